From an optimization exercise on the open Yosys and OpenROAD flow, aimed at small area; shortcuts taken in it are not production practice. Only simulation tests tie the RTL to the original design; equivalence was not proved. The runs stand in the order in which they began. Some may have run side by side, so a run need not build on the results above it, and the first need not be the original design. Some runs may be left out. An edit can pass the tests and still lose a function that they never use. The clock cells of runs 5 to 9 come from the design's own scripts or RTL, not from TritonCTS. The flow treats the clock pin as an ideal source. Dropping or thinning the clock tree relies on that and would not hold on a real chip. Power and IR drop assume default switching activity.

==> flow/run.sh <==
#!/bin/bash
# synth_recipe.tcl (not shown) runs the flow's synth.tcl, then flattens the netlist and writes it again
# the make line also repeats each setting of config.mk as NAME=value (left out here)
make -C /OpenROAD-flow-scripts/flow DESIGN_CONFIG=/design/flow/config.mk WORK_HOME=/design/flow/orfs CLKGATE_MAP_FILE= SYNTH_SCRIPT=/design/flow/synth_recipe.tcl finish
==> flow/config.mk <==
export PLATFORM = sky130hd
export DESIGN_NAME = cpu
export DESIGN_NICKNAME = cpu
export VERILOG_FILES = /design/flow/design.v
export SDC_FILE = /design/flow/constraint.sdc
export NUM_CORES = 4
export LEC_CHECK = 0
export CAP_MARGIN = 20
export CORE_MARGIN = 2
export CORE_UTILIZATION = 40
export SLEW_MARGIN = 20
==> flow/constraint.sdc <==
create_clock -name core_clock -period 5.0 [get_ports {clk}]
set_input_delay 1.0000 -clock core_clock [delete_from_list [all_inputs] [get_ports {clk}]]
set_output_delay 1.0000 -clock core_clock [all_outputs]
set_load 0.01 [all_outputs]
==> flow/design.v <==
module ram16x8 (data_out, clk, w_mem, address, data_in);
input[3:0] address;
input[7:0] data_in;
input w_mem, clk;
output[7:0] data_out;
reg[7:0] ram_data[15:0];
reg[7:0] data_out;
always@(posedge clk)begin
	if (w_mem == 1'b0)
		data_out <= ram_data[address];
	else
		ram_data[address] <= data_in;
end
endmodule
module cpu(out, in, clk, reset);
parameter DATA_IN=0, REG_C_O=1, ALU_OUT=2, MEM_OUT=3;
input[7:0] in;
input clk, reset;
output[7:0] out;
reg[7:0] reg_a, reg_b, reg_c, instr, write_data, out;
wire[7:0] in, mem_out, alu_out;
wire clk, reset;
wire [3:0] addr;
wire [1:0] sel;
wire ready, w_out, w_reg_a, w_reg_b, w_reg_c, w_mem;
always@(alu_out or in or mem_out or reg_c or sel)begin
	if (sel == DATA_IN)
		write_data = in;
	else if (sel == ALU_OUT)
		write_data = alu_out;
	else if (sel==MEM_OUT)
		write_data=mem_out; 
  else
 	  write_data=reg_c; 
end   
always@(posedge clk)begin
	if(reset)begin
		instr <= 0;
		reg_a <= 0;
		reg_b <= 0;
		reg_c <= 0;
		out <= 0;
	end
	else begin
	    instr <= in;
		if(ready)begin
			if (w_reg_c)
				reg_c <= write_data;
			else if (w_reg_a)
				reg_a <= write_data;
			else if (w_reg_b)
				reg_b <= write_data;
			else if(w_out)
				out <= write_data;
      else
        out <= 0;
		end
	end
end
ram16x8 r1(
	.data_out	(mem_out[7:0]),
	.address	(addr[3:0]),
	.data_in	(write_data[7:0]),
	.w_mem		(w_mem),
	.clk		(clk));
ALU a1(
	.alu_out	(alu_out[7:0]),
	.reg_a		(reg_a[7:0]),
	.reg_b		(reg_b[7:0]),
	.sel_fun	(instr[6:4]));
Control c1(
	.addr		(addr[3:0]),
	.sel		(sel[1:0]),
	.ready		(ready),
	.w_out		(w_out),
	.w_reg_a	(w_reg_a),
	.w_reg_b	(w_reg_b),
	.w_reg_c	(w_reg_c),
	.w_mem		(w_mem),
	.opcode		(instr[7:0]),
	.clk		(clk),
	.reset		(reset));
endmodule
module Control(opcode, clk, reset, addr, sel, ready,
		w_out, w_reg_a, w_reg_b, w_reg_c, w_mem) ;
parameter DATA_IN=0, REG_C_O=1, ALU_OUT=2, MEM_OUT=3;
parameter ST_0=0, ST_1=1, ST_2=2, ST_3=3;
input[7:0] opcode;
input clk, reset;
output[3:0] addr;
output[1:0] sel;
output ready, w_out, w_reg_a, w_reg_b, w_reg_c, w_mem;
reg[3:0] addr;
reg[1:0] sel;
reg ready, w_mem, w_out, w_reg_a, w_reg_b, w_reg_c;
reg[1:0] current_state, next_state;
always@(posedge clk)begin
	if (!reset)
		current_state <= next_state;
	else
		current_state <= ST_0;
	end
always@(current_state or opcode)begin
	case(current_state)
	ST_0:begin
		ready = 1;
		addr = opcode[3:0];
		case (opcode[7:4])
		4'b0000:begin
				w_out=0; w_reg_a=0; w_reg_b=0; w_reg_c=1; w_mem=0;
				sel=ALU_OUT; next_state=ST_0; 
				end
		4'b0001:begin
				w_out=0; w_reg_a=0; w_reg_b=0; w_reg_c=1; w_mem=0; 
				sel=ALU_OUT; next_state=ST_0;
				end
		4'b0010:begin
				w_out=0; w_reg_a=0; w_reg_b=0; w_reg_c=1; w_mem=0; 
				sel=ALU_OUT; next_state=ST_0;
				end
		4'b0011:begin
				w_out=0; w_reg_a=0; w_reg_b=0; w_reg_c=1; w_mem=0; 
				sel=ALU_OUT; next_state=ST_0;
				end
		4'b0100:begin
				w_out=0; w_reg_a=0; w_reg_b=0; w_reg_c=1; w_mem=0;
				sel=ALU_OUT; next_state=ST_0;
				end
		4'b0101:begin
				w_out=0; w_reg_a=0; w_reg_b=0; w_reg_c=1; w_mem=0;
				sel=ALU_OUT; next_state=ST_0;
				end
		4'b0110:begin
				w_out=0; w_reg_a=1; w_reg_b=0; w_reg_c=0; w_mem=0;
				sel=DATA_IN; next_state=ST_1;
				end
		4'b0111:begin
				w_out=0; w_reg_a=0; w_reg_b=1; w_reg_c=0; w_mem=0; 
				sel=DATA_IN; next_state=ST_1;  
				end
		4'b1000:begin
				w_out=0; w_reg_a=0; w_reg_b=0; w_reg_c=0; w_mem=1; 
				sel=DATA_IN; next_state=ST_1;
				end
		4'b1001:begin  
				w_out=0; w_reg_a=0; w_reg_b=0; w_reg_c=0; w_mem=1; 
				sel=REG_C_O; next_state=ST_0;  
				end
		4'b1010:begin  
				w_out=0; w_reg_a=0; w_reg_b=0; w_reg_c=0; w_mem=0; 
				sel=MEM_OUT; next_state=ST_2;  
				end
		4'b1011:begin  
				w_out=1; w_reg_a=0; w_reg_b=0; w_reg_c=0; w_mem=0;
				sel=REG_C_O; next_state=ST_0;  
				end
		4'b1100:begin  
				w_out=0; w_reg_a=0; w_reg_b=0; w_reg_c=0; w_mem=0; 
				sel=MEM_OUT; next_state=ST_3;   
				end
		4'b1101:begin  
				w_out=0; w_reg_a=1; w_reg_b=0; w_reg_c=0; w_mem=0;
				sel=REG_C_O; next_state=ST_0;
				end
		4'b1110:begin  
				w_out=0; w_reg_a=0; w_reg_b=1; w_reg_c=0; w_mem=0;
				sel=REG_C_O; next_state=ST_0;
				end
		default:begin
				w_out=0; w_reg_a=0; w_reg_b=0; w_reg_c=0; w_mem=0;
				sel=ALU_OUT; next_state=ST_0;
				end
		endcase
	end
	ST_1 : begin
			ready = 0; addr = 0;
			w_out = 0; w_reg_a = 0; w_reg_b = 0; w_reg_c = 0; w_mem = 0;
			sel = DATA_IN; next_state = ST_0;  
			end
	ST_2 : begin
			ready = 1; addr = 0;
			w_out = 0; w_reg_a = 0; w_reg_b = 0; w_reg_c = 1; w_mem = 0;
			sel = MEM_OUT; next_state = ST_0;  
			end
	ST_3 : begin
			ready = 1; addr = 0;
			w_out = 1; w_reg_a = 0; w_reg_b = 0; w_reg_c = 0; w_mem = 0;
			sel = MEM_OUT; next_state = ST_0;  
			end       
	endcase 
end
endmodule
module ALU(alu_out, reg_a, reg_b, sel_fun) ;
input[7:0]  reg_a, reg_b;
input[2:0] 	sel_fun;
output[7:0] alu_out;
reg[7:0] 	alu_out;
always@(reg_a or reg_b or sel_fun)begin
	case (sel_fun) 
	3'b000 : alu_out = reg_a + reg_b;  
	3'b001 : alu_out = reg_a - reg_b;  
	3'b010 : alu_out = reg_a + 1;
	3'b011 : alu_out = reg_a - 1;
	3'b100 : alu_out = reg_a + reg_b + 1;  
	3'b101 : alu_out = ~reg_a;  
	default: alu_out = 8'b0;
	endcase
end
endmodule
==> results.toml, run 1 <==
[drt]
drc_errors = 0
routed_wl_um = 23500
drt_iter0_drc = 577
vias = 6202
viasPerCell = 5.83
dr.pass1.iters = 6
wl_per_cell_um = 22.1
detail-route-antenna-nets = 0

[sta]
finalSetupViolations = 0
fin_skew_ns = 0.0118
finalCritPeriodShare_pct = 80.3
setup_slack_ns = 0.984
tightest_slew_ns = 0.986
finalHoldViolations = 0
max_freq_ghz = 0.249
setup-tns-final_ns = 0
timing.hold.ws_ns = 0.454
relSlewSlack_pct = 34.0
period_needed_ns = 4.02
final_max_slew_viol_count = 0
grt_setup_unrepaired = "false"

[logic_synthesis]
yosysSeqAreaShare_pct = 58.4
yosysWarningCount = 4
yosys.cell_types.count = 65
async_flop_share_pct = 0
ys_ff_latch = 186
synth_top_family_by_area = "compound AO/OA/AOI/OAI gates"
synthCells = 769
synth_nets = 802
synth.mux.area_fraction_pct = 5.70
yosys.area_share.simple_pct = 13.3
syn_area_mm2 = 0.00871
synth-edff-count = 136
synth_compound_area_share_pct = 15.5
synthAdderAreaFrac_pct = 3.48
ys.flop_type = "edfxtp_1"
synth_xor_area_share_pct = 0.704
syn-mean-instance-area_um2 = 11.3

[clocking]
hold_buffers = 0
clock_latency_ns = 0.44
clock-root-buffer = "clkbuf_16"
cts_sinks = 186
post_cts_buffers = 0
cts.clk_slew.worst_paths_ns = 0.07
h-tree-depth = 4
ctsResizeCount = 0
cts-buffers-inserted = 17
tritoncts = "yes"
cts_max_path_buffers = 2

[global_route]
grt_max_degree = 41
grt_pass1_wl_um = 36300
grt_pass1_vias = 5997
track_usage_pct = 21.5
grt.overflow.total = 0
antenna_found_initial = 0

[placed_design]
pre_cts_slack_ns = 1.05
finalWeightedCongestion = 0.885
portBuffers = 17
dpl.hpwl_um = 16300

[run]
timing.max_cap.violations = 0

[floorplan]
die_w_um = 152
fp.coreArea_mm2 = 0.0212
dieArea_mm2 = 0.0230
rows = 53
dieHeight_um = 152
start_util_pct = 41.0
io_pins = 18

[finish]
syn_to_final_growth_pct = 12.1
drive_gt1_share_pct = 10.3
antenna_cells = 0
final_nets = 809
layout_commonest_cell = "edfxtp_1"
mostFrequentLayoutCells = "136 x edfxtp_1, 81 x nor2_1, 63 x a21oi_1, 63 x nand2_1, 49 x dfxtp_1"
utilization_pct = 46.0

[setup_path]
start_kind = "flip-flop"
path_class = "flip-flop to flip-flop"
cp_max_fo = 18
cp.arrival_ns = 4.09
crit_path_end_kind = "flip-flop"
worstPathRequired_ns = 5.08

[power_and_ir_drop]
power_mw = 3.56
power_density_mw_per_mm2 = 365
ir_drop_mv = 0.199
p_leak_nw = 3.31

[min_path]
hold_path_class = "flip-flop to flip-flop"

[run_status]
status = "finished clean"
==> area by class of cell <==
type                    instances  area [um2]
flip-flops and latches        186        5090
well taps                     275         344
multi-input cells             519        3390
clock inverters                13         161
repair buffers                 28         253
fillers                      1935       11500
clock buffers                  19         433
inverters                      24        90.1
==> power by group <==
group	internal [mW]	total, mW	leakage [nW]	switching [mW]
clock	0.752	1.36	0.283	0.606
combinational	0.129	0.426	1.37	0.297
sequential	1.75	1.78	1.66	0.0324
total	2.63	3.56	3.31	0.936
==> sequential cells by signal (all words and copies together) (netlist names), named ones only <==
name / count
reg_b: 8
reg_a: 8
r1.ram_data: 128
r1.data_out: 8
reg_c: 8
instr: 7
out: 8
c1.current_state: 2
==> layer usage <==
layer  GRT usage [%]  part of all wire (%)  vias to the layer above
li1                -                     -                     2884
met1            30.8                    46                     3066
met2            32.5                    46                      220
met3            5.48                   6.8                       32
met4            5.97                   1.8                        0
met5               0                     0                        -
==> logic make-up (layout without fill, tap and decap cells) <==
logic type / after synthesis / after routing
and+or+nand+nor: 240 / 240
adders and majority gates: 23 / 23
muxes: 41 / 41
xor gates and xnor gates: 7 / 7
buffers and inverters: 64 / 84
DFF: 186 / 186
AOI/OAI and AO/OA: 208 / 208
==> path summary, 6_finish.rpt <==
kind                               start                  to  slack, ns  depth (start not counted)
worst min-delay path              out[7]              out[7]       0.45                          2
worst max-delay path            instr[6]  r1.ram_data[14][5]       0.98                         12
worst min register to register    out[7]              out[7]       0.45                          2
worst max register to register  instr[6]  r1.ram_data[14][5]       0.98                         12
==> cells in the mapped netlist, drive strengths merged, types with 6 or more instances <==
master | n | area (um2)
o221ai | 13 | 114
nand3 | 8 | 40.0
or3 | 6 | 37.5
a22oi | 14 | 105
nand2b | 13 | 81.3
buf | 10 | 50.1
o22ai | 11 | 82.6
clkbuf | 30 | 113
mux2i | 17 | 170
nor2 | 81 | 304
nor2b | 24 | 150
nand3b | 14 | 105
edfxtp | 136 | 4080
o21ai | 53 | 269
nor3 | 8 | 40.0
o2111ai | 8 | 70.1
nand2 | 63 | 236
ha | 21 | 263
inv | 24 | 90.1
a21oi | 65 | 325
dfxtp | 50 | 1000
o22a | 6 | 52.6
mux2 | 19 | 214
==> worst max-delay path, stage by stage, from the launching register on <==
cell      delay, ns
dfxtp_1        0.78
inv_2          0.22
nand2_1        0.22
a21oi_1        0.06
a311o_1        0.34
ha_1           0.35
and2_1         0.18
a221oi_1       0.41
nand2_1        0.12
xnor2_1        0.15
o21ai_1        0.07
o21ai_1        0.37
inv_1          0.36
==> per-stage QoR <==
| stage | area, um2 | cells |
|---|---|---|
| 3_3_place_gp | 9140 | 1031 |
| 5_1_grt | 9760 | 1064 |
| 6_report | 9760 | 1064 |
| 4_1_cts | 9750 | 1063 |
| 3_5_place_dp | 9150 | 1031 |
| 2_1_floorplan | 8710 | 769 |
==> run 2, diff against run 1 <==
==> flow/design.v (replaced) <==
module cpu(out, in, clk, reset);
input  [7:0] in;
input        clk, reset;
output [7:0] out;
reg  [7:0] out;
reg  [7:0] reg_a, reg_b, reg_c;
reg  [7:0] mem [0:15];
reg  [3:0] op;      
reg  [3:0] n;       
reg        s1, s0;
wire ex    = ~s1 & ~s0;
wire two   = s1;
wire two_a = s1 & ~s0;
wire two_c = s1 &  s0;
wire op_alu = ex & ~op[3] & ~(op[2] & op[1]);    
wire op_lda = ex & (op == 4'h6);
wire op_ldb = ex & (op == 4'h7);
wire op_sti = ex & (op == 4'h8);
wire op_stc = ex & (op == 4'h9);
wire op_ldm = ex & (op == 4'ha);
wire op_outc= ex & (op == 4'hb);
wire op_outm= ex & (op == 4'hc);
wire op_ac  = ex & (op == 4'hd);
wire op_bc  = ex & (op == 4'he);
wire op_nop = ex & (op == 4'hf);
wire [2:0] f = op[2:0];
wire use_b = ~f[1] & ~(f[2] & f[0]);             
wire inv_q = f[0] & ~f[2];                        
wire inv_p = f[2] & f[0];                         
wire cin   = (~f[2] & (f[0] ^ f[1])) | (f[2] & ~f[0]);  
wire [7:0] p = reg_a ^ {8{inv_p}};
wire [7:0] q = (reg_b & {8{use_b}}) ^ {8{inv_q}};
wire [7:0] alu = p + q + {7'b0, cin};
wire [7:0] rd = mem[n];
wire nr = ~reset;
wire sel_in  = nr & (op_lda | op_ldb | op_sti);
wire sel_c   = nr & (op_stc | op_outc | op_ac | op_bc);
wire sel_alu = nr & op_alu;
wire sel_mem = nr & two;
wire [7:0] bus = ({8{sel_in}}  & in)
               | ({8{sel_c}}   & reg_c)
               | ({8{sel_alu}} & alu)
               | ({8{sel_mem}} & rd);
wire ld_a   = reset | op_lda | op_ac;
wire ld_b   = reset | op_ldb | op_bc;
wire ld_c   = reset | op_alu | two_a;
wire ld_out = reset | two_c | op_sti | op_stc | op_ldm | op_outc | op_outm | op_nop;
wire wr_mem = op_sti | op_stc;
wire s1_nx = nr & (op_ldm | op_outm);
wire s0_nx = reset | op_lda | op_ldb | op_sti | op_outm;
always @(posedge clk) begin
	s1 <= s1_nx;
	s0 <= s0_nx;
	op <= in[7:4];
	if (!s1_nx)
		n <= in[3:0];
	if (ld_a)   reg_a <= bus;
	if (ld_b)   reg_b <= bus;
	if (ld_c)   reg_c <= bus;
	if (ld_out) out   <= bus & {8{~wr_mem}};
	if (wr_mem) mem[n] <= bus;
end
endmodule
==> run 2 against run 1 <==
First-iteration DRC count decreased by 40%. Combinational power down 37%. Non-clock buffer count down 6. Sequential power down 6%. Wire length shrank 27%. Power down 9.8%. Design area shrank 14%. Die area shrank 13%. Utilization shrank 0.56 points. Clock skew shrank 0.0029 ns. Critical path depth unchanged. Area after synthesis fell by 14%.
==> results.toml, run 2 <==
[run_status]
status = "finished clean"

[power_and_ir_drop]
p_comb_share_pct = 8.3
power_mw = 3.22
intPower_mw = 2.48
swShare_pct = 22.8
power_density_mw_per_mm2 = 381
ir_drop_mv = 0.271
power_switching_mw = 0.733
p_seq_share_pct = 51.9
p_leak_nw = 2.92
pwr-share-clk_pct = 39.8

[drt]
viasPerCell = 5.69
dr.pass1.iters = 5
vias = 4135
detail-route-antenna-nets = 0
routed_wl_um = 17100
drt_iter0_drc = 348
drc_errors = 0
wl_per_cell_um = 23.5

[setup_path]
crit_path_top_delay_cell = "nand3_1"
cp_max_fo = 19
crit_family = "adder cells"
start_kind = "flip-flop"
worstPathBufferInverterCount = 2
crit_path_end_kind = "flip-flop"
path_class = "flip-flop to flip-flop"
cp.arrival_ns = 4.15
max_stage_delay_ns = 0.60
worstPathRequired_ns = 5.11
path_cells = "inv_1, ha_1, mux2_2, fa_1, inv_1, fa_1, nor2b_1, o21ai_0, a21boi_0, a211oi_1, nor2_1, nand3_1"

[sta]
finalCritPeriodShare_pct = 80.9
relSlewSlack_pct = 24.5
period_needed_ns = 4.04
tightest_slew_ns = 1.13
final_max_slew_viol_count = 0
fin_skew_ns = 0.00892
grt_setup_unrepaired = "false"
timing.hold.ws_ns = 0.706
max_freq_ghz = 0.247
finalSetupViolations = 0
setup-tns-final_ns = 0
finalHoldViolations = 0

[logic_synthesis]
synth-edff-count = 164
syn-mean-instance-area_um2 = 16.4
async_flop_share_pct = 0
synth.area.top_cells = "edfxtp_1 65%, mux2i_1 5.3%, mux4_2 4.5%, dfxtp_1 2.7%, ha_1 1.7%"
ys.flop_type = "edfxtp_1"
synthCells = 459
syn_area_mm2 = 0.00752
yosysMostFrequentCell = "edfxtp_1"
yosysWarningCount = 1
synthTopCellsByCount = "164 x edfxtp_1, 40 x mux2i_1, 27 x nor2_1"
synth_top_cell_by_area = "edfxtp_1"
yosys.cell_types.count = 63
yosysSeqAreaShare_pct = 68.1
ys_ff_latch = 174
synth.top_cell.area_share_pct = 65.5
synth_nets = 481

[clocking]
cts_sinks = 174
cts-buffers-inserted = 17
post_cts_buffers = 0
tritoncts = "yes"
ctsResizeCount = 0
h-tree-depth = 4
clock-root-buffer = "clkbuf_16"
clock_latency_ns = 0.43
cts_max_path_buffers = 2
cts.clk_slew.worst_paths_ns = 0.06
hold_buffers = 0

[floorplan]
dieHeight_um = 141
start_util_pct = 40.5
fp.coreArea_mm2 = 0.0186
io_pins = 18
dieArea_mm2 = 0.0199
die_w_um = 141
rows = 50

[finish]
num-fill-cells = 1575
drive_gt1_share_pct = 15.0
largest_reg_flops = 128
layout_commonest_cell = "edfxtp_1"
multi_input_area_mm2 = 0.00221
design_area_mm2 = 0.00844
seqCellArea_mm2 = 0.00513
final_nets = 502
utilization_pct = 45.4
antenna_cells = 0
top_register = "mem"
syn_to_final_growth_pct = 12.2
mostFrequentLayoutCells = "164 x edfxtp_1, 40 x mux2i_1, 26 x nor2_1"

[min_path]
hold_path_class = "flip-flop to flip-flop"

[global_route]
grt_pass1_vias = 4101
track_usage_pct = 18.1
grt_max_degree = 32
grt.overflow.total = 0
antenna_found_initial = 0
grt_pass1_wl_um = 25800

[placed_design]
dpl.hpwl_um = 11200
finalWeightedCongestion = 0.865
dpl_cell_area_mm2 = 0.00787
portBuffers = 17

[run]
timing.max_cap.violations = 0
[run 2: cells by family (layout without fill, tap and decap cells)]
logic type / Yosys count / count (layout) / share of synthesized area, %
AOI/OAI and AO/OA: 66 / 66 / 6.55
xor gates and xnor gates: 12 / 12 / 1.40
adders and majority gates: 12 / 12 / 2.20
buffers and inverters: 29 / 63 / 2.73
DFF: 174 / 174 / 68.1
muxes: 69 / 69 / 12.6
and+or+nand+nor: 97 / 97 / 6.44
[run 2: stage by stage]
stage / setup slack (ns) / std cells
3_3_place_gp: 1.15 / 695
4_1_cts: 0.975 / 727
5_1_grt: 0.591 / 727
2_1_floorplan: 1.64 / 459
6_report: 0.956 / 727
3_5_place_dp: 1.01 / 695
[run 2: worst reg2reg max path: stages, from the launching register on]
cell and delay (ns):
dfxtp_1 0.58, inv_1 0.15, ha_1 0.31, mux2_2 0.28, fa_1 0.48, inv_1 0.11, fa_1 0.21, nor2b_1 0.06
o21ai_0 0.19, a21boi_0 0.14, a211oi_1 0.47, nor2_1 0.15, nand3_1 0.60
[run 2: final timing paths]
| check | startpoint | endpoint | slack, ns | depth (start not counted) |
|---|---|---|---|---|
| worst max register to register | op[0] | reg_a[4] | 0.96 | 12 |
| worst min register to register | reg_c[4] | out[4] | 0.71 | 2 |
| worst min-delay path | reg_c[4] | out[4] | 0.71 | 2 |
| worst max-delay path | op[0] | reg_a[4] | 0.96 | 12 |
[run 2: layout make-up]
class | instances | area share [%]
Timing Repair Buffer | 22 | 2.46
Multi-Input combinational cell | 256 | 26.2
Tap cell | 234 | 3.47
Clock buffer | 18 | 5.08
Inverter | 9 | 0.400
Sequential cell | 174 | 60.7
Clock inverter | 14 | 1.69
[run 2: routing by layer]
metal | vias to the layer above | GRT usage (%) | wire length, um
met5 | - | 0 | 0
met1 | 2122 | 24.0 | 7550
met4 | 0 | 7.53 | 487
li1 | 1840 | - | -
met3 | 31 | 3.94 | 861
met2 | 142 | 29.0 | 8200
[run 2: power by group through the flow]
stage / logic [mW] / registers (mW) / clock network, mW
after floorplan: 0.187 / 1.69 / 0
after global placement: 0.261 / 1.70 / 0
after detailed placement: 0.265 / 1.70 / 0
after CTS: 0.266 / 1.67 / 1.29
after global routing: 0.288 / 1.67 / 1.35
final: 0.267 / 1.67 / 1.28
==> run 3, diff against run 2 <==
==> flow/design.v (replaced) <==
module cpu_aoi222(a0, s0, a1, s1, a2, s2, y);
input a0, s0, a1, s1, a2, s2;
output y;
assign y = ~((a0 & s0) | (a1 & s1) | (a2 & s2));
endmodule
module cpu_a2bb2oi(an, sn, b, s, y);
input an, sn, b, s;
output y;
assign y = ~((~an & ~sn) | (b & s));
endmodule
module cpu_addbit(a, b, x, y, ci, s, co);
input a, b, x, y, ci;
output s, co;
wire q = b ? x : y;
assign {co, s} = a + q + ci;
endmodule
module cpu_nor2(a, b, y);
input a, b;
output y;
assign y = ~(a | b);
endmodule
module cpu_nand3(a, b, c, y);
input a, b, c;
output y;
assign y = ~(a & b & c);
endmodule
module cpu_nand2(a, b, y);
input a, b;
output y;
assign y = ~(a & b);
endmodule
module cpu_dec(n, en_r, en_w, rs, we);
input [3:0] n;
input en_r, en_w;
output [15:0] rs, we;
wire [3:0] nn = ~n;
wire [3:0] lo_n, hr_n, hw_n;
genvar j, k;
generate for (j = 0; j < 4; j = j + 1) begin : g_pre
	cpu_nand2 u_lo(.a(j[0] ? n[0] : nn[0]), .b(j[1] ? n[1] : nn[1]), .y(lo_n[j]));
	cpu_nand3 u_hr(.a(j[0] ? n[2] : nn[2]), .b(j[1] ? n[3] : nn[3]), .c(en_r), .y(hr_n[j]));
	cpu_nand3 u_hw(.a(j[0] ? n[2] : nn[2]), .b(j[1] ? n[3] : nn[3]), .c(en_w), .y(hw_n[j]));
end endgenerate
generate for (k = 0; k < 16; k = k + 1) begin : g_out
	cpu_nor2 u_r(.a(hr_n[k/4]), .b(lo_n[k%4]), .y(rs[k]));
	cpu_nor2 u_w(.a(hw_n[k/4]), .b(lo_n[k%4]), .y(we[k]));
end endgenerate
endmodule
module cpu(out, in, clk, reset);
input  [7:0] in;
input        clk, reset;
output [7:0] out;
reg  [7:0] out;
reg  [7:0] reg_a, reg_b, reg_c;
reg  [7:0] mem [0:15];
reg  [3:0] op;      
reg  [3:0] n;       
reg        s1, s0;
wire ex    = ~s1 & ~s0;
wire two_a = s1 & ~s0;
wire two_c = s1 &  s0;
reg  [3:0] enc_in;
always @(*) begin
	case (in[7:4])
	4'h0: enc_in = 4'b0001;  4'h1: enc_in = 4'b0110;  4'h2: enc_in = 4'b0100;  4'h3: enc_in = 4'b0011;
	4'h4: enc_in = 4'b0101;  4'h5: enc_in = 4'b0000;  4'h6: enc_in = 4'b1000;  4'h7: enc_in = 4'b1001;
	4'h8: enc_in = 4'b1010;  4'h9: enc_in = 4'b1011;  4'ha: enc_in = 4'b1100;  4'hb: enc_in = 4'b1101;
	4'hc: enc_in = 4'b0111;  4'hd: enc_in = 4'b1110;  4'he: enc_in = 4'b1111;  default: enc_in = 4'b0010;
	endcase
end
wire is_not = (op == 4'b0000);
wire is_nop = (op == 4'b0010);
wire is_outm= (op == 4'b0111);
wire op_alu = ex & ~op[3] & ~is_nop & ~is_outm;    
wire op_add = op_alu & ~is_not;                    
wire op_not = ex & is_not;
wire op_lda = ex & (op == 4'b1000);
wire op_ldb = ex & (op == 4'b1001);
wire op_sti = ex & (op == 4'b1010);
wire op_stc = ex & (op == 4'b1011);
wire op_ldm = ex & (op == 4'b1100);
wire op_outc= ex & (op == 4'b1101);
wire op_outm= ex & is_outm;
wire op_ac  = ex & (op == 4'b1110);
wire op_bc  = ex & (op == 4'b1111);
wire op_nop = ex & is_nop;
wire add_x = op[0];
wire add_y = op[1];
wire cin   = op[2];
wire [8:0] c;
wire [7:0] sum;
assign c[0] = cin;
genvar i, b;
generate for (i = 0; i < 8; i = i + 1) begin : g_add
	cpu_addbit u_add(.a(reg_a[i]), .b(reg_b[i]), .x(add_x), .y(add_y),
	                 .ci(c[i]), .s(sum[i]), .co(c[i+1]));
end endgenerate
wire nr = ~reset;
wire sel_in  = nr & (op_lda | op_ldb | op_sti);
wire sel_c   = nr & (op_stc | op_outc | op_ac | op_bc);
wire sel_add = nr & op_add;
wire seln_not = ~(nr & op_not);
wire sel_mem = nr & s1;
wire [15:0] rs, we;
wire wr_mem = op_sti | op_stc;
cpu_dec u_dec(.n(n), .en_r(sel_mem), .en_w(wr_mem), .rs(rs), .we(we));
wire [7:0] bus;
generate for (b = 0; b < 8; b = b + 1) begin : g_bus
	wire [6:0] g;
	for (i = 0; i < 5; i = i + 1) begin : g_m
		cpu_aoi222 u_m(.a0(mem[3*i][b]),   .s0(rs[3*i]),
		               .a1(mem[3*i+1][b]), .s1(rs[3*i+1]),
		               .a2(mem[3*i+2][b]), .s2(rs[3*i+2]), .y(g[i]));
	end
	cpu_aoi222 u_r(.a0(in[b]), .s0(sel_in), .a1(reg_c[b]), .s1(sel_c),
	               .a2(sum[b]), .s2(sel_add), .y(g[5]));
	cpu_a2bb2oi u_n(.an(reg_a[b]), .sn(seln_not), .b(mem[15][b]), .s(rs[15]),
	                .y(g[6]));
	assign bus[b] = ~&g;
end endgenerate
wire ld_a   = reset | op_lda | op_ac;
wire ld_b   = reset | op_ldb | op_bc;
wire ld_c   = reset | op_alu | two_a;
wire ld_out = reset | two_c | op_sti | op_stc | op_ldm | op_outc | op_outm | op_nop;
wire s1_nx = nr & (op_ldm | op_outm);
wire s0_nx = reset | op_lda | op_ldb | op_sti | op_outm;
always @(posedge clk) begin
	s1 <= s1_nx;
	s0 <= s0_nx;
	op <= enc_in;
	if (!s1_nx)
		n <= in[3:0];
	if (ld_a)   reg_a <= bus;
	if (ld_b)   reg_b <= bus;
	if (ld_c)   reg_c <= bus;
	if (ld_out) out   <= bus & {8{~wr_mem}};
end
generate for (i = 0; i < 16; i = i + 1) begin : g_mem
	always @(posedge clk)
		if (we[i]) mem[i] <= bus;
end endgenerate
endmodule
==> flow/flow/run.sh (new file) <==
#!/bin/bash
# The standard ORFS layout, with two changes made through ORFS's own variables:
# a clock tree of clkbuf_8 without dummy loads, and power recovery (downsizing
# of gates off the critical paths) after global routing.
set -euo pipefail
export CTS_ARGS="-sink_clustering_enable -repair_clock_nets -dont_use_dummy_load -buf_list sky130_fd_sc_hd__clkbuf_8"
export RECOVER_POWER=100
bash standard.sh > standard.log 2>&1
==> flow/standard.sh (new file) <==
#!/bin/bash
# synth_recipe.tcl (not shown) runs the flow's synth.tcl, then flattens the netlist and writes it again
# the make line also repeats each setting of config.mk as NAME=value (left out here)
make -C /OpenROAD-flow-scripts/flow DESIGN_CONFIG=/design/flow/config.mk WORK_HOME=/design/flow/orfs CLKGATE_MAP_FILE= SYNTH_SCRIPT=/design/flow/synth_recipe.tcl "${@:-finish}"
--- a/flow/config.mk
+++ b/flow/config.mk
@@ -11 +11,2 @@
 export SLEW_MARGIN = 20
+export SYNTH_HIERARCHICAL = 1
removed: flow/run.sh
==> run 3 against run 2 <==
Still clean. Sequential power about the same. Design area down 11%. Utilization rose by 0.33 points. Area after synthesis fell by 11%. Combinational power is 4% lower. Critical endpoint is now mem[1][7].
==> results.toml, run 3 <==
[global_route]
grt_pass1_vias = 3653
antenna_found_initial = 0
grt.overflow.total = 0
grt_pass1_wl_um = 22000
grt_max_degree = 21
track_usage_pct = 17.2

[finish]
syn_to_final_growth_pct = 12.6
mostFrequentLayoutCells = "164 x edfxtp_1, 48 x a222oi_1, 34 x nor2_1"
utilization_pct = 45.8
antenna_cells = 0
num-fill-cells = 1393
top_register = "mem"
drive_gt1_share_pct = 15.3
layout_commonest_cell = "edfxtp_1"
largest_reg_flops = 128
final_cells = 645
final_nets = 448

[sta]
finalCritPeriodShare_pct = 95.5
max_freq_ghz = 0.209
tightest_slew_ns = 1.09
final_max_slew_viol_count = 0
relSlewSlack_pct = 27.5
period_needed_ns = 4.77
finalSetupViolations = 0
finalHoldViolations = 0
setup-tns-final_ns = 0
fin_skew_ns = 0.0172

[drt]
detail-route-antenna-nets = 0
dr.pass1.iters = 6
viasPerCell = 5.84
wl_met2_um = 6750
routed_wl_um = 14600
drt_iter0_drc = 549
drc_errors = 0
vias = 3766
drt-met1-wl_um = 6460
top_layer = "met4"
wl_per_cell_um = 22.6
met3_length_um = 885

[run]
timing.max_cap.violations = 0

[floorplan]
dieHeight_um = 133
dieArea_mm2 = 0.0178
io_pins = 18
rows = 47
fp.coreArea_mm2 = 0.0165
die_w_um = 133
start_util_pct = 40.7

[power_and_ir_drop]
p_leak_nw = 2.49
ir_drop_mv = 0.136
power_mw = 2.63
power_density_mw_per_mm2 = 349

[setup_path]
worstPathBufferInverterCount = 2
cp_max_fo = 9
worstPathRequired_ns = 5.21
cp-startpoint = "reg_b[0]"
crit_family = "adder cells"
path_cells = "mux2_4, fa_2, fa_2, fa_2, fa_2, fa_2, fa_2, fa_2, fa_1, a222oi_1, and4_1, nand4_1, buf_6, buf_6"
cp.arrival_ns = 4.98
path_class = "flip-flop to flip-flop"
start_kind = "flip-flop"
crit_path_top_delay_cell = "fa_1"
crit_path_end_kind = "flip-flop"
r2r-start = "reg_b[0]"
crit_top_cell = "fa_2"
max_stage_delay_ns = 0.43

[clocking]
cts_sinks = 170
hold_buffers = 0
cts-buffers-inserted = 17
clock-root-buffer = "clkbuf_8"
cts_max_path_buffers = 2
clock_latency_ns = 0.46
h-tree-depth = 4
tritoncts = "yes"
cts.clk_slew.worst_paths_ns = 0.08

[logic_synthesis]
synthCells = 370
synth_top_cell_by_area = "edfxtp_1"
synth.top_cell.area_share_pct = 73.6
yosysWarningCount = 9
synth-edff-count = 164
ys_ff_latch = 170
syn-mean-instance-area_um2 = 18.1
yosysMostFrequentCell = "edfxtp_1"
synth.area.top_cells = "edfxtp_1 74%, a222oi_1 7.2%, fa_1 2.4%, nor2_1 1.9%, dfxtp_1 1.8%"
ys.flop_type = "edfxtp_1"
syn_area_mm2 = 0.00670
synthTopCellsByCount = "164 x edfxtp_1, 48 x a222oi_1, 34 x nor2_1"
yosys.cell_types.count = 39
async_flop_share_pct = 0
yosysSeqAreaShare_pct = 75.4
synth_nets = 391

[min_path]
hold_path_class = "flip-flop to flip-flop"
hold_start = "mem[15][6]"

[placed_design]
finalWeightedCongestion = 0.795
placedCellCount = 625
dpl.hpwl_um = 9810
portBuffers = 17

[run_status]
status = "finished clean"
==> run 3: cell types whose count changed after synthesis, sizes merged, moves of 8 or more <==
cell and change:
buf -9, xnor2 -9, nand2 -18, a222oi +48
and4 +8, mux4 -18, mux2i -40, o21ai -8
a2bb2oi +8
==> run 3: per-stage QoR <==
stage	hold slack [ns]	instance area [um2]	worst slack (ns)
after floorplan	0.591	6710	0.00210
after global placement	0.634	7290	0.158
after detailed placement	0.635	7290	0.103
after CTS	0.647	7520	0.0917
after global routing	0.661	7540	-0.00320
final	0.653	7540	0.226
==> run 3: final timing paths <==
check | endpoint | slack (ns) | cells past startpoint
setup / recovery | mem[1][7] | 0.23 | 14
hold / removal | out[6] | 0.65 | 2
setup reg to reg | mem[1][7] | 0.23 | 14
hold reg to reg | out[6] | 0.65 | 2
==> run 3: cell families (layout without fill, tap and decap cells) <==
family / after synthesis / in the layout / synth area share, %
flip-flops: 170 / 170 / 75.4
AND/OR/NAND/NOR: 90 / 90 / 7.21
AO/OA/AOI/OAI: 74 / 74 / 11.0
buffers and inverters: 14 / 69 / 1.23
adder cells (fa/ha/maj): 12 / 12 / 3.10
multiplexers: 8 / 8 / 1.79
XOR/XNOR: 2 / 2 / 0.262
==> run 3: repair_timing <==
item	in CTS	in global routing
resized for setup	0	9
setup endpoints to repair	0	20
setup buffers	0	1
==> run 3: final cells by class <==
class / instances / area [um2] / share of cell area, %
Multi-Input combinational cell: 186 / 1590 / 21.1
Tap cell: 220 / 275 / 3.65
Clock buffer: 17 / 234 / 3.10
Sequential cell: 170 / 5040 / 66.9
Inverter: 8 / 30.0 / 0.398
Timing Repair Buffer: 44 / 360 / 4.78
==> run 3: worst register-to-register path, stage by stage (launching register included) <==
cell and delay (ns):
edfxtp_1 0.38, mux2_4 0.31, fa_2 0.34, fa_2 0.35, fa_2 0.34, fa_2 0.35
fa_2 0.36, fa_2 0.37, fa_2 0.34, fa_1 0.43, a222oi_1 0.32, and4_1 0.25
nand4_1 0.11, buf_6 0.17, buf_6 0.13
==> run 3: power breakdown <==
| group | total [mW] | internal (mW) | switching [mW] |
|---|---|---|---|
| logic | 0.256 | 0.104 | 0.152 |
| clock network | 0.709 | 0.300 | 0.409 |
| registers | 1.67 | 1.64 | 0.0265 |
==> run 3: per-layer routing <==
metal,GRT usage [%],up-vias
met1,23.7,1910
li1,-,1692
met5,0,-
met3,4.41,22
met4,8.51,0
met2,25.5,142
==> run 3: Yosys stat by module (local to each module, per instance) <==
module | cell area (um2) | times used | cells inside | flops+latches
cpu_dec | 15.0 | 1 | 4 | 0
cpu_nor2 | 3.75 | 32 | 1 | 0
cpu_nand3 | 5.00 | 8 | 1 | 0
cpu | 5620 | 1 | 250 | 170
cpu_a2bb2oi | 15.0 | 8 | 1 | 0
cpu_nand2 | 3.75 | 4 | 1 | 0
cpu_addbit | 35.0 | 8 | 2 | 0
cpu_aoi222 | 10.0 | 48 | 1 | 0
==> run 4, diff against run 3 <==
==> flow/flow/run.sh (replaced) <==
#!/bin/bash
# The standard ORFS layout (standard.sh), steered through ORFS's own variables:
#  - port buffers are buf_1 (the smallest buffer) instead of the resizer's pick;
#  - after floorplan, every combinational cell is swapped to the smallest cell
#    of its family (flow/downsize.tcl); later repair steps upsize where needed;
#  - a clock tree of clkbuf_8 without dummy loads;
#  - power recovery (downsizing off the critical paths) after global routing.
set -euo pipefail
here=$(pwd)
export BUFFER_PORTS_ARGS="-buffer_cell sky130_fd_sc_hd__buf_1"
export POST_FLOORPLAN_TCL="$here/flow/downsize.tcl"
export CTS_ARGS="-sink_clustering_enable -repair_clock_nets -dont_use_dummy_load -buf_list sky130_fd_sc_hd__clkbuf_8"
export RECOVER_POWER=100
bash standard.sh > standard.log 2>&1
==> flow/flow/downsize.tcl (new file) <==
# Swap every combinational cell to the smallest-area cell of its family
# (same name up to the drive-strength suffix); the later repair steps
# upsize again wherever slew, capacitance or timing needs it.
proc ds_family {name} {
  if {[regexp {^(sky130_fd_sc_hd__[a-z0-9]+)_[0-9]+$} $name -> fam]} { return $fam }
  return ""
}
set ds_db [ord::get_db]
set ds_best [dict create]
foreach lib [$ds_db getLibs] {
  foreach m [$lib getMasters] {
    set fam [ds_family [$m getName]]
    if {$fam eq ""} continue
    set lc [get_lib_cells -quiet */[$m getName]]
    if {$lc eq "" || [get_property $lc dont_use]} continue
    set a [expr {[$m getWidth] * [$m getHeight]}]
    if {![dict exists $ds_best $fam] || $a < [lindex [dict get $ds_best $fam] 1]} {
      dict set ds_best $fam [list $m $a]
    }
  }
}
set ds_n 0
foreach inst [[ord::get_db_block] getInsts] {
  set m [$inst getMaster]
  set name [$m getName]
  if {[regexp {df|dl|edf|sdf|conb|tap|fill|decap|clkbuf|clkinv|diode} $name]} continue
  set fam [ds_family $name]
  if {$fam eq "" || ![dict exists $ds_best $fam]} continue
  set best [lindex [dict get $ds_best $fam] 0]
  if {$best ne $m && [lindex [dict get $ds_best $fam] 1] < [$m getWidth] * [$m getHeight]} {
    replace_cell [get_cells [$inst getName]] [get_lib_cells */[$best getName]]
    incr ds_n
  }
}
puts "downsize: swapped $ds_n instances to their family's smallest cell"
--- a/flow/config.mk
+++ b/flow/config.mk
@@ -9,3 +9,3 @@
 export CORE_MARGIN = 2
-export CORE_UTILIZATION = 40
+export CORE_UTILIZATION = 55
 export SLEW_MARGIN = 20
==> run 4 against run 3 <==
Count of clock-buffer cells in the layout is the same. Global-route usage grew 6.8 points. Area after synthesis unchanged. Sequential share of layout area rose by 3.6 points. Synthesized cell count unchanged. Combinational power is 9.0% lower. Power is 1.1% lower. Clock power about the same. Wire length down 0.62%. Worst hold slack improved by 0.021 ns. Critical endpoint is now mem[10][7]. Highest routed layer unchanged. Sequential power hardly changed. Final cell count shrank 13%.
==> results.toml, run 4 <==
[finish]
seqCellArea_mm2 = 0.00504
largest_reg_flops = 128
syn_to_final_growth_pct = 6.77
multi_input_area_mm2 = 0.00150
num-fill-cells = 917
mostFrequentLayoutCells = "164 x edfxtp_1, 48 x a222oi_1, 35 x nor2_1"
antenna_cells = 0
top_register = "mem"
drive_gt1_share_pct = 7.97
utilization_pct = 59.8
layout_commonest_cell = "edfxtp_1"
final_nets = 437

[sta]
setup_slack_ns = 0.0864
setup-tns-final_ns = 0
final_max_slew_viol_count = 0
relSlewSlack_pct = 38.1
fin_skew_ns = 0.0256
tightest_slew_ns = 0.929
finalCritPeriodShare_pct = 98.3
finalHoldViolations = 0
period_needed_ns = 4.91
grt_setup_unrepaired = "true"
timing.hold.ws_ns = 0.674
max_freq_ghz = 0.204
finalSetupViolations = 0

[min_path]
hold_start = "mem[4][2]"
hold_path_class = "flip-flop to flip-flop"

[logic_synthesis]
async_flop_share_pct = 0
synthCells = 370
synthAdderAreaFrac_pct = 3.10
ys.flop_type = "edfxtp_1"
synth_xor_area_share_pct = 0.262
synth_compound_area_share_pct = 11.0
yosys.cell_types.count = 39
synth_top_cell_by_area = "edfxtp_1"
synth_nets = 391
syn_area_mm2 = 0.00670
syn-mean-instance-area_um2 = 18.1
synth_top_family_by_area = "compound AO/OA/AOI/OAI gates"
ys_ff_latch = 170
yosys.area_share.simple_pct = 7.21
yosysMostFrequentCell = "edfxtp_1"
synth-edff-count = 164
synthTopCellsByCount = "164 x edfxtp_1, 48 x a222oi_1, 34 x nor2_1"
synth.top_cell.area_share_pct = 73.6
yosysSeqAreaShare_pct = 75.4
synth.area.top_cells = "edfxtp_1 74%, a222oi_1 7.2%, fa_1 2.4%, nor2_1 1.9%, dfxtp_1 1.8%"
yosysWarningCount = 9
synth.mux.area_fraction_pct = 1.79

[drt]
drc_errors = 0
vias = 3725
viasPerCell = 6.64
wl_per_cell_um = 25.8
routed_wl_um = 14500
detail-route-antenna-nets = 0
drt_iter0_drc = 643
dr.pass1.iters = 9

[setup_path]
r2r_cells = 14
cp-endpoint = "mem[10][7]"
cp-startpoint = "reg_b[0]"
worstPathRequired_ns = 5.20
start_kind = "flip-flop"
r2r-end = "mem[10][7]"
cp.arrival_ns = 5.12
r2r-start = "reg_b[0]"
path_class = "flip-flop to flip-flop"
r2r_setup_slack_ns = 0.09
cp_max_fo = 8
crit_path_end_kind = "flip-flop"

[power_and_ir_drop]
power_mw = 2.60
p_leak_nw = 2.32
ir_drop_mv = 0.210
power_density_mw_per_mm2 = 364

[clocking]
cts.clk_slew.worst_paths_ns = 0.09
clock-root-buffer = "clkbuf_8"
cts_max_path_buffers = 2
h-tree-depth = 4
hold_buffers = 0
clock_latency_ns = 0.46
cts-buffers-inserted = 17
cts_sinks = 170
tritoncts = "yes"

[floorplan]
rows = 40
dieArea_mm2 = 0.0131
start_util_pct = 56.0
io_pins = 18
die_w_um = 114
fp.coreArea_mm2 = 0.0120
dieHeight_um = 114

[placed_design]
dpl.hpwl_um = 9720
finalWeightedCongestion = 0.749
pre_cts_slack_ns = -0.428
portBuffers = 17

[global_route]
track_usage_pct = 24.0
grt_pass1_wl_um = 22000
grt_pass1_vias = 3586
grt_max_degree = 18
grt.overflow.total = 0
antenna_found_initial = 0

[run_status]
status = "finished clean"

[run]
timing.max_cap.violations = 0
==> run 4: cell counts after synthesis <==
Identical to the previous run, type by type.
==> run 4: Yosys stat by module, one instance, submodules excluded <==
module,cell area [um2],times used,flip-flops and latches
cpu_aoi222,10.0,48,0
cpu_addbit,35.0,8,0
cpu,5620,1,170
cpu_nand3,5.00,8,0
cpu_dec,15.0,1,0
cpu_nor2,3.75,32,0
cpu_nand2,3.75,4,0
cpu_a2bb2oi,15.0,8,0
==> run 4: layout make-up <==
| type | count | area share, % |
|---|---|---|
| Tap cell | 147 | 2.57 |
| Clock buffer | 17 | 3.27 |
| Multi-Input combinational cell | 186 | 20.9 |
| Inverter | 8 | 0.420 |
| Timing Repair Buffer | 33 | 2.22 |
| Sequential cell | 170 | 70.6 |
==> run 4: worst max-delay path, cell delays in order, from the launching register on <==
cell and delay (ns):
edfxtp_1 0.38, mux2_4 0.32, fa_2 0.34, fa_2 0.35
fa_2 0.35, fa_2 0.35, fa_2 0.35, fa_2 0.38
fa_2 0.38, fa_1 0.45, a222oi_1 0.35, and4_1 0.25
nand4_1 0.12, buf_6 0.17, buf_4 0.15
==> run 4: metal layers <==
metal / up-vias / GRT usage [%] / part of all wire [%]
met5: - / 0 / 0
met1: 1876 / 33.7 / 43
met3: 30 / 4.82 / 5.8
li1: 1661 / - / -
met4: 0 / 10.2 / 2.8
met2: 158 / 37.3 / 49
==> run 4: logic make-up after synthesis <==
group | count (synthesis)
multiplexers | 8
buffers and inverters | 14
AND/OR/NAND/NOR | 90
flip-flops | 170
adder cells (fa/ha/maj) | 12
AO/OA/AOI/OAI | 74
XOR/XNOR | 2
==> run 4: metrics by stage <==
step                      cells  area [um2]
after global placement      542        6900
after detailed placement    542        6900
after CTS                   561        7180
after floorplan             370        6710
after global routing        561        7150
final                       561        7150
==> run 4: how the worst min path moves through the flow <==
stage	endpoint	slack, ns	depth (start not counted)
after floorplan	out[6]	0.59	2
after global placement	mem[11][7]	0.64	2
after detailed placement	mem[11][7]	0.65	2
after CTS	s1	0.68	2
after global routing	mem[9][7]	0.73	3
final	mem[11][2]	0.67	2
==> run 4: power by group <==
part / total (mW) / internal (mW) / switching, mW
clock network: 0.706 / 0.300 / 0.406
logic: 0.233 / 0.0804 / 0.152
registers: 1.66 / 1.64 / 0.0243
total: 2.60 / 2.02 / 0.583
==> run 4: what timing repair did <==
item,in CTS,in global routing
endpoints found under the setup margin,33,18
pin swaps,4,8
cloned,1,0
endpoints found under the hold margin,0,0
buffers inserted,1,0
resized for setup,11,1
==> run 5, diff against run 4 <==
--- a/flow/design.v
+++ b/flow/design.v
@@ -5,6 +5,6 @@
 endmodule
-module cpu_a2bb2oi(an, sn, b, s, y);
-input an, sn, b, s;
+module cpu_cmux(bus, s, sel_s, a, seln_n, y);
+input bus, s, sel_s, a, seln_n;
 output y;
-assign y = ~((~an & ~sn) | (b & s));
+assign y = bus | (s & sel_s) | (~a & ~seln_n);
 endmodule
@@ -61,30 +61,20 @@
 wire two_c = s1 &  s0;
-reg  [3:0] enc_in;
-always @(*) begin
-	case (in[7:4])
-	4'h0: enc_in = 4'b0001;  4'h1: enc_in = 4'b0110;  4'h2: enc_in = 4'b0100;  4'h3: enc_in = 4'b0011;
-	4'h4: enc_in = 4'b0101;  4'h5: enc_in = 4'b0000;  4'h6: enc_in = 4'b1000;  4'h7: enc_in = 4'b1001;
-	4'h8: enc_in = 4'b1010;  4'h9: enc_in = 4'b1011;  4'ha: enc_in = 4'b1100;  4'hb: enc_in = 4'b1101;
-	4'hc: enc_in = 4'b0111;  4'hd: enc_in = 4'b1110;  4'he: enc_in = 4'b1111;  default: enc_in = 4'b0010;
-	endcase
-end
-wire is_not = (op == 4'b0000);
-wire is_nop = (op == 4'b0010);
-wire is_outm= (op == 4'b0111);
-wire op_alu = ex & ~op[3] & ~is_nop & ~is_outm;    
-wire op_add = op_alu & ~is_not;                    
-wire op_not = ex & is_not;
-wire op_lda = ex & (op == 4'b1000);
-wire op_ldb = ex & (op == 4'b1001);
-wire op_sti = ex & (op == 4'b1010);
-wire op_stc = ex & (op == 4'b1011);
-wire op_ldm = ex & (op == 4'b1100);
-wire op_outc= ex & (op == 4'b1101);
-wire op_outm= ex & is_outm;
-wire op_ac  = ex & (op == 4'b1110);
-wire op_bc  = ex & (op == 4'b1111);
-wire op_nop = ex & is_nop;
-wire add_x = op[0];
-wire add_y = op[1];
-wire cin   = op[2];
+wire [3:0] o = {op[3], op[2], op[1] ^ op[0], op[0]};    
+wire [3:0] enc_in = {in[7], in[6], in[5] ^ in[4], in[4]};
+wire op_alu = ex & ~o[3] & ~(o[2] & o[1]);       
+wire op_add = op_alu & ~(o[2] & o[0]);           
+wire op_not = ex & (o == 4'h5);
+wire op_lda = ex & (o == 4'h6);
+wire op_ldb = ex & (o == 4'h7);
+wire op_sti = ex & (o == 4'h8);
+wire op_stc = ex & (o == 4'h9);
+wire op_ldm = ex & (o == 4'ha);
+wire op_outc= ex & (o == 4'hb);
+wire op_outm= ex & (o == 4'hc);
+wire op_ac  = ex & (o == 4'hd);
+wire op_bc  = ex & (o == 4'he);
+wire op_nop = ex & (o == 4'hf);
+wire add_x = ~op[1];
+wire add_y = op[0];
+wire cin   = op[2] | op[1];
 wire [8:0] c;
@@ -107,4 +97,5 @@
 wire [7:0] bus;
+wire [7:0] c_in;
 generate for (b = 0; b < 8; b = b + 1) begin : g_bus
-	wire [6:0] g;
+	wire [5:0] g;
 	for (i = 0; i < 5; i = i + 1) begin : g_m
@@ -115,6 +106,6 @@
 	cpu_aoi222 u_r(.a0(in[b]), .s0(sel_in), .a1(reg_c[b]), .s1(sel_c),
-	               .a2(sum[b]), .s2(sel_add), .y(g[5]));
-	cpu_a2bb2oi u_n(.an(reg_a[b]), .sn(seln_not), .b(mem[15][b]), .s(rs[15]),
-	                .y(g[6]));
+	               .a2(mem[15][b]), .s2(rs[15]), .y(g[5]));
 	assign bus[b] = ~&g;
+	cpu_cmux u_c(.bus(bus[b]), .s(sum[b]), .sel_s(sel_add), .a(reg_a[b]),
+	             .seln_n(seln_not), .y(c_in[b]));
 end endgenerate
@@ -134,3 +125,3 @@
 	if (ld_b)   reg_b <= bus;
-	if (ld_c)   reg_c <= bus;
+	if (ld_c)   reg_c <= c_in;
 	if (ld_out) out   <= bus & {8{~wr_mem}};
--- a/flow/flow/run.sh
+++ b/flow/flow/run.sh
@@ -5,3 +5,5 @@
 #    of its family (flow/downsize.tcl); later repair steps upsize where needed;
-#  - a clock tree of clkbuf_8 without dummy loads;
+#  - the clock tree is a root clkbuf_8 driving 12 clkbuf_8 leaves, one per
+#    cluster of nearby flip-flops (flow/cts_hook.tcl, flow/mycts.tcl), in place
+#    of TritonCTS; the rest of the CTS step (legalisation, repair) is ORFS's;
 #  - power recovery (downsizing off the critical paths) after global routing.
@@ -11,3 +13,3 @@
 export POST_FLOORPLAN_TCL="$here/flow/downsize.tcl"
-export CTS_ARGS="-sink_clustering_enable -repair_clock_nets -dont_use_dummy_load -buf_list sky130_fd_sc_hd__clkbuf_8"
+export PRE_CTS_TCL="$here/flow/cts_hook.tcl"
 export RECOVER_POWER=100
==> flow/flow/cts_hook.tcl (new file) <==
# Replaces TritonCTS with a two-level tree built by mycts.tcl: the clock port
# drives one root clkbuf_8, which drives 12 clkbuf_8 leaves, each feeding the
# clock pins of one cluster of nearby flip-flops (k-means on their locations).
source [file join [file dirname [info script]] mycts.tcl]
rename clock_tree_synthesis orig_clock_tree_synthesis
proc clock_tree_synthesis {args} {
  mycts_build 12 sky130_fd_sc_hd__clkbuf_8 sky130_fd_sc_hd__clkbuf_8
}
==> flow/flow/mycts.tcl (new file) <==
proc mycts_build {nleaf leaf_cell root_cell} {
  set block [ord::get_db_block]
  set db [ord::get_db]
  set clknet [$block findNet clk]
  set sinks {}
  foreach it [$clknet getITerms] { lappend sinks $it }
  set n [llength $sinks]
  set xs {}; set ys {}
  foreach it $sinks {
    set bb [[$it getInst] getBBox]
    lappend xs [expr {([$bb xMin] + [$bb xMax]) / 2.0}]
    lappend ys [expr {([$bb yMin] + [$bb yMax]) / 2.0}]
  }
  # k-means, seeded by sorting along a space-filling order
  set idx [lsort -integer -indices [lmap x $xs y $ys {expr {int($x/10000)*1000000 + int($y)}}]]
  set cx {}; set cy {}
  for {set k 0} {$k < $nleaf} {incr k} {
    set j [lindex $idx [expr {int(($k + 0.5) * $n / $nleaf)}]]
    lappend cx [lindex $xs $j]; lappend cy [lindex $ys $j]
  }
  set asg [lrepeat $n 0]
  for {set iter 0} {$iter < 50} {incr iter} {
    # balanced-ish assignment: nearest centre, with a size cap
    set cap [expr {int(ceil(1.15 * $n / $nleaf))}]
    set cnt [lrepeat $nleaf 0]
    set order {}
    for {set i 0} {$i < $n} {incr i} {
      set best 1e30
      for {set k 0} {$k < $nleaf} {incr k} {
        set d [expr {abs([lindex $xs $i]-[lindex $cx $k]) + abs([lindex $ys $i]-[lindex $cy $k])}]
        if {$d < $best} {set best $d}
      }
      lappend order [list $i $best]
    }
    foreach p [lsort -real -decreasing -index 1 $order] {
      set i [lindex $p 0]
      set ds {}
      for {set k 0} {$k < $nleaf} {incr k} {
        lappend ds [list $k [expr {abs([lindex $xs $i]-[lindex $cx $k]) + abs([lindex $ys $i]-[lindex $cy $k])}]]
      }
      foreach kd [lsort -real -index 1 $ds] {
        set k [lindex $kd 0]
        if {[lindex $cnt $k] < $cap} { lset asg $i $k; lset cnt $k [expr {[lindex $cnt $k]+1}]; break }
      }
    }
    set sx [lrepeat $nleaf 0.0]; set sy [lrepeat $nleaf 0.0]
    for {set i 0} {$i < $n} {incr i} {
      set k [lindex $asg $i]
      lset sx $k [expr {[lindex $sx $k] + [lindex $xs $i]}]
      lset sy $k [expr {[lindex $sy $k] + [lindex $ys $i]}]
    }
    for {set k 0} {$k < $nleaf} {incr k} {
      if {[lindex $cnt $k] > 0} {
        lset cx $k [expr {[lindex $sx $k] / [lindex $cnt $k]}]
        lset cy $k [expr {[lindex $sy $k] / [lindex $cnt $k]}]
      }
    }
  }
  set lm [$db findMaster $leaf_cell]
  set src $clknet
  if {$root_cell ne ""} {
    set rm [$db findMaster $root_cell]
    set root [odb::dbInst_create $block $rm clkbuf_root]
    set mx 0.0; set my 0.0
    for {set k 0} {$k < $nleaf} {incr k} { set mx [expr {$mx + [lindex $cx $k]}]; set my [expr {$my + [lindex $cy $k]}] }
    $root setLocation [expr {int($mx/$nleaf)}] [expr {int($my/$nleaf)}]
    $root setPlacementStatus PLACED
    set rnet [odb::dbNet_create $block clknet_root]
    $rnet setSigType CLOCK
    [$root findITerm A] connect $clknet
    [$root findITerm X] connect $rnet
    set src $rnet
  }
  set lnets {}
  for {set k 0} {$k < $nleaf} {incr k} {
    set b [odb::dbInst_create $block $lm clkbuf_leaf_$k]
    $b setLocation [expr {int([lindex $cx $k])}] [expr {int([lindex $cy $k])}]
    $b setPlacementStatus PLACED
    set net [odb::dbNet_create $block clknet_leaf_$k]
    $net setSigType CLOCK
    [$b findITerm A] connect $src
    [$b findITerm X] connect $net
    lappend lnets $net
  }
  for {set i 0} {$i < $n} {incr i} {
    set it [lindex $sinks $i]
    $it disconnect
    $it connect [lindex $lnets [lindex $asg $i]]
  }
  puts "mycts: $n sinks, $nleaf leaves of $leaf_cell, cluster sizes [lsort -integer $cnt]"
}
==> run 5 against run 4 <==
Via count decreased by 3.2%. Wire length shrank 4.9%. Sequential share of layout area rose by 2.1 points. Sequential cell count stayed put. First-iteration DRC count down 4.4%. Clock power decreased by 12%. Die area is 1.9% lower. Worst hold slack worse by 0.055 ns. Global-route usage shrank 2.5 points. Synthesized cell count decreased by 2.2%. Final cell count fell by 3.2%. Setup slack better by 0.27 ns. Critical endpoint is now reg_c[7]. Largest cell class unchanged. Largest power group unchanged.
==> results.toml, run 5 <==
[logic_synthesis]
synthCells = 362
synth-edff-count = 164
async_flop_share_pct = 0
synth.top_cell.area_share_pct = 75.0
synth.area.top_cells = "edfxtp_1 75%, a222oi_1 7.3%, fa_1 2.4%, mux2_4 2.1%, nor2_1 1.9%"
synth_nets = 384
synth_top_cell_by_area = "edfxtp_1"
synthTopCellsByCount = "164 x edfxtp_1, 48 x a222oi_1, 34 x nor2_1"
syn_area_mm2 = 0.00656
ys_ff_latch = 170
syn-mean-instance-area_um2 = 18.1
yosysSeqAreaShare_pct = 76.9
yosysMostFrequentCell = "edfxtp_1"
ys.flop_type = "edfxtp_1"
yosysWarningCount = 9
yosys.cell_types.count = 34

[drt]
drc_errors = 0
wl_per_cell_um = 25.3
dr.pass1.iters = 19
viasPerCell = 6.64
routed_wl_um = 13800
drt_iter0_drc = 615
vias = 3607
detail-route-antenna-nets = 0

[setup_path]
start_kind = "flip-flop"
cp.arrival_ns = 4.83
r2r-start = "op[1]"
crit_path_end_kind = "flip-flop"
cp_max_fo = 4
path_class = "flip-flop to flip-flop"
cp-startpoint = "op[1]"
worstPathRequired_ns = 5.19

[sta]
timing.hold.ws_ns = 0.619
setup-tns-final_ns = 0
final_max_slew_viol_count = 0
finalHoldViolations = 0
period_needed_ns = 4.65
max_freq_ghz = 0.215
relSlewSlack_pct = 28.8
finalCritPeriodShare_pct = 92.9
tightest_slew_ns = 1.07
setup_slack_ns = 0.354
grt_setup_unrepaired = "false"
fin_skew_ns = 0.0326
finalSetupViolations = 0

[clocking]
hold_buffers = 0
clock_latency_ns = 0.44
ctsResizeCount = 0
post_cts_buffers = 0
cts.clk_slew.worst_paths_ns = 0.10

[min_path]
hold_start = "reg_a[5]"
hold_path_class = "flip-flop to flip-flop"

[power_and_ir_drop]
p_comb_share_pct = 4.9
power_mw = 2.34
power_switching_mw = 0.482
pwr-share-clk_pct = 26.5
p_seq_share_pct = 68.6
p_leak_nw = 2.23
power_density_mw_per_mm2 = 337
ir_drop_mv = 0.226
intPower_mw = 1.86
swShare_pct = 20.6

[finish]
layout_commonest_cell = "edfxtp_1"
utilization_pct = 60.3
num-fill-cells = 869
antenna_cells = 0
final_cells = 543
final_nets = 424
drive_gt1_share_pct = 3.75
design_area_mm2 = 0.00694
largest_reg_flops = 128
syn_to_final_growth_pct = 5.78
top_register = "mem"
mostFrequentLayoutCells = "164 x edfxtp_1, 48 x a222oi_1, 35 x nor2_1"

[placed_design]
finalWeightedCongestion = 0.802
placedCellCount = 530
dpl_cell_area_mm2 = 0.00680
dpl.hpwl_um = 9310
pre_cts_slack_ns = 0.351
portBuffers = 17

[floorplan]
rows = 39
dieHeight_um = 113
die_w_um = 113
io_pins = 18
fp.coreArea_mm2 = 0.0115
start_util_pct = 57.0
dieArea_mm2 = 0.0128

[run]
timing.max_cap.violations = 0

[global_route]
grt_pass1_wl_um = 20800
grt_pass1_vias = 3509
antenna_found_initial = 0
track_usage_pct = 21.6
grt.overflow.total = 0
grt_max_degree = 21

[run_status]
status = "finished clean"
==> run 5: changes by cell type after synthesis, sizes merged, moves of 3 or more <==
cell     previous run  this run
buf                 4         1
nand4               8         0
a21oi               3        10
a2bb2oi             8         0
nand3              12        18
o21ai               3         9
==> run 5: final timing paths <==
check                  end  slack, ns  depth (start not counted)
hold reg to reg   reg_c[5]       0.62                          1
setup reg to reg  reg_c[7]       0.35                         12
setup / recovery  reg_c[7]       0.35                         12
hold / removal    reg_c[5]       0.62                          1
==> run 5: kinds of logic (layout without fill, tap and decap cells) <==
logic type                 after synthesis  after routing  share of synthesized area (%)
and+or+nand+nor                         82             82                           6.56
muxes                                   12             12                           2.54
xor gates and xnor gates                 1              1                          0.133
buffers and inverters                    8             46                          0.515
AOI/OAI and AO/OA                       77             77                           10.2
DFF                                    170            170                           76.9
adders and majority gates               12             12                           3.20
==> run 5: layout make-up <==
cell class | instances | area, um2 | share of cell area (%)
Timing Repair Buffer | 26 | 97.6 | 1.41
Tap cell | 143 | 179 | 2.58
Inverter | 7 | 26.3 | 0.379
Multi-Input combinational cell | 184 | 1420 | 20.4
Sequential cell | 170 | 5040 | 72.7
Buffer | 13 | 179 | 2.58
==> run 5: metal layers <==
layer  track usage [%]  up-vias  part of all wire (%)
li1                  -     1611                     -
met2              35.5      126                    49
met1              32.8     1850                    43
met5                 0        -                     0
met3              1.82       20                   6.2
met4              3.33        0                   1.7
==> run 5: power by group through the flow <==
stage / clock [mW] / sequential, mW / combinational, mW
3_3_place_gp: 0 / 1.64 / 0.118
2_1_floorplan: 0 / 1.64 / 0.0841
5_1_grt: 0.693 / 1.61 / 0.130
6_report: 0.621 / 1.60 / 0.115
3_5_place_dp: 0 / 1.64 / 0.121
4_1_cts: 0.471 / 1.64 / 0.121
==> run 5: worst max-delay path: stages (launching register included) <==
cell,delay (ns)
dfxtp_1,0.38
inv_1,0.06
mux2_1,0.31
fa_1,0.39
fa_1,0.42
fa_1,0.42
fa_1,0.42
fa_1,0.42
fa_1,0.43
fa_1,0.43
fa_1,0.46
a21oi_1,0.14
o21ai_0,0.11
==> run 5: modules after synthesis (local to each module, per instance) <==
module | flops+latches | times used | area [um2] | cells inside
cpu | 170 | 1 | 5530 | 234
cpu_addbit | 0 | 8 | 35.0 | 2
cpu_dec | 0 | 1 | 15.0 | 4
cpu_aoi222 | 0 | 48 | 10.0 | 1
cpu_cmux | 0 | 8 | 10.0 | 2
cpu_nand3 | 0 | 8 | 5.00 | 1
cpu_nand2 | 0 | 4 | 3.75 | 1
cpu_nor2 | 0 | 32 | 3.75 | 1
==> run 6, diff against run 5 <==
--- a/flow/design.v
+++ b/flow/design.v
@@ -52,3 +52,5 @@
 output [7:0] out;
-reg  [7:0] out;
+reg  [7:0] out_q;   
+reg        z;       
+assign out = out_q & {8{~z}};
 reg  [7:0] reg_a, reg_b, reg_c;
@@ -58,20 +60,18 @@
 reg        s1, s0;
-wire ex    = ~s1 & ~s0;
-wire two_a = s1 & ~s0;
-wire two_c = s1 &  s0;
-wire [3:0] o = {op[3], op[2], op[1] ^ op[0], op[0]};    
+wire ex    = ~s0;
+wire two_c = s1;
 wire [3:0] enc_in = {in[7], in[6], in[5] ^ in[4], in[4]};
-wire op_alu = ex & ~o[3] & ~(o[2] & o[1]);       
-wire op_add = op_alu & ~(o[2] & o[0]);           
-wire op_not = ex & (o == 4'h5);
-wire op_lda = ex & (o == 4'h6);
-wire op_ldb = ex & (o == 4'h7);
-wire op_sti = ex & (o == 4'h8);
-wire op_stc = ex & (o == 4'h9);
-wire op_ldm = ex & (o == 4'ha);
-wire op_outc= ex & (o == 4'hb);
-wire op_outm= ex & (o == 4'hc);
-wire op_ac  = ex & (o == 4'hd);
-wire op_bc  = ex & (o == 4'he);
-wire op_nop = ex & (o == 4'hf);
+wire op_alu = ex & ~op[3] & ~(op[2] & (op[1] ^ op[0]));   
+wire op_add = ex & ~op[3] & ~(op[2] & (op[1] | op[0]));   
+wire op_not = ex & (op == 4'b0111);    
+wire op_lda = ex & (op == 4'b0110);    
+wire op_ldb = ex & (op == 4'b0101);    
+wire op_sti = ex & (op == 4'b1000);    
+wire op_stc = ex & (op == 4'b1011);    
+wire op_ldm = ex & (op == 4'b1010);    
+wire op_outc= ex & (op == 4'b1001);    
+wire op_outm= ex & (op == 4'b1100);    
+wire op_ac  = ex & (op == 4'b1111);    
+wire op_bc  = ex & (op == 4'b1110);    
+wire op_nop = ex & (op == 4'b1101);    
 wire add_x = ~op[1];
@@ -92,3 +92,3 @@
 wire seln_not = ~(nr & op_not);
-wire sel_mem = nr & s1;
+wire sel_mem = nr & (op_ldm | op_outm);
 wire [15:0] rs, we;
@@ -113,6 +113,7 @@
 wire ld_b   = reset | op_ldb | op_bc;
-wire ld_c   = reset | op_alu | two_a;
-wire ld_out = reset | two_c | op_sti | op_stc | op_ldm | op_outc | op_outm | op_nop;
-wire s1_nx = nr & (op_ldm | op_outm);
-wire s0_nx = reset | op_lda | op_ldb | op_sti | op_outm;
+wire ld_c   = reset | op_alu | op_ldm;
+wire ld_out = op_outc | op_outm;
+wire z_nx   = reset | op_sti | op_stc | op_ldm | op_outm | op_nop | (z & ~two_c & ~op_outc);
+wire s1_nx = nr & op_outm;
+wire s0_nx = reset | op_lda | op_ldb | op_sti | op_ldm | op_outm;
 always @(posedge clk) begin
@@ -121,4 +122,3 @@
 	op <= enc_in;
-	if (!s1_nx)
-		n <= in[3:0];
+	n <= in[3:0];
 	if (ld_a)   reg_a <= bus;
@@ -126,3 +126,4 @@
 	if (ld_c)   reg_c <= c_in;
-	if (ld_out) out   <= bus & {8{~wr_mem}};
+	if (ld_out) out_q <= bus;
+	z <= z_nx;
 end
--- a/flow/flow/run.sh
+++ b/flow/flow/run.sh
@@ -5,3 +5,3 @@
 #    of its family (flow/downsize.tcl); later repair steps upsize where needed;
-#  - the clock tree is a root clkbuf_8 driving 12 clkbuf_8 leaves, one per
+#  - the clock tree is a root clkbuf_8 driving 10 clkbuf_8 leaves, one per
 #    cluster of nearby flip-flops (flow/cts_hook.tcl, flow/mycts.tcl), in place
==> flow/flow/cts_hook.tcl (replaced) <==
# Replaces TritonCTS with a two-level tree built by mycts.tcl: the clock port
# drives one root clkbuf_8, which drives 10 clkbuf_8 leaves, each feeding the
# clock pins of one cluster of nearby flip-flops (k-means on their locations).
source [file join [file dirname [info script]] mycts.tcl]
rename clock_tree_synthesis orig_clock_tree_synthesis
proc clock_tree_synthesis {args} {
  mycts_build 10 sky130_fd_sc_hd__clkbuf_8 sky130_fd_sc_hd__clkbuf_8
}
==> run 6 against run 5 <==
First-iteration DRC count shrank 8.0%. Sequential share of layout area is 0.079 points higher. Sequential power about the same. Power decreased by 2.0%. Final cell count is 0.55% higher. Global-route usage grew 0.23 points. Combinational power about the same.
==> results.toml, run 6 <==
[run_status]
status = "finished clean"

[drt]
vias = 3565
drt_iter0_drc = 566
drc_errors = 0
routed_wl_um = 13900
wl_per_cell_um = 25.5
viasPerCell = 6.53
dr.pass1.iters = 7
detail-route-antenna-nets = 0

[sta]
relSlewSlack_pct = 38.2
tightest_slew_ns = 0.920
fin_skew_ns = 0.0197
max_freq_ghz = 0.209
setup-tns-final_ns = 0
final_max_slew_viol_count = 0
finalCritPeriodShare_pct = 95.6
grt_setup_unrepaired = "false"
finalHoldViolations = 0
period_needed_ns = 4.78
finalSetupViolations = 0

[finish]
layout_commonest_cell = "edfxtp_1"
top_register = "mem"
antenna_cells = 0
utilization_pct = 60.0
mostFrequentLayoutCells = "160 x edfxtp_1, 48 x a222oi_1, 37 x nor2_1"
final_nets = 427
syn_to_final_growth_pct = 5.20
largest_reg_flops = 128
drive_gt1_share_pct = 3.47

[power_and_ir_drop]
p_leak_nw = 2.18
power_density_mw_per_mm2 = 332
ir_drop_mv = 0.208

[global_route]
grt_max_degree = 21
grt_pass1_wl_um = 21100
grt.overflow.total = 0
grt_pass1_vias = 3521
track_usage_pct = 21.8
antenna_found_initial = 0

[floorplan]
dieArea_mm2 = 0.0128
rows = 39
io_pins = 18
die_w_um = 113
start_util_pct = 57.0
fp.coreArea_mm2 = 0.0115
dieHeight_um = 113

[clocking]
post_cts_buffers = 0
cts.clk_slew.worst_paths_ns = 0.11
hold_buffers = 0
clock_latency_ns = 0.41
ctsResizeCount = 0

[logic_synthesis]
synthCells = 372
yosys.cell_types.count = 33
yosysWarningCount = 9
yosysSeqAreaShare_pct = 76.5
yosysMostFrequentCell = "edfxtp_1"
synth-edff-count = 160
ys_ff_latch = 171
synth_nets = 394
syn_area_mm2 = 0.00657
synth_top_cell_by_area = "edfxtp_1"
async_flop_share_pct = 0
ys.flop_type = "edfxtp_1"
synthTopCellsByCount = "160 x edfxtp_1, 48 x a222oi_1, 37 x nor2_1"
synth.area.top_cells = "edfxtp_1 73%, a222oi_1 7.3%, dfxtp_1 3.4%, fa_1 2.4%, nor2_1 2.1%"
synth.top_cell.area_share_pct = 73.2
syn-mean-instance-area_um2 = 17.6

[setup_path]
cp-endpoint = "reg_c[7]"
r2r-start = "op[1]"
path_class = "flip-flop to flip-flop"
cp_max_fo = 11
crit_path_end_kind = "flip-flop"
cp-startpoint = "op[1]"
r2r_cells = 12
r2r_setup_slack_ns = 0.22
start_kind = "flip-flop"
r2r-end = "reg_c[7]"
worstPathRequired_ns = 5.17
cp.arrival_ns = 4.95

[placed_design]
portBuffers = 17
finalWeightedCongestion = 0.895
dpl.hpwl_um = 9280

[run]
timing.max_cap.violations = 0

[min_path]
hold_path_class = "flip-flop to flip-flop"
-- run 6: worst min path at each step --
stage | start | to | slack [ns] | depth (start not counted)
floorplan | s0 | s0 | 0.49 | 1
global placement | s1 | z | 0.51 | 2
detailed placement | s1 | z | 0.52 | 2
CTS | s1 | z | 0.52 | 2
global route | s1 | z | 0.58 | 2
finish | s1 | z | 0.53 | 2
-- run 6: power breakdown --
group	total [mW]	leakage (nW)	internal [mW]	switching [mW]
logic	0.118	0.504	0.0378	0.0799
registers	1.61	1.59	1.59	0.0170
clock network	0.569	0.0791	0.199	0.371
-- run 6: stage by stage --
stage / std cells / area (um2) / power, mW / setup slack [ns] / hold WS, ns
2_1_floorplan: 372 / 6570 / 1.72 / 0.449 / 0.492
3_3_place_gp: 535 / 6770 / 1.75 / 0.301 / 0.514
3_5_place_dp: 535 / 6770 / 1.76 / 0.215 / 0.522
4_1_cts: 546 / 6920 / 2.19 / 0.210 / 0.522
5_1_grt: 546 / 6910 / 2.39 / 0.0129 / 0.583
6_report: 546 / 6910 / 2.29 / 0.221 / 0.532
-- run 6: metal layers --
metal / track usage, % / up-vias / part of all wire, %
met1: 32.3 / 1817 / 43
li1: - / 1609 / -
met4: 3.09 / 0 / 1.6
met2: 36.5 / 124 / 50
met5: 0 / - / 0
met3: 2.30 / 15 / 5.7
-- run 6: cell families (layout without fill, tap and decap cells) --
group | count (synthesis) | count (layout) | share of synthesized area [%]
simple gates | 88 | 88 | 6.90
compound gates | 77 | 77 | 10.0
fa+ha+maj | 12 | 12 | 3.20
mux | 11 | 11 | 2.29
flops | 171 | 171 | 76.5
xor+xnor | 1 | 1 | 0.133
buf+inv | 12 | 43 | 0.934
-- run 6: layout make-up --
cell class / instances / area (um2)
Tap cell: 143 / 179
Fill cell: 900 / 4610
Sequential cell: 171 / 5020
Multi-Input combinational cell: 189 / 1430
Inverter: 9 / 33.8
Timing Repair Buffer: 23 / 86.3
Buffer: 11 / 151
-- run 6: critical path, cell delays in order, from the launching register on --
cell	delay, ns
dfxtp_1	0.37
inv_1	0.17
mux2_1	0.36
fa_1	0.39
fa_1	0.42
fa_1	0.42
fa_1	0.43
fa_1	0.43
fa_1	0.43
fa_1	0.43
fa_1	0.47
a21oi_1	0.14
o21ai_1	0.09
-- run 6: modules after synthesis, one instance, submodules excluded --
module      flops+latches  copies in the design
cpu_cmux                0                     8
cpu_addbit              0                     8
cpu_nand3               0                     8
cpu                   171                     1
cpu_nand2               0                     4
cpu_dec                 0                     1
cpu_nor2                0                    32
cpu_aoi222              0                    48
==> run 7, diff against run 6 <==
--- a/flow/design.v
+++ b/flow/design.v
@@ -15,2 +15,7 @@
 assign {co, s} = a + q + ci;
+endmodule
+module cpu_xor2(a, b, y);
+input a, b;
+output y;
+assign y = a ^ b;
 endmodule
@@ -63,3 +68,5 @@
 wire [3:0] enc_in = {in[7], in[6], in[5] ^ in[4], in[4]};
-wire op_alu = ex & ~op[3] & ~(op[2] & (op[1] ^ op[0]));   
+wire o1;                                                   
+cpu_xor2 u_o1(.a(op[1]), .b(op[0]), .y(o1));
+wire op_alu = ex & ~op[3] & ~(op[2] & o1);                
 wire op_add = ex & ~op[3] & ~(op[2] & (op[1] | op[0]));   
==> run 7 against run 6 <==
Power rose by 0.93%. Combinational power barely moved. Setup slack improved by 0.051 ns. Sequential share of layout area fell by 0.066 points. Area after synthesis rose by 0.15%. Design area barely moved. Largest power group unchanged.
==> results.toml, run 7 <==
[finish]
drive_gt1_share_pct = 3.21
final_cells = 548
mostFrequentLayoutCells = "160 x edfxtp_1, 48 x a222oi_1, 34 x nor2_1"
top_register = "mem"
num-fill-cells = 888
antenna_cells = 0
layout_commonest_cell = "edfxtp_1"
syn_to_final_growth_pct = 5.14
seqCellArea_mm2 = 0.00502
largest_reg_flops = 128
multi_input_area_mm2 = 0.00142
final_nets = 425

[clocking]
ctsResizeCount = 0
hold_buffers = 0
post_cts_buffers = 0
cts.clk_slew.worst_paths_ns = 0.12
clock_latency_ns = 0.44

[logic_synthesis]
yosysWarningCount = 9
async_flop_share_pct = 0
synth_top_cell_by_area = "edfxtp_1"
yosysMostFrequentCell = "edfxtp_1"
ys.flop_type = "edfxtp_1"
synth-edff-count = 160
synth_nets = 388
synthCells = 370
ys_ff_latch = 171
yosysSeqAreaShare_pct = 76.4
yosys.cell_types.count = 36
synthTopCellsByCount = "160 x edfxtp_1, 48 x a222oi_1, 33 x nor2_1"
synth.area.top_cells = "edfxtp_1 73%, a222oi_1 7.3%, dfxtp_1 3.3%, fa_1 2.4%, nor2_1 1.9%"
syn-mean-instance-area_um2 = 17.8
synth.top_cell.area_share_pct = 73.1
syn_area_mm2 = 0.00658

[global_route]
grt_pass1_vias = 3537
grt_pass1_wl_um = 21000
grt.overflow.total = 0
grt_max_degree = 21
track_usage_pct = 21.8
antenna_found_initial = 0

[power_and_ir_drop]
power_density_mw_per_mm2 = 335
p_comb_share_pct = 5.2
intPower_mw = 1.83
power_switching_mw = 0.485
p_leak_nw = 2.17
swShare_pct = 21.0
p_seq_share_pct = 69.4
ir_drop_mv = 0.194
pwr-share-clk_pct = 25.4

[drt]
wl_per_cell_um = 25.4
vias = 3629
dr.pass1.iters = 6
drc_errors = 0
drt_iter0_drc = 554
viasPerCell = 6.62
top_layer = "met4"
wl_met2_um = 6650
routed_wl_um = 13900
drt-met1-wl_um = 6120
met3_length_um = 833
detail-route-antenna-nets = 0

[run_status]
status = "finished clean"

[setup_path]
cp.arrival_ns = 4.92
cp_max_fo = 8
crit_path_end_kind = "flip-flop"
worstPathBufferInverterCount = 1
crit_top_cell = "fa_1"
max_stage_delay_ns = 0.47
crit_path_top_delay_cell = "fa_1"
crit_family = "adder cells"
path_cells = "inv_1, mux2_1, fa_1, fa_1, fa_1, fa_1, fa_1, fa_1, fa_1, fa_1, a21oi_1, o21ai_1"
worstPathRequired_ns = 5.20
path_class = "flip-flop to flip-flop"
start_kind = "flip-flop"

[sta]
timing.hold.ws_ns = 0.553
finalSetupViolations = 0
tightest_slew_ns = 1.19
period_needed_ns = 4.73
relSlewSlack_pct = 20.7
finalCritPeriodShare_pct = 94.6
grt_setup_unrepaired = "false"
finalHoldViolations = 0
final_max_slew_viol_count = 0
max_freq_ghz = 0.211
setup-tns-final_ns = 0
fin_skew_ns = 0.0347

[placed_design]
portBuffers = 17
placedCellCount = 537
finalWeightedCongestion = 0.838
dpl.hpwl_um = 9450

[floorplan]
fp.coreArea_mm2 = 0.0116
dieArea_mm2 = 0.0128
start_util_pct = 56.9
io_pins = 18
die_w_um = 113
dieHeight_um = 113
rows = 39

[min_path]
hold_path_class = "flip-flop to flip-flop"

[run]
timing.max_cap.violations = 0
## run 7: cell types whose count changed after synthesis, moves of 3 or more
cell	change
ha_1	-4
nand2_1	-3
nand2b_1	+3
nor2_1	-4
xnor2_1	+4
## run 7: final timing paths
path                    to  slack [ns]   from  cells past startpoint
setup reg to reg  reg_c[7]        0.27  op[1]                     12
setup / recovery  reg_c[7]        0.27  op[1]                     12
hold / removal           z        0.55     s1                      3
hold reg to reg          z        0.55     s1                      3
## run 7: through the flow
stage          setup slack (ns)  power [mW]  utilization (%)  instance area, um2
2_1_floorplan             0.277        1.73                -                6580
3_3_place_gp              0.385        1.76             58.8                6800
3_5_place_dp              0.270        1.77             58.8                6800
4_1_cts                   0.270        2.20             60.1                6950
5_1_grt                  0.0524        2.40             59.8                6910
6_report                  0.272        2.31             59.8                6910
## run 7: layout make-up
type | instances | share of cell area (%)
buffer | 11 | 2.19
timing repair buffer | 28 | 1.63
multi-input combinational | 188 | 20.5
inverter | 7 | 0.380
tap | 143 | 2.59
sequential | 171 | 72.7
## run 7: power by group through the flow
stage	Sequential, mW	Combinational, mW	Clock [mW]
5_1_grt	1.61	0.137	0.650
6_report	1.61	0.121	0.587
3_5_place_dp	1.64	0.125	0
2_1_floorplan	1.64	0.0914	0
3_3_place_gp	1.64	0.120	0
4_1_cts	1.64	0.126	0.432
## run 7: routing by layer
metal	vias to the layer above	track usage, %
li1	1619	-
met1	1869	33.1
met2	120	35.4
met3	21	1.82
met4	0	4.31
met5	-	0
## run 7: per-module statistics from Yosys, one instance, submodules excluded
| module | cells inside | flops+latches |
|---|---|---|
| cpu | 241 | 171 |
| cpu_addbit | 2 | 0 |
| cpu_dec | 4 | 0 |
| cpu_aoi222 | 1 | 0 |
| cpu_cmux | 2 | 0 |
| cpu_xor2 | 1 | 0 |
| cpu_nand3 | 1 | 0 |
| cpu_nand2 | 1 | 0 |
| cpu_nor2 | 1 | 0 |
## run 7: worst min-delay path, delay by kind of cell, from the launching register on
kind	cells	cell delay, ns
buffers and inverters	1	0.04
AOI/OAI and AO/OA	2	0.16
DFF	1	0.31
## run 7: logic make-up after synthesis
group | share of synthesized area (%)
flops | 76.4
simple gates | 7.59
fa+ha+maj | 2.44
xor+xnor | 1.05
mux | 1.98
compound gates | 9.59
buf+inv | 0.932
==> run 8, diff against run 7 <==
--- a/flow/config.mk
+++ b/flow/config.mk
@@ -10,2 +10,3 @@
 export CORE_UTILIZATION = 55
+export GPL_TIMING_DRIVEN = 0
 export SLEW_MARGIN = 20
==> run 8 against run 7 <==
Highest routed layer unchanged. Clock power down 1%. Global-route usage down 0.23 points. Setup slack worse by 0.014 ns. Fmax down 0.30%. Die area unchanged. Still clean on timing, DRC and antenna. Worst hold slack worse by 0.022 ns. Sequential share of layout area about the same. Critical path depth up 1. Clock skew down 0.017 ns. Register-to-register slack about the same. Largest power group unchanged.
==> results.toml, run 8 <==
[run_status]
status = "finished clean"

[setup_path]
cp.arrival_ns = 4.92
crit_family = "adder cells"
crit_path_top_delay_cell = "fa_1"
start_kind = "flip-flop"
worstPathBufferInverterCount = 2
crit_path_end_kind = "flip-flop"
worstPathRequired_ns = 5.18
path_cells = "buf_6, clkinvlp_4, mux2_1, fa_2, fa_2, fa_2, fa_1, fa_1, fa_1, fa_1, fa_1, a21oi_1, o21ai_1"
crit_top_cell = "fa_1"
cp_max_fo = 10
path_class = "flip-flop to flip-flop"
max_stage_delay_ns = 0.46

[drt]
dr.pass1.iters = 9
vias = 3527
detail-route-antenna-nets = 0
drt_iter0_drc = 519
wl_per_cell_um = 25.2
viasPerCell = 6.51
drc_errors = 0
routed_wl_um = 13700

[sta]
fin_skew_ns = 0.0176
relSlewSlack_pct = 33.3
finalHoldViolations = 0
period_needed_ns = 4.74
finalSetupViolations = 0
final_max_slew_viol_count = 0
finalCritPeriodShare_pct = 94.8
timing.hold.ws_ns = 0.531
max_freq_ghz = 0.211
tightest_slew_ns = 0.993
setup-tns-final_ns = 0
setup_slack_ns = 0.258
grt_setup_unrepaired = "false"

[run]
timing.max_cap.violations = 0

[power_and_ir_drop]
p_seq_share_pct = 69.6
intPower_mw = 1.83
p_comb_share_pct = 5.4
p_leak_nw = 2.16
pwr-share-clk_pct = 25.1
ir_drop_mv = 0.205
power_density_mw_per_mm2 = 335
power_mw = 2.31
swShare_pct = 20.8
power_switching_mw = 0.480

[logic_synthesis]
synth-edff-count = 160
synthCells = 370
ys_ff_latch = 171
synth.area.top_cells = "edfxtp_1 73%, a222oi_1 7.3%, dfxtp_1 3.3%, fa_1 2.4%, nor2_1 1.9%"
yosysSeqAreaShare_pct = 76.4
yosys.cell_types.count = 36
ys.flop_type = "edfxtp_1"
synth_top_cell_by_area = "edfxtp_1"
yosysWarningCount = 9
synth.top_cell.area_share_pct = 73.1
synth_nets = 388
synthTopCellsByCount = "160 x edfxtp_1, 48 x a222oi_1, 33 x nor2_1"
yosysMostFrequentCell = "edfxtp_1"
syn-mean-instance-area_um2 = 17.8
syn_area_mm2 = 0.00658
async_flop_share_pct = 0

[global_route]
grt_pass1_wl_um = 20700
track_usage_pct = 21.6
grt.overflow.total = 0
grt_max_degree = 21
antenna_found_initial = 0
grt_pass1_vias = 3403

[clocking]
cts.clk_slew.worst_paths_ns = 0.09
clock_latency_ns = 0.44
hold_buffers = 0

[min_path]
hold_path_class = "flip-flop to flip-flop"

[placed_design]
finalWeightedCongestion = 0.804
dpl_cell_area_mm2 = 0.00673
placedCellCount = 530
pre_cts_slack_ns = -0.407
dpl.hpwl_um = 8730
portBuffers = 17

[floorplan]
fp.coreArea_mm2 = 0.0116
dieArea_mm2 = 0.0128
rows = 39
io_pins = 18
dieHeight_um = 113
start_util_pct = 56.9
die_w_um = 113

[finish]
multi_input_area_mm2 = 0.00143
largest_reg_flops = 128
syn_to_final_growth_pct = 5.10
seqCellArea_mm2 = 0.00503
antenna_cells = 0
mostFrequentLayoutCells = "160 x edfxtp_1, 48 x a222oi_1, 34 x nor2_1"
final_cells = 542
top_register = "mem"
utilization_pct = 59.8
final_nets = 419
drive_gt1_share_pct = 4.76
layout_commonest_cell = "edfxtp_1"
design_area_mm2 = 0.00691
num-fill-cells = 878
run 8: cell counts after synthesis:
No cell type changed its count.
run 8: final timing paths:
kind	startpoint	to	slack, ns	depth (start not counted)
max	op[1]	reg_c[7]	0.26	13
min	s1	z	0.53	3
max reg2reg	op[1]	reg_c[7]	0.26	13
min reg2reg	s1	z	0.53	3
run 8: cells by family (layout without fill, tap and decap cells):
| group | Yosys count | after routing | share of synthesized area [%] |
|---|---|---|---|
| xor+xnor | 7 | 7 | 1.05 |
| compound gates | 74 | 74 | 9.59 |
| fa+ha+maj | 8 | 8 | 2.44 |
| flops | 171 | 171 | 76.4 |
| buf+inv | 11 | 40 | 0.932 |
| mux | 9 | 9 | 1.98 |
| simple gates | 90 | 90 | 7.59 |
run 8: worst reg2reg max path: cells and delay by family, from the launching register on:
kind / cells / cell delay (ns)
AO/OA/AOI/OAI: 2 / 0.24
adder cells (fa/ha/maj): 8 / 3.32
buffers and inverters: 2 / 0.25
flip-flops: 1 / 0.39
multiplexers: 1 / 0.31
run 8: final cells by class:
type,count,area share (%)
buffer,15,2.57
multi-input combinational,188,20.6
sequential,171,72.7
timing repair buffer,18,1.03
inverter,7,0.435
tap,143,2.59
run 8: timing repair:
item / in CTS / in global routing
endpoints found under the setup margin: 2 / 1
hold endpoints to repair: 0 / 0
buffers inserted: 1 / 0
gates resized for setup: 5 / 3
run 8: routing by layer:
metal / track usage (%) / share of wire [%] / routed length [um] / up-vias
li1: - / - / - / 1613
met1: 34.9 / 47 / 6370 / 1780
met2: 33.2 / 45 / 6160 / 119
met3: 1.87 / 6.7 / 917 / 15
met4: 3.33 / 1.5 / 206 / 0
met5: 0 / 0 / 0 / -
run 8: modules after synthesis, one instance, submodules excluded:
module      copies in the design  cells
cpu_nor2                      32      1
cpu_aoi222                    48      1
cpu                            1    241
cpu_nand3                      8      1
cpu_addbit                     8      2
cpu_cmux                       8      2
cpu_nand2                      4      1
cpu_xor2                       1      1
cpu_dec                        1      4
run 8: power by group through the flow:
| stage | Sequential, mW | Combinational, mW | Clock (mW) |
|---|---|---|---|
| 3_3_place_gp | 1.64 | 0.117 | 0 |
| 4_1_cts | 1.64 | 0.125 | 0.432 |
| 5_1_grt | 1.61 | 0.142 | 0.641 |
| 2_1_floorplan | 1.64 | 0.0914 | 0 |
| 6_report | 1.61 | 0.124 | 0.580 |
| 3_5_place_dp | 1.64 | 0.121 | 0 |
==> run 9, diff against run 8 <==
--- a/flow/config.mk
+++ b/flow/config.mk
@@ -9,4 +9,3 @@
 export CORE_MARGIN = 2
-export CORE_UTILIZATION = 55
-export GPL_TIMING_DRIVEN = 0
+export CORE_UTILIZATION = 50
 export SLEW_MARGIN = 20
==> run 9 against run 8 <==
Still clean. Setup slack improved by 0.028 ns. Worst hold slack improved by 0.047 ns. Clock skew rose by 0.020 ns. Critical path type unchanged.
==> results.toml, run 9 <==
[logic_synthesis]
yosys.cell_types.count = 36
synth.top_cell.area_share_pct = 73.1
synth-edff-count = 160
yosysSeqAreaShare_pct = 76.4
synthTopCellsByCount = "160 x edfxtp_1, 48 x a222oi_1, 33 x nor2_1"
async_flop_share_pct = 0
synthCells = 370
yosysWarningCount = 9
synth_nets = 388
ys.flop_type = "edfxtp_1"
syn-mean-instance-area_um2 = 17.8
synth_top_cell_by_area = "edfxtp_1"
yosysMostFrequentCell = "edfxtp_1"
synth.area.top_cells = "edfxtp_1 73%, a222oi_1 7.3%, dfxtp_1 3.3%, fa_1 2.4%, nor2_1 1.9%"
ys_ff_latch = 171
syn_area_mm2 = 0.00658

[sta]
grt_setup_unrepaired = "false"
fin_skew_ns = 0.0374
max_freq_ghz = 0.212
finalCritPeriodShare_pct = 94.3
tightest_slew_ns = 1.11
relSlewSlack_pct = 25.8
period_needed_ns = 4.71
setup-tns-final_ns = 0
finalSetupViolations = 0
final_max_slew_viol_count = 0
setup_slack_ns = 0.286
finalHoldViolations = 0

[finish]
top_register = "mem"
num-fill-cells = 1033
syn_to_final_growth_pct = 5.75
antenna_cells = 0
largest_reg_flops = 128
multi_input_area_mm2 = 0.00142
final_nets = 425
mostFrequentLayoutCells = "160 x edfxtp_1, 48 x a222oi_1, 34 x nor2_1"
drive_gt1_share_pct = 3.46
design_area_mm2 = 0.00695
seqCellArea_mm2 = 0.00502
final_cells = 577
layout_commonest_cell = "edfxtp_1"

[global_route]
antenna_found_initial = 0
grt_pass1_vias = 3546
grt_pass1_wl_um = 21100
grt_max_degree = 21
track_usage_pct = 19.6
grt.overflow.total = 0

[drt]
dr.pass1.iters = 5
drt_iter0_drc = 616
detail-route-antenna-nets = 0
drc_errors = 0
routed_wl_um = 13800
wl_per_cell_um = 23.9
viasPerCell = 6.29
vias = 3632

[floorplan]
rows = 41
dieArea_mm2 = 0.0141
die_w_um = 119
dieHeight_um = 119
io_pins = 18
fp.coreArea_mm2 = 0.0127
start_util_pct = 51.7

[power_and_ir_drop]
ir_drop_mv = 0.165
power_density_mw_per_mm2 = 332
p_leak_nw = 2.17

[setup_path]
cp.arrival_ns = 4.90
cp_max_fo = 8
path_class = "flip-flop to flip-flop"
worstPathRequired_ns = 5.18
crit_path_end_kind = "flip-flop"
start_kind = "flip-flop"
r2r_setup_slack_ns = 0.29

[min_path]
hold_path_class = "flip-flop to flip-flop"

[run]
timing.max_cap.violations = 0

[clocking]
ctsResizeCount = 0
cts.clk_slew.worst_paths_ns = 0.11
post_cts_buffers = 0
hold_buffers = 0
clock_latency_ns = 0.45

[placed_design]
dpl.hpwl_um = 9080
finalWeightedCongestion = 0.812
pre_cts_slack_ns = 0.275
portBuffers = 17
placedCellCount = 566
dpl_cell_area_mm2 = 0.00683

[run_status]
status = "finished clean"
run 9: Yosys stat by module, one instance, submodules excluded, a selection:
module / cells inside / copies in the design / cell area (um2) / flops+latches
cpu: 241 / 1 / 5540 / 171
cpu_addbit: 2 / 8 / 35.0 / 0
cpu_aoi222: 1 / 48 / 10.0 / 0
cpu_cmux: 2 / 8 / 10.0 / 0
cpu_dec: 4 / 1 / 15.0 / 0
cpu_nand2: 1 / 4 / 3.75 / 0
cpu_nor2: 1 / 32 / 3.75 / 0
cpu_xor2: 1 / 1 / 8.76 / 0
run 9: area by class of cell:
cell class                 count  share of cell area [%]
tap                          172                    3.10
multi-input combinational    188                    20.4
timing repair buffer          28                    1.67
sequential                   171                    72.3
buffer                        11                    2.18
inverter                       7                   0.378
run 9: metal layers:
metal  share of wire [%]  up-vias  track usage, %
li1                    -     1616               -
met4                 2.7        0            4.76
met2                  47      156            31.0
met3                 7.6       25            1.79
met1                  42     1835            29.8
met5                   0        -               0
run 9: worst paths after layout:
check,depth (start not counted),endpoint,startpoint
setup / recovery,12,reg_c[7],op[1]
hold / removal,3,z,s1
setup reg to reg,12,reg_c[7],op[1]
hold reg to reg,3,z,s1
run 9: cells by family (layout without fill, tap and decap cells):
group	Yosys count	in the layout	synth area share (%)
flip-flops	171	171	76.4
AND/OR/NAND/NOR	90	90	7.59
AO/OA/AOI/OAI	74	74	9.59
buffers and inverters	11	46	0.932
multiplexers	9	9	1.98
adder cells (fa/ha/maj)	8	8	2.44
XOR/XNOR	7	7	1.05
run 9: per-stage QoR:
step / hold slack (ns) / total power [mW] / utilization (%)
after floorplan: 0.481 / 1.73 / -
after global placement: 0.515 / 1.76 / 53.7
after detailed placement: 0.539 / 1.76 / 53.7
after CTS: 0.539 / 2.20 / 54.9
after global routing: 0.635 / 2.39 / 54.7
final: 0.578 / 2.31 / 54.7
run 9: where the power goes:
group | internal [mW] | switching [mW] | total, mW
clock network | 0.198 | 0.383 | 0.581
logic | 0.0403 | 0.0807 | 0.121
registers | 1.59 | 0.0158 | 1.61
total | 1.83 | 0.480 | 2.31
run 9: critical path: stages, from the launching register on:
cell and delay [ns]:
dfxtp_1 0.34, inv_1 0.11, mux2_1 0.35, fa_1 0.39
fa_1 0.43, fa_1 0.42, fa_1 0.43, fa_1 0.43
fa_1 0.43, fa_1 0.43, fa_1 0.46, a21oi_1 0.15
o21ai_1 0.09

==> separate check: timing with driven ports <==
The results above use ideal ports. As a check the final layouts listed here were re-extracted and re-timed, cells and wires unchanged.
Step 1 assumes that a clkbuf_16 drives the clock port and a buf_2 every other input.
Step 2, shift: input delay + t, output delay - t, t = (earliest + latest rising clock arrival at the registers) / 2. This alone moves slack from input paths to output paths.
a / b / c = no drivers / after step 1 / after step 2; a / b = the first two.
run | t (ns) | setup WS [ns] | worst hold slack (ns) | clock arrival spread, ns | worst slew at a driven data input, ns
run 1 | 0.476 | 0.984 / 0.984 / 0.984 | 0.454 / 0.454 / 0.454 | 0.012 / 0.012 | 0.06
run 2 | 0.464 | 0.956 / 0.956 / 0.956 | 0.706 / 0.706 / 0.706 | 0.009 / 0.009 | 0.05
run 3 | 0.489 | 0.226 / 0.226 / 0.075 | 0.653 / 0.653 / 0.653 | 0.018 / 0.018 | 0.03
run 4 | 0.481 | 0.086 / 0.086 / 0.086 | 0.674 / 0.674 / 0.674 | 0.026 / 0.025 | 0.03
run 5 | 0.461 | 0.354 / 0.354 / 0.354 | 0.619 / 0.619 / 0.619 | 0.033 / 0.033 | 0.04
run 6 | 0.437 | 0.221 / 0.221 / 0.221 | 0.532 / 0.532 / 0.532 | 0.020 / 0.020 | 0.05
run 7 | 0.453 | 0.272 / 0.272 / 0.255 | 0.553 / 0.553 / 0.553 | 0.034 / 0.034 | 0.05
run 8 | 0.466 | 0.258 / 0.258 / 0.258 | 0.531 / 0.531 / 0.531 | 0.018 / 0.018 | 0.04
run 9 | 0.461 | 0.286 / 0.286 / 0.286 | 0.578 / 0.578 / 0.578 | 0.037 / 0.038 | 0.07
After both steps every run listed still meets setup and hold. The setup slack of run 3, which loses most, moves by 0.000 ns with the drivers and by -0.151 ns with both steps.
